This is an optimization exercise on Yosys and OpenROAD, whose aim is small area, not a production implementation.
In this exercise RTL edits were held to simulation tests only and were not proved equivalent to the original.
The runs stand in the order in which they began. Some may have run side by side, so a run need not build on the results above it, and the first need not be the original design.
Not every run is shown, and edits may drop behaviour that the tests do not exercise.
No driver is modelled on the clock port, so clocking that relies on it looks cheaper here than on a real chip.
Power is estimated from default activity; no workload was simulated.

===== flow/design.v =====
`timescale 1 ns / 1 ps
`timescale 1 ns / 1 ps
module CPWindowAdding(
	input SYS_CLK,
	input RST,
	input [27:0] DATA_IN,
	input [6:0] DATA_INDEX_IN,
	input DATA_IN_VALID,
	output reg [27:0] DATA_OUT,
    output reg DATA_OUT_LAST,
	output reg DATA_OUT_VALID 
);
reg read_enable;
reg data_from_ram_enable;
reg [6:0] read_address;
reg data_out_last;  
reg [128*28-1:0] delay_line;
always @ (posedge SYS_CLK)
    delay_line <= {delay_line[127*28-1:0], DATA_IN};
wire [27:0] delayed_128 = delay_line[128*28-1:127*28];  
wire [27:0] delayed_127 = delay_line[127*28-1:126*28];  
always @ (posedge SYS_CLK)
    begin
        if(RST)
        	begin
                data_out_last <= 1'b0;
        		read_enable <= 1'b0;
                data_from_ram_enable <= 1'b0;
        	end
        else
        	begin
                data_out_last <= 1'B0;
                data_from_ram_enable <= read_enable;
        		if (DATA_INDEX_IN == 7'd126) 
        		    begin
        		        read_enable <= 1'b1;
        		    end
        		if (read_address == 7'd127) 
        		    begin
        		        read_enable <= 1'b0;
                        data_out_last <= 1'b1;
        		    end
        	end
    end
always @ (posedge SYS_CLK)
    begin
        if(RST)
        	begin
        		read_address <= 7'd0;
        	end
        else
        	begin
 				if (DATA_INDEX_IN == 7'd127 ||read_enable) 
 				    begin
 				        read_address <= read_address + 1'b1;
 				    end
 				else 
 				    begin
 				        read_address <= 7'd0;
 				    end       		
        	end
    end
reg [26:0] prev_first_half;
always @ (posedge SYS_CLK)
    begin
        if (RST)
            prev_first_half <= 27'd0;
        else if (DATA_INDEX_IN == 7'd127)
            prev_first_half <= delayed_127[27:1];
    end
wire [27:0] window = {DATA_IN[27], DATA_IN[27:1]} + {prev_first_half[26], prev_first_half};
always @ (posedge SYS_CLK)
    begin
        if (DATA_INDEX_IN == 7'd96)
            DATA_OUT <= window;
        else if (DATA_INDEX_IN > 7'd96)
            DATA_OUT <= DATA_IN;
        else
            DATA_OUT <= delayed_128;
    end
always @ (posedge SYS_CLK)
    begin
        if(RST)
        	begin
                DATA_OUT_LAST <= 1'b0;
        		DATA_OUT_VALID <= 1'b0;
        	end
        else
        	begin
                DATA_OUT_LAST <= data_out_last;
        		if (DATA_INDEX_IN >= 7'd96 || data_from_ram_enable)
        		    DATA_OUT_VALID <= 1'b1;
        		else if (~DATA_IN_VALID)
        		    DATA_OUT_VALID <= 1'b0;
        	end
    end
endmodule

===== flow/run.sh =====
#!/bin/bash
# synth_recipe.tcl (not shown) runs the flow's synth.tcl, then flattens the netlist and writes it again
# the make line also repeats each setting of config.mk as NAME=value (left out here)
make -C /OpenROAD-flow-scripts/flow DESIGN_CONFIG=/design/flow/config.mk WORK_HOME=/design/flow/orfs CLKGATE_MAP_FILE= SYNTH_SCRIPT=/design/flow/synth_recipe.tcl finish

===== flow/config.mk =====
export PLATFORM = sky130hd
export DESIGN_NAME = CPWindowAdding
export DESIGN_NICKNAME = CPWindowAdding
export VERILOG_FILES = /design/flow/design.v
export SDC_FILE = /design/flow/constraint.sdc
export NUM_CORES = 4
export LEC_CHECK = 0
export CAP_MARGIN = 20
export CORE_MARGIN = 2
export CORE_UTILIZATION = 65
export PLACE_DENSITY = 0.75
export SLEW_MARGIN = 20

===== flow/constraint.sdc =====
create_clock -name core_clock -period 6.5 [get_ports {SYS_CLK}]
set_input_delay 1.3000 -clock core_clock [delete_from_list [all_inputs] [get_ports {SYS_CLK}]]
set_output_delay 1.3000 -clock core_clock [all_outputs]
set_load 0.01 [all_outputs]

==> flow_summary.ini, run 1 <==
[power]
switching_share = 0.1964
ir_drop_uv = 300.9
powerDensity_nw_per_um2 = 471.3
p_int_mw = 33.54
p_switching_mw = 8.199
power.share.clock = 0.446
power.leakage_nw = 36.33
pwr-share-seq = 0.551
power_frac_comb = 0.003

[synthesis]
synthTopCellsByArea = dfxtp_1 96%, nand2_1 0.61%, a21oi_1 0.52%, ha_1 0.46%, nor2_1 0.18%
ys_seq_area_frac = 0.9646
yosys.area.top_type_share = 0.9646
syn_nets = 4187
synth-compound-area-share = 0.01273
ys_types = 54
synth_mux_area_frac = 0.0003963
synth_xor_area_frac = 0.002774
postSynthAreaPerCell_um2 = 18.39
synth_top_family_by_area = compound AO/OA/AOI/OAI gates
yosys_most_used_dff = dfxtp_1
ys_warn_count = 1
synthSimpleGateAreaFrac = 0.01248
syn-cell-area_um2 = 75780
synth_largest_area_cell = dfxtp_1
synth-seq-cells = 3651
synth_fa_ha_area_frac = 0.004888
synth_enable_flop_cells = 0
syn_inst = 4120
async_reset_ff_frac = 0

[clock_tree]
h-tree-depth = 5
ctsResizeCount = 0
cts_root_buf = clkbuf_16
clkLatencyLatePin_ns = 0.88
holdBufCountCts = 0
cts_buffer_depth = 4
cts-buffers-inserted = 319
cts_tree = done
postCtsSetupRepairBufs = 0
clk_pin_slew_ns = 0.07
clock_sinks = 3651

[hold_path]
hp-class = reg2reg

[status]
status = complete, no violations

[floorplan]
start_util = 0.6538
die_w_um = 345.4
dieArea_um2 = 119300
die_h_um = 345.4
placement_rows = 125
core_um2 = 115900
ios = 68

[final_layout]
area.growth.synth_to_final_pct = 16.89
antenna_cells = 0
fillers = 5776
nNetsFinal = 4550
drive_above_1_share = 0.1056

[timing]
tightest_slew_ns = 1.080
post-route-period-util = 0.5438
min_period_ns = 3.535
rsz0062_at_grt = false
finalMaxSlewViolations = 0
fin_hold_ws_ns = 0.2962
clock_skew_ns = 0.05211
finalHoldViolCount = 0
tns_ns = 0
final-setup-viol-count = 0
max_freq_mhz = 282.9
relSlewSlack = 0.2798

[drt]
drtAntennaViolNets = 0
wl_um = 119800
wl_per_cell_um = 19.23
wl_met1_um = 53510
dr_wl_met2_um = 57880
firstDrtPassIters = 5
drc = 0
maxUsedRoutingLayer = met5
vias = 28160
via_per_inst = 4.520
drtIter0Drc = 1609
routed-wl-met3_um = 6183

[grt]
groute.usage.overall = 0.2076
grt_pass1_vias = 31650
antenna_found_initial = 9
grt_max_degree = 39
grt-ovfl-total = 0
grt_pass1_wl_um = 187800

[placement]
place_congestion = 0.7728
io_buffers = 67
hpwl_um = 50410

[run]
cap_violations = 0

[setup_path]
required_ns = 7.27
path_class = in2reg
crit_path_max_fanout = 4
arrival_ns = 4.31
end_kind = register
cp-start-kind = primary input
-- cells in the mapped netlist, types with 7 or more instances --
library cell / count
xnor2_1: 15
o21ai_0: 23
nand3_1: 13
dfxtp_1: 3651
nand4_1: 7
and3_1: 7
a21oi_1: 79
inv_1: 10
nand2_1: 123
ha_1: 28
clkbuf_1: 23
nor2_1: 37
a21o_1: 9
nor3_1: 12
xor2_1: 9
-- sequential cells by signal, indices dropped and copies added (netlist names) --
register              count
prev_first_half          27
DATA_OUT_LAST             1
DATA_OUT                 28
data_from_ram_enable      1
delay_line             3584
read_address              7
read_enable               1
data_out_last             1
DATA_OUT_VALID            1
-- layer usage --
metal,up-vias,track usage
met5,-,0
met4,4,0.06293
met3,195,0.04862
met2,626,0.3403
met1,13690,0.2772
li1,13650,-
-- through the flow --
stage	cells	worst slack (ns)	total power, mW	area [µm²]	utilization
after global placement	5686	2.217	23.58	78260	0.6753
final	6231	2.965	41.74	88570	0.7643
after global routing	6231	2.921	42.96	88570	0.7643
after detailed placement	5686	2.208	23.60	78260	0.6753
after floorplan	4120	3.260	23.46	75780	-
after CTS	6231	3.085	42.13	88570	0.7643
-- kinds of logic after synthesis --
group / after synthesis
DFF: 3651
and+or+nand+nor: 217
AOI/OAI and AO/OA: 156
buffers and inverters: 40
adders and majority gates: 29
xor gates and xnor gates: 24
muxes: 3
-- placed cells by master, fill, tap and decap left out, types with 3 or more instances in the layout --
master	Yosys	routed
nor2_1	37	37
nand4_1	7	7
clkinv_8	0	9
bufinv_16	0	21
clkbuf_16	0	322
nor2b_1	4	4
buf_4	0	5
a211oi_1	6	6
clkinvlp_4	0	12
xnor2_1	15	15
a211o_1	5	5
nand2_1	123	123
clkdlybuf4s50_1	0	66
a21oi_1	79	79
clkbuf_1	23	64
o21ai_0	23	23
a31oi_1	6	6
nor3_1	12	12
nand3_1	13	13
inv_6	0	7
a21o_1	9	9
xor2_1	9	9
clkbuf_8	0	59
ha_1	28	28
clkinv_4	0	3
o21bai_1	4	4
mux2i_1	3	3
and3_1	7	7
inv_1	10	10
o21ai_1	4	4
clkinv_2	0	47
dfxtp_1	3651	3651
-- power by group through the flow --
stage          logic (mW)  clock network (mW)  registers [mW]
2_1_floorplan      0.0508                   0            23.4
3_3_place_gp        0.135                   0            23.4
3_5_place_dp        0.135                   0            23.5
4_1_cts             0.138                19.0            23.0
5_1_grt             0.147                19.8            23.0
6_report            0.139                18.6            23.0
-- worst paths after layout --
path | start | endpoint | slack, ns | cells after the start
setup / recovery | DATA_IN[1] | DATA_OUT[16]$_DFF_P_ | 2.97 | 11
hold / removal | delay_line[1879]$_DFF_P_ | delay_line[1907]$_DFF_P_ | 0.30 | 0
setup reg to reg | prev_first_half[0]$_SDFFE_PP0P_ | DATA_OUT[24]$_DFF_P_ | 3.64 | 10
hold reg to reg | delay_line[1879]$_DFF_P_ | delay_line[1907]$_DFF_P_ | 0.30 | 0
-- critical path: stages --
cell and delay, ns:
clkdlybuf4s50_1 0.52, ha_1 0.30, inv_1 0.10, fa_1 0.22, and2b_1 0.22, o21ai_1 0.25, o21ai_2 0.15, a21oi_1 0.52
nor2_1 0.14, or3_1 0.33, a31o_2 0.25
-- area by class of cell --
type                            instances  area (µm²)  area share
Sequential cell                      3651       73090      0.8252
Clock buffer                          445        9110      0.1029
Multi-Input combinational cell        429        2522     0.02848
Tap cell                             1524        1907     0.02153
Clock inverter                        100        1201     0.01356
Timing Repair Buffer                   72       703.2    0.007939
Inverter                               10       37.54   0.0004238
==> run 2, diff against run 1 <==
--- a/flow/config.mk
+++ b/flow/config.mk
@@ -8,5 +8,4 @@
 export CAP_MARGIN = 20
 export CORE_MARGIN = 2
-export CORE_UTILIZATION = 65
-export PLACE_DENSITY = 0.75
+export CORE_UTILIZATION = 40
 export SLEW_MARGIN = 20
==> run 2 against run 1 <==
Clock skew up 0.0058 ns. Via count down 2.8%. Sequential share of layout area down 2.1 points. Register-to-register slack better by 0.16 ns. Sequential cell count unchanged. Routed wire length down 25%. Worst hold slack worse by 0.021 ns. Largest power group unchanged. Global-route usage down 11 points. Clock-buffer cell count up 47. Maximum frequency down 1.6%. Total power up 2.3%.
==> flow_summary.ini, run 2 <==
[synthesis]
syn_nets = 4187
syn-cell-area_um2 = 75780
syn_inst = 4120
ys_warn_count = 1
synth-seq-cells = 3651
synth_largest_area_cell = dfxtp_1
synth_enable_flop_cells = 0
yosys.area.top_type_share = 0.9646
postSynthAreaPerCell_um2 = 18.39
ys_top_cells_by_count = 3651 x dfxtp_1, 123 x nand2_1, 79 x a21oi_1
async_reset_ff_frac = 0
ys_seq_area_frac = 0.9646
ys_types = 54
synth_most_common_cell = dfxtp_1
synthTopCellsByArea = dfxtp_1 96%, nand2_1 0.61%, a21oi_1 0.52%, ha_1 0.46%, nor2_1 0.18%
yosys_most_used_dff = dfxtp_1

[grt]
grt_pass1_wl_um = 148700
grt-ovfl-total = 0
groute.usage.overall = 0.09649
antenna_found_initial = 12
grt_pass1_vias = 28120
grt_max_degree = 39

[clock_tree]
cts_tree = done
clk_pin_slew_ns = 0.06
ctsResizeCount = 0
cts-buffers-inserted = 346
cts_buffer_depth = 4
clock_sinks = 3651
holdBufCountCts = 0
clkLatencyLatePin_ns = 0.92
h-tree-depth = 5
postCtsSetupRepairBufs = 0
cts_root_buf = clkbuf_16

[drt]
wl_per_cell_um = 12.42
drc = 0
drtIter0Drc = 1151
drtAntennaViolNets = 0
firstDrtPassIters = 5
vias = 27370
wl_um = 90180
via_per_inst = 3.769

[final_layout]
most-common-layout-cells = 3651 x dfxtp_1, 347 x clkbuf_16, 122 x nand2_1
top_regs = delay_line: 3584 flops, DATA_OUT: 28 flops, prev_first_half: 27 flops
fillers = 15560
final_cell_area_um2 = 90870
drive_above_1_share = 0.1144
final_util = 0.4834
largest_reg_flops = 3584
area.growth.synth_to_final_pct = 19.92
final_common_cell = dfxtp_1
largest_register = delay_line
nNetsFinal = 4578

[placement]
pre_cts_ws_ns = 1.895
place_congestion = 0.7191
hpwl_um = 45780
place_area_um2 = 79490
io_buffers = 67

[timing]
finalHoldViolCount = 0
relSlewSlack = 0.4771
final-setup-viol-count = 0
max_freq_mhz = 278.3
tns_ns = 0
post-route-period-util = 0.5529
rsz0062_at_grt = false
finalMaxSlewViolations = 0
worst_slack_ns = 2.906
min_period_ns = 3.594
tightest_slew_ns = 0.7825
clock_skew_ns = 0.05789

[hold_path]
hp-class = reg2reg
hold_depth = 0

[floorplan]
start_util = 0.4031
die_w_um = 439.2
placement_rows = 159
ios = 68
core_um2 = 188000
dieArea_um2 = 192900
die_h_um = 439.2

[power]
ir_drop_uv = 301.0
switching_share = 0.1861
powerDensity_nw_per_um2 = 469.7
p_int_mw = 34.74
p_switching_mw = 7.942
power.leakage_nw = 36.86
power_frac_comb = 0.003
pwr-share-seq = 0.538
power.share.clock = 0.459

[setup_path]
crit_path_max_fanout = 4
required_ns = 7.23
end_kind = register
cp-start-kind = primary input
reg2reg_depth = 10
path_class = in2reg
arrival_ns = 4.32

[status]
status = complete, no violations

[run]
cap_violations = 0
## run 2: cell count changes in the layout (fill, tap and decap cells not counted), sizes merged
cell           before  now
bufinv             21   30
clkbuf            445  492
clkdlybuf4s50      66   67
clkinv             59   54
diode               0    3
inv                18   23
## run 2: area by class of cell
class | instances | area [µm²] | share of cell area
sequential | 3651 | 73090 | 0.8043
clock buffer | 492 | 9958 | 0.1096
tap | 2495 | 3122 | 0.03435
multi-input combinational | 429 | 2524 | 0.02777
clock inverter | 109 | 1415 | 0.01557
timing repair buffer | 73 | 715.7 | 0.007876
inverter | 10 | 37.54 | 0.0004131
antenna | 3 | 7.507 | 0.00008261
## run 2: final timing paths
| check | from | end | slack, ns |
|---|---|---|---|
| setup / recovery | DATA_IN[1] | DATA_OUT[24]$_DFF_P_ | 2.91 |
| hold / removal | delay_line[1288]$_DFF_P_ | delay_line[1316]$_DFF_P_ | 0.28 |
| setup reg to reg | prev_first_half[0]$_SDFFE_PP0P_ | DATA_OUT[24]$_DFF_P_ | 3.80 |
| hold reg to reg | delay_line[1288]$_DFF_P_ | delay_line[1316]$_DFF_P_ | 0.28 |
## run 2: layer usage
metal  global-route usage  vias to the layer above  routed length (µm)
met5                    0                        -                   0
met4              0.05897                        0                4502
met3              0.02834                      317                4832
met2               0.1356                      482               36830
met1               0.1308                    12830               44010
li1                     -                    13740                   -
## run 2: metrics by stage
stage	std cells	total power, mW	hold WS [ns]
CTS	7259	43.37	0.2798
global placement	6658	23.60	0.3097
detailed placement	6658	23.60	0.3121
global route	7261	44.31	0.2885
finish	7262	42.68	0.2755
floorplan	4120	23.46	0.3096
## run 2: power groups by stage
stage / registers (mW) / clock network (mW) / logic (mW)
floorplan: 23.4 / 0 / 0.0508
global placement: 23.5 / 0 / 0.141
detailed placement: 23.5 / 0 / 0.141
CTS: 23.0 / 20.3 / 0.141
global route: 23.0 / 21.2 / 0.149
finish: 23.0 / 19.6 / 0.138
## run 2: cells by family (layout without fill, tap and decap cells)
logic type,count (synthesis),count (layout),synth area share
buffers and inverters,40,684,0.002163
adder cells (fa/ha/maj),29,29,0.004888
flip-flops,3651,3651,0.9646
XOR/XNOR,24,24,0.002774
other,0,3,0
multiplexers,3,3,0.0003963
AND/OR/NAND/NOR,217,217,0.01248
AO/OA/AOI/OAI,156,156,0.01273
## run 2: worst max-delay path, stage by stage
cell and delay [ns]:
clkdlybuf4s50_1 0.72, ha_1 0.30, inv_1 0.07, fa_1 0.37, and2b_1 0.22, o21ai_1 0.10
o21ai_2 0.26, a21oi_1 0.24, o41ai_1 0.47, xnor2_1 0.17, o21ai_0 0.09
==> run 3, diff against run 2 <==
==> flow/flow/run.sh (new file) <==
#!/bin/bash
# Own flow: the standard layout, with the clock tree built from clkbuf_8
# leaf clusters and no dummy loads, and the ports buffered with buf_1.
set -euo pipefail
export CTS_ARGS="-sink_clustering_enable -repair_clock_nets -dont_use_dummy_load -buf_list sky130_fd_sc_hd__clkbuf_8 -sink_clustering_size 18 -sink_clustering_max_diameter 45"
export BUFFER_PORTS_ARGS="-buffer_cell sky130_fd_sc_hd__buf_1"
bash standard.sh finish > standard_flow.log 2>&1
==> flow/standard.sh (new file) <==
#!/bin/bash
# synth_recipe.tcl (not shown) runs the flow's synth.tcl, then flattens the netlist and writes it again
# the make line also repeats each setting of config.mk as NAME=value (left out here)
make -C /OpenROAD-flow-scripts/flow DESIGN_CONFIG=/design/flow/config.mk WORK_HOME=/design/flow/orfs CLKGATE_MAP_FILE= SYNTH_SCRIPT=/design/flow/synth_recipe.tcl "${@:-finish}"
--- a/flow/config.mk
+++ b/flow/config.mk
@@ -8,4 +8,5 @@
 export CAP_MARGIN = 20
 export CORE_MARGIN = 2
-export CORE_UTILIZATION = 40
+export CORE_UTILIZATION = 75
+export PLACE_DENSITY = 0.85
 export SLEW_MARGIN = 20
removed: flow/run.sh
==> run 3 against run 2 <==
Synthesized cell count did not move. Synthesized area is the same. Clock skew up 0.037 ns. Setup slack better by 0.22 ns. Critical path depth is 1 lower. Register-to-register slack lost 0.37 ns. Via count grew 0.52%. Die area decreased by 46%. Routed wire length up 34%. Critical path type unchanged. Critical endpoint unchanged. Largest power group unchanged.
==> flow_summary.ini, run 3 <==
[setup_path]
reg2reg_depth = 10
path_class = in2reg
r2r-start = prev_first_half[0]$_SDFFE_PP0P_
crit_path_start = DATA_IN[2]
rr_endpoint = DATA_OUT[24]$_DFF_P_
worst-path-buf-inv = 2
endpoint = DATA_OUT[24]$_DFF_P_
critPathMaxStageDelay_ns = 0.50
r2r_slack_ns = 3.43
cp.depth = 10
end_kind = register
crit_chain = buf_1, inv_1, fa_1, and2b_1, o21ai_1, o21ai_2, a21oi_1, o41ai_1, xnor2_1, o21ai_0
cp_top_family = compound AO/OA/AOI/OAI gates
crit_path_max_fanout = 4
cp-start-kind = primary input
arrival_ns = 4.06
required_ns = 7.19
worst_path_max_delay_cell = fa_1

[clock_tree]
cts_tree = done
clkLatencyLatePin_ns = 0.92
h-tree-depth = 4
cts-buffers-inserted = 225
cts_buffer_depth = 3
holdBufCountCts = 0
postCtsSetupRepairBufs = 0
cts_root_buf = clkbuf_8
ctsResizeCount = 0
clk_pin_slew_ns = 0.10
clock_sinks = 3651

[hold_path]
hp-class = reg2reg

[drt]
drtAntennaViolNets = 0
drtIter0Drc = 1687
vias = 27510
wl_um = 120700
firstDrtPassIters = 5
via_per_inst = 4.836
wl_per_cell_um = 21.22
drc = 0

[synthesis]
synth_largest_area_cell = dfxtp_1
ys_warn_count = 1
postSynthAreaPerCell_um2 = 18.39
ys_types = 54
synth_most_common_cell = dfxtp_1
ys_top_cells_by_count = 3651 x dfxtp_1, 123 x nand2_1, 79 x a21oi_1
synthTopCellsByArea = dfxtp_1 96%, nand2_1 0.61%, a21oi_1 0.52%, ha_1 0.46%, nor2_1 0.18%
synth_enable_flop_cells = 0
synth-seq-cells = 3651
syn-cell-area_um2 = 75780
async_reset_ff_frac = 0
syn_inst = 4120
yosys_most_used_dff = dfxtp_1
syn_nets = 4187
ys_seq_area_frac = 0.9646
yosys.area.top_type_share = 0.9646

[floorplan]
die_w_um = 321.9
core_um2 = 100100
placement_rows = 116
start_util = 0.7566
dieArea_um2 = 103600
ios = 68
die_h_um = 321.9

[power]
ir_drop_uv = 289.6
powerDensity_nw_per_um2 = 401.5
power.leakage_nw = 32.73

[timing]
clock_skew_ns = 0.09448
tns_ns = 0
min_period_ns = 3.369
rsz0062_at_grt = false
relSlewSlack = 0.4646
tightest_slew_ns = 0.8012
fin_hold_ws_ns = 0.2550
max_freq_mhz = 296.8
final-setup-viol-count = 0
post-route-period-util = 0.5184
finalHoldViolCount = 0
finalMaxSlewViolations = 0

[grt]
grt-ovfl-total = 0
groute.usage.overall = 0.2314
grt_max_degree = 39
antenna_found_initial = 12
grt_pass1_wl_um = 176400
grt_pass1_vias = 29960

[final_layout]
nNetsFinal = 4457
most-common-layout-cells = 3651 x dfxtp_1, 225 x clkbuf_8, 123 x nand2_1
area.growth.synth_to_final_pct = 6.493
fillers = 4327
drive_above_1_share = 0.05492
final_common_cell = dfxtp_1
largest_register = delay_line
top_regs = delay_line: 3584 flops, DATA_OUT: 28 flops, prev_first_half: 27 flops
largest_reg_flops = 3584

[placement]
place_congestion = 0.7727
io_buffers = 67
hpwl_um = 66510

[status]
status = complete, no violations

[run]
cap_violations = 0
==> run 3: cell counts after synthesis <==
No cell type changed its count.
==> run 3: worst register-to-register path, stage by stage (launching register included) <==
cell and delay [ns]:
dfxtp_1 0.37, ha_1 0.25, inv_1 0.11, fa_1 0.42, and2b_1 0.27, o21ai_1 0.14
o21ai_2 0.32, a21oi_1 0.27, o41ai_1 0.45, xnor2_1 0.17, o21ai_0 0.09
==> run 3: how the worst min path moves through the flow <==
stage                                         from                        to  slack (ns)  cells after the start
after global placement    delay_line[1487]$_DFF_P_  delay_line[1515]$_DFF_P_        0.31                      0
after floorplan            delay_line[972]$_DFF_P_  delay_line[1000]$_DFF_P_        0.31                      0
after CTS                 delay_line[2029]$_DFF_P_  delay_line[2057]$_DFF_P_        0.26                      0
final                     delay_line[2029]$_DFF_P_  delay_line[2057]$_DFF_P_        0.25                      0
after global routing       delay_line[570]$_DFF_P_   delay_line[598]$_DFF_P_        0.25                      0
after detailed placement  delay_line[2386]$_DFF_P_  delay_line[2414]$_DFF_P_        0.31                      0
==> run 3: power breakdown <==
group	switching [mW]	total, mW	internal (mW)
sequential	0.165	23.0	22.8
combinational	0.0911	0.123	0.0317
clock	6.17	9.28	3.11
==> run 3: per-layer routing <==
layer / up-vias / global-route usage / share of wire
met2: 762 / 0.3863 / 0.49
li1: 13190 / - / -
met1: 13250 / 0.2982 / 0.41
met4: 6 / 0.08006 / 0.035
met5: - / 0 / 0.00025
met3: 312 / 0.05684 / 0.059
==> run 3: area by class of cell <==
cell class,count,area (µm²),share of cell area
repair buffers,73,317.8,0.003938
diodes,3,7.507,0.00009303
well taps,1298,1624,0.02013
clock buffers,225,3097,0.03838
inverters,10,37.54,0.0004652
multi-input cells,429,2521,0.03124
flip-flops and latches,3651,73090,0.9058
==> run 3: logic make-up after synthesis <==
| kind of cell | Yosys count | synth area share |
|---|---|---|
| adders and majority gates | 29 | 0.004888 |
| buffers and inverters | 40 | 0.002163 |
| AOI/OAI and AO/OA | 156 | 0.01273 |
| muxes | 3 | 0.0003963 |
| and+or+nand+nor | 217 | 0.01248 |
| DFF | 3651 | 0.9646 |
| xor gates and xnor gates | 24 | 0.002774 |
==> run 3: per-stage QoR <==
step,total power [mW],cells,util,setup slack [ns],cell area [µm²]
after floorplan,23.46,4120,-,3.260,75780
after detailed placement,23.61,5460,0.7745,2.480,77560
after global routing,33.36,5688,0.8057,3.013,80690
after global placement,23.55,5460,0.7745,2.568,77560
final,32.40,5689,0.8058,3.131,80690
after CTS,32.48,5685,0.8054,3.362,80660
==> run 4, diff against run 3 <==
==> flow/run.sh (new file) <==
#!/bin/bash
# synth_recipe.tcl (not shown) runs the flow's synth.tcl, then flattens the netlist and writes it again
# the make line also repeats each setting of config.mk as NAME=value (left out here)
make -C /OpenROAD-flow-scripts/flow DESIGN_CONFIG=/design/flow/config.mk WORK_HOME=/design/flow/orfs CLKGATE_MAP_FILE= SYNTH_SCRIPT=/design/flow/synth_recipe.tcl finish
--- a/flow/config.mk
+++ b/flow/config.mk
@@ -8,5 +8,8 @@
 export CAP_MARGIN = 20
 export CORE_MARGIN = 2
-export CORE_UTILIZATION = 75
-export PLACE_DENSITY = 0.85
+export CORE_UTILIZATION = 80
+export CTS_BUF_LIST = sky130_fd_sc_hd__clkbuf_8
+export CTS_CLUSTER_DIAMETER = 40
+export CTS_CLUSTER_SIZE = 16
+export PLACE_DENSITY = 0.88
 export SLEW_MARGIN = 20
removed: flow/flow/run.sh
removed: flow/standard.sh
==> run 4 against run 3 <==
The flow now stops in 3_5_place_dp. Synthesized area unchanged. Synthesized cell count unchanged.
==> flow_summary.ini, run 4 <==
[synthesis]
synth-seq-cells = 3651
syn_nets = 4187
yosys.area.top_type_share = 0.9646
synth_largest_area_cell = dfxtp_1
syn_inst = 4120
ys_seq_area_frac = 0.9646
ys_top_cells_by_count = 3651 x dfxtp_1, 123 x nand2_1, 79 x a21oi_1
synth_enable_flop_cells = 0
synth_most_common_cell = dfxtp_1
synthTopCellsByArea = dfxtp_1 96%, nand2_1 0.61%, a21oi_1 0.52%, ha_1 0.46%, nor2_1 0.18%
async_reset_ff_frac = 0
syn-cell-area_um2 = 75780
yosys_most_used_dff = dfxtp_1
ys_warn_count = 1
ys_types = 54
postSynthAreaPerCell_um2 = 18.39

[floorplan]
start_util = 0.8095
placement_rows = 112
die_w_um = 311.8
die_h_um = 311.8
ios = 68

[placement]
place_congestion = 0.8055
hpwl_um = 83090
io_buffers = 67

[status]
failing_step = 3_5_place_dp
status = stopped before the end
first-error = [ERROR DPL-0033] detailed placement checks failed during check placement.
[run 4: how the worst min path moves through the flow]
| stage | cells after the start | slack (ns) | startpoint | to |
|---|---|---|---|---|
| after floorplan | 0 | 0.31 | delay_line[972]$_DFF_P_ | delay_line[1000]$_DFF_P_ |
| after global placement | 0 | 0.31 | delay_line[2212]$_DFF_P_ | delay_line[2240]$_DFF_P_ |
[run 4: power by group through the flow]
stage	sequential [mW]	clock, mW	combinational [mW]
global placement	23.4	0	0.132
floorplan	23.4	0	0.0508
[run 4: logic make-up after synthesis]
family                   synth area share
AND/OR/NAND/NOR                   0.01248
AO/OA/AOI/OAI                     0.01273
multiplexers                    0.0003963
buffers and inverters            0.002163
adder cells (fa/ha/maj)          0.004888
XOR/XNOR                         0.002774
flip-flops                         0.9646
==> run 5, diff against run 4 <==
==> flow/design.v (replaced) <==
`timescale 1 ns / 1 ps
`timescale 1 ns / 1 ps
module CPWindowAdding(
	input SYS_CLK,
	input RST,
	input [27:0] DATA_IN,
	input [6:0] DATA_INDEX_IN,
	input DATA_IN_VALID,
	output reg [27:0] DATA_OUT,
    output reg DATA_OUT_LAST,
	output reg DATA_OUT_VALID 
);
reg [128*28-1:0] delay_line;
always @ (posedge SYS_CLK)
    delay_line <= {delay_line[127*28-1:0], DATA_IN};
wire [27:0] delayed_128 = delay_line[128*28-1:127*28];  
wire [27:0] delayed_127 = delay_line[127*28-1:126*28];  
reg read_active;
reg [6:0] read_count;
always @ (posedge SYS_CLK)
    begin
        if (RST)
            read_active <= 1'b0;
        else
            read_active <= (read_active && read_count != 7'd127) || DATA_INDEX_IN == 7'd127;
        read_count <= read_active ? read_count + 1'b1 : 7'd0;
    end
reg [26:0] prev_first_half;
always @ (posedge SYS_CLK)
    begin
        if (RST)
            prev_first_half <= 27'd0;
        else if (DATA_INDEX_IN == 7'd127)
            prev_first_half <= delayed_127[27:1];
    end
wire [27:0] window = {DATA_IN[27], DATA_IN[27:1]} + {prev_first_half[26], prev_first_half};
always @ (posedge SYS_CLK)
    begin
        if (DATA_INDEX_IN == 7'd96)
            DATA_OUT <= window;
        else if (DATA_INDEX_IN > 7'd96)
            DATA_OUT <= DATA_IN;
        else
            DATA_OUT <= delayed_128;
    end
always @ (posedge SYS_CLK)
    begin
        if(RST)
        	begin
                DATA_OUT_LAST <= 1'b0;
        		DATA_OUT_VALID <= 1'b0;
        	end
        else
        	begin
                DATA_OUT_LAST <= read_active && read_count == 7'd127;
        		if (DATA_INDEX_IN >= 7'd96 || read_active)
        		    DATA_OUT_VALID <= 1'b1;
        		else if (~DATA_IN_VALID)
        		    DATA_OUT_VALID <= 1'b0;
        	end
    end
endmodule
==> flow/flow/run.sh (new file) <==
#!/bin/bash
# Own flow: the standard layout (standard.sh) with a leaner clock tree:
# clkbuf_16 branches, clkbuf_8 leaf buffers over small clusters, no dummy
# loads, and post_cts.tcl upsizing any slow leaf buffer; the ports are
# buffered with buf_1. make's full output goes to standard_flow.log and each
# ORFS step's log to orfs/logs/.
set -euo pipefail
export CTS_ARGS="-sink_clustering_enable -repair_clock_nets -dont_use_dummy_load -root_buf sky130_fd_sc_hd__clkbuf_16 -buf_list sky130_fd_sc_hd__clkbuf_16 -sink_clustering_buffer sky130_fd_sc_hd__clkbuf_8 -sink_clustering_size 20 -sink_clustering_max_diameter 40"
export BUFFER_PORTS_ARGS="-buffer_cell sky130_fd_sc_hd__buf_1"
export POST_CTS_TCL="$(pwd)/flow/post_cts.tcl"
bash standard.sh finish > standard_flow.log 2>&1
==> flow/flow/post_cts.tcl (new file) <==
estimate_parasitics -placement
set upsized 0
foreach inst [get_cells -quiet clkbuf_leaf_*] {
  set y [get_pins -of_objects $inst -filter "direction==output"]
  if {[get_property $y slew_max] > 0.100} {
    replace_cell $inst sky130_fd_sc_hd__clkbuf_16
    incr upsized
  }
}
puts "post_cts: upsized $upsized leaf clock buffers"
if {$upsized > 0} {
  detailed_placement
  check_placement -verbose
  estimate_parasitics -placement
}
set worst 0
foreach inst [get_cells -quiet clkbuf_leaf_*] {
  set y [get_pins -of_objects $inst -filter "direction==output"]
  set s [get_property $y slew_max]
  if {$s > $worst} { set worst $s }
}
puts "post_cts: worst leaf clock buffer output slew $worst"
==> flow/standard.sh (new file) <==
#!/bin/bash
# synth_recipe.tcl (not shown) runs the flow's synth.tcl, then flattens the netlist and writes it again
# the make line also repeats each setting of config.mk as NAME=value (left out here)
make -C /OpenROAD-flow-scripts/flow DESIGN_CONFIG=/design/flow/config.mk WORK_HOME=/design/flow/orfs CLKGATE_MAP_FILE= SYNTH_SCRIPT=/design/flow/synth_recipe.tcl "${@:-finish}"
--- a/flow/config.mk
+++ b/flow/config.mk
@@ -8,8 +8,5 @@
 export CAP_MARGIN = 20
 export CORE_MARGIN = 2
-export CORE_UTILIZATION = 80
-export CTS_BUF_LIST = sky130_fd_sc_hd__clkbuf_8
-export CTS_CLUSTER_DIAMETER = 40
-export CTS_CLUSTER_SIZE = 16
-export PLACE_DENSITY = 0.88
+export CORE_UTILIZATION = 75
+export PLACE_DENSITY = 0.85
 export SLEW_MARGIN = 20
removed: flow/run.sh
==> run 5 against run 4 <==
Now clean on timing, DRC and antenna. Synthesized area is essentially flat. Synthesized cell count shrank 0.49%.
==> flow_summary.ini, run 5 <==
[setup_path]
crit_chain = buf_1, ha_1, inv_1, fa_1, nor2b_1, o2111ai_1, a211oi_1, nor3_2, nor4bb_1, a211oi_2, xnor2_1, o21ai_1
path_class = in2reg
required_ns = 7.12
crit_path_max_fanout = 3
end_kind = register
critPathMaxStageDelay_ns = 0.88
worst_path_max_delay_cell = nor4bb_1
arrival_ns = 5.41
cp-start-kind = primary input
reg2reg_depth = 11

[floorplan]
die_h_um = 321.8
placement_rows = 116
die_w_um = 321.8
start_util = 0.7563
dieArea_um2 = 103500
ios = 68
core_um2 = 100100

[drt]
firstDrtPassIters = 9
drtIter0Drc = 3192
dr_wl_met2_um = 78130
drtAntennaViolNets = 0
maxUsedRoutingLayer = met5
wl_met1_um = 61230
routed-wl-met3_um = 10690
via_per_inst = 5.214
drc = 0
vias = 29570
wl_um = 157200
wl_per_cell_um = 27.72

[synthesis]
ys_warn_count = 1
postSynthAreaPerCell_um2 = 18.47
ys_top_cells_by_count = 3649 x dfxtp_1, 98 x nand2_1, 83 x a21oi_1
yosys.area.top_type_share = 0.9644
syn-cell-area_um2 = 75740
ys_seq_area_frac = 0.9644
syn_nets = 4167
async_reset_ff_frac = 0
synth_most_common_cell = dfxtp_1
synth-seq-cells = 3649
synthTopCellsByArea = dfxtp_1 96%, a21oi_1 0.55%, nand2_1 0.49%, ha_1 0.46%, o21ai_0 0.19%
synth_largest_area_cell = dfxtp_1
syn_inst = 4100
synth_enable_flop_cells = 0
ys_types = 57
yosys_most_used_dff = dfxtp_1

[clock_tree]
clock_sinks = 3649
clk_pin_slew_ns = 0.11
cts_tree = done
clkLatencyLatePin_ns = 0.84

[hold_path]
hold_depth = 0
hp-class = reg2reg

[final_layout]
top_regs = delay_line: 3584 flops, DATA_OUT: 28 flops, prev_first_half: 27 flops
area.growth.synth_to_final_pct = 8.767
final_common_cell = dfxtp_1
most-common-layout-cells = 3649 x dfxtp_1, 160 x clkbuf_16, 98 x nand2_1
nNetsFinal = 4436
largest_register = delay_line
drive_above_1_share = 0.05542
largest_reg_flops = 3584
fillers = 4076

[status]
status = complete, no violations

[timing]
final-setup-viol-count = 0
tightest_slew_ns = 1.003
relSlewSlack = 0.3219
max_freq_mhz = 208.7
tns_ns = 0
finalMaxSlewViolations = 0
finalHoldViolCount = 0
rsz0062_at_grt = false
clock_skew_ns = 0.1156
fin_hold_ws_ns = 0.2596
post-route-period-util = 0.7370
min_period_ns = 4.791

[grt]
antenna_found_initial = 12
grt_max_degree = 37
grt_pass1_vias = 32930
groute.usage.overall = 0.2918
grt_pass1_wl_um = 217400
grt-ovfl-total = 0

[power]
power.leakage_nw = 33.41
powerDensity_nw_per_um2 = 430.9
ir_drop_uv = 441.9

[placement]
place_congestion = 0.7929
hpwl_um = 61480
io_buffers = 67

[run]
cap_violations = 0
-- run 5: path summary, 6_finish.rpt --
kind,startpoint,to,slack [ns]
worst min register to register,delay_line[267]$_DFF_P_,delay_line[295]$_DFF_P_,0.26
worst min-delay path,delay_line[267]$_DFF_P_,delay_line[295]$_DFF_P_,0.26
worst max register to register,prev_first_half[0]$_SDFFE_PP0P_,DATA_OUT[24]$_DFF_P_,2.00
worst max-delay path,DATA_IN[1],DATA_OUT[24]$_DFF_P_,1.71
-- run 5: routing by layer --
layer,vias up,GRT usage
met5,-,0
met4,8,0.1106
met3,572,0.06992
met2,1272,0.4855
met1,14560,0.3744
li1,13150,-
-- run 5: kinds of logic (layout without fill, tap and decap cells) --
logic type,Yosys count,count (layout),synth area share
multiplexers,2,2,0.0002643
AND/OR/NAND/NOR,194,194,0.01217
XOR/XNOR,24,24,0.002775
adder cells (fa/ha/maj),29,29,0.004890
flip-flops,3649,3649,0.9644
AO/OA/AOI/OAI,162,162,0.01287
buffers and inverters,40,307,0.002593
other,0,5,0
-- run 5: worst max-delay path, delay by kind of cell --
family	cells	cell delay [ns]
simple gates	3	1.35
compound gates	4	1.09
fa+ha+maj	2	1.05
buf+inv	2	0.35
xor+xnor	1	0.25
-- run 5: cell type report --
type / count / area, µm² / area share
antenna: 5 / 12.51 / 0.0001519
clock buffer: 219 / 4816 / 0.05846
inverter: 14 / 52.55 / 0.0006379
multi-input combinational: 411 / 2505 / 0.03041
sequential: 3649 / 73050 / 0.8867
tap: 1298 / 1624 / 0.01971
timing repair buffer: 74 / 324.1 / 0.003934
-- run 5: where the power goes --
part / switching (mW) / total [mW] / leakage (nW) / internal [mW]
clock network: 7.14 / 12.3 / 2.40 / 5.20
logic: 0.107 / 0.140 / 1.08 / 0.0331
registers: 0.203 / 23.0 / 29.9 / 22.8
total: 7.45 / 35.5 / 33.4 / 28.0
-- run 5: metrics by stage --
| stage | area [µm²] | util | setup WS [ns] | power [mW] | cells |
|---|---|---|---|---|---|
| final | 82380 | 0.8226 | 1.709 | 35.50 | 5670 |
| after global placement | 77530 | 0.7742 | 2.370 | 23.53 | 5445 |
| after global routing | 82370 | 0.8225 | 1.906 | 36.30 | 5666 |
| after floorplan | 75740 | - | 3.244 | 23.45 | 4100 |
| after detailed placement | 77530 | 0.7742 | 2.118 | 23.59 | 5445 |
==> run 6, diff against run 5 <==
==> flow/flow/run.sh (replaced) <==
#!/bin/bash
# Own flow: the standard layout (standard.sh) with a leaner clock tree:
# clkbuf_8 buffers over small clusters of flip-flops, no dummy loads, and
# post_cts.tcl upsizing any leaf buffer whose slew comes out high. The ports
# are buffered with buf_1. make's full output goes to standard_flow.log and
# each ORFS step's log to orfs/logs/.
set -euo pipefail
export CTS_ARGS="-sink_clustering_enable -repair_clock_nets -dont_use_dummy_load -buf_list sky130_fd_sc_hd__clkbuf_8 -sink_clustering_size 17 -sink_clustering_max_diameter 40"
export BUFFER_PORTS_ARGS="-buffer_cell sky130_fd_sc_hd__buf_1"
export POST_CTS_TCL="$(pwd)/flow/post_cts.tcl"
bash standard.sh finish > standard_flow.log 2>&1
==> flow/flow/post_cts.tcl (replaced) <==
set leaf_slew_limit 0.110
proc slow_leaves {limit} {
  set slow {}
  foreach inst [get_cells -quiet clkbuf_leaf_*] {
    if {[get_property $inst ref_name] ne "sky130_fd_sc_hd__clkbuf_8"} { continue }
    set y [get_pins -of_objects $inst -filter "direction==output"]
    if {[get_property $y slew_max] > $limit} { lappend slow $inst }
  }
  return $slow
}
for {set round 1} {$round <= 3} {incr round} {
  estimate_parasitics -placement
  set slow [slow_leaves $leaf_slew_limit]
  puts "post_cts: round $round, [llength $slow] slow leaf clock buffers"
  if {[llength $slow] == 0} { break }
  foreach inst $slow { replace_cell $inst sky130_fd_sc_hd__clkbuf_16 }
  detailed_placement -incremental
  check_placement -verbose
}
estimate_parasitics -placement
set worst 0
foreach inst [get_cells -quiet clkbuf_leaf_*] {
  set y [get_pins -of_objects $inst -filter "direction==output"]
  set s [get_property $y slew_max]
  if {$s > $worst} { set worst $s }
}
puts "post_cts: worst leaf clock buffer output slew $worst"
--- a/flow/config.mk
+++ b/flow/config.mk
@@ -8,5 +8,5 @@
 export CAP_MARGIN = 20
 export CORE_MARGIN = 2
-export CORE_UTILIZATION = 75
-export PLACE_DENSITY = 0.85
+export CORE_UTILIZATION = 62
+export PLACE_DENSITY = 0.72
 export SLEW_MARGIN = 20
==> run 6 against run 5 <==
Largest cell class unchanged. Synthesized cell count did not move. Maximum frequency up 40%. Clock-buffer cell count is 71 higher. Synthesized area is the same. Routed wire length shrank 45%. Utilization down 15 points. Sequential share of layout area grew 0.49 points. Via count down 12%. Still clean on timing, DRC and antenna. Register-to-register slack better by 1.2 ns. Global-route usage fell by 15 points. Cell count is 7.0% higher. Design area shrank 0.55%.
==> flow_summary.ini, run 6 <==
[setup_path]
worst-path-buf-inv = 2
required_ns = 7.35
crit_chain = buf_1, ha_1, inv_1, fa_1, nor2b_1, o2111ai_1, a211oi_1, o31ai_2, a31oi_1, a221oi_2, xor2_1, o22ai_1
cp_top_family = compound AO/OA/AOI/OAI gates
r2r_slack_ns = 3.24
critPathMaxStageDelay_ns = 0.51
crit_path_max_fanout = 3
arrival_ns = 4.27
worst_path_max_delay_cell = ha_1
reg2reg_depth = 11
r2r-start = prev_first_half[0]$_SDFFE_PP0P_
cp-start-kind = primary input
rr_endpoint = DATA_OUT[26]$_DFF_P_
path_class = in2reg
end_kind = register

[grt]
grt_pass1_vias = 26320
grt-ovfl-total = 0
grt_pass1_wl_um = 139700
groute.usage.overall = 0.1425
antenna_found_initial = 5
grt_max_degree = 34

[hold_path]
hp-class = reg2reg
hold_depth = 0
min_to = delay_line[2889]$_DFF_P_
min_from = delay_line[2861]$_DFF_P_

[timing]
tns_ns = 0
max_freq_mhz = 292.1
fin_hold_ws_ns = 0.2640
relSlewSlack = 0.2959
finalHoldViolCount = 0
finalMaxSlewViolations = 0
rsz0062_at_grt = false
post-route-period-util = 0.5266
final-setup-viol-count = 0
tightest_slew_ns = 1.056
clock_skew_ns = 0.09124
min_period_ns = 3.423

[final_layout]
final_cells = 6066
largest_register = delay_line
drive_above_1_share = 0.07054
largest_reg_flops = 3584
final_common_cell = dfxtp_1
final_cell_area_um2 = 81930
most-common-layout-cells = 3649 x dfxtp_1, 290 x clkbuf_8, 98 x nand2_1
area.growth.synth_to_final_pct = 8.173
fillers = 7769
top_regs = delay_line: 3584 flops, DATA_OUT: 28 flops, prev_first_half: 27 flops
nNetsFinal = 4506

[synthesis]
yosys_most_used_dff = dfxtp_1
ys_warn_count = 1
syn-cell-area_um2 = 75740
synthTopCellsByArea = dfxtp_1 96%, a21oi_1 0.55%, nand2_1 0.49%, ha_1 0.46%, o21ai_0 0.19%
ys_seq_area_frac = 0.9644
synth_largest_area_cell = dfxtp_1
syn_inst = 4100
ys_top_cells_by_count = 3649 x dfxtp_1, 98 x nand2_1, 83 x a21oi_1
async_reset_ff_frac = 0
syn_nets = 4167
synth_enable_flop_cells = 0
ys_types = 57
synth_most_common_cell = dfxtp_1
yosys.area.top_type_share = 0.9644
postSynthAreaPerCell_um2 = 18.47
synth-seq-cells = 3649

[clock_tree]
clk_pin_slew_ns = 0.10
cts_tree = done
clock_sinks = 3649
clkLatencyLatePin_ns = 0.96

[status]
status = complete, no violations

[floorplan]
die_h_um = 353.5
ios = 68
start_util = 0.6231
dieArea_um2 = 125000
core_um2 = 121600
placement_rows = 128
die_w_um = 353.5

[power]
p_switching_mw = 6.298
power.share.clock = 0.305
fin_total_pwr_mw = 33.15
p_int_mw = 26.85
power.leakage_nw = 33.10
ir_drop_uv = 281.6
powerDensity_nw_per_um2 = 404.6
power_frac_comb = 0.003
switching_share = 0.1900
pwr-share-seq = 0.691

[drt]
drtAntennaViolNets = 0
via_per_inst = 4.304
wl_um = 86970
wl_per_cell_um = 14.34
drtIter0Drc = 1330
drc = 0
vias = 26110
firstDrtPassIters = 4

[run]
cap_violations = 0

[placement]
dpl.cell_count = 5772
place_area_um2 = 77930
io_buffers = 67
place_congestion = 0.7688
hpwl_um = 45700
-- run 6: cell count changes in the layout (fill, tap and decap cells not counted), sizes merged --
cell / previous run / this run
diode: 5 / 4
clkbuf: 219 / 291
buf: 74 / 72
-- run 6: worst max-delay path by stage --
| stage | cells past startpoint | start | slack (ns) | end |
|---|---|---|---|---|
| global route | 12 | DATA_IN[1] | 2.98 | DATA_OUT[26]$_DFF_P_ |
| global placement | 12 | DATA_IN[1] | 2.29 | DATA_OUT[26]$_DFF_P_ |
| finish | 12 | DATA_IN[1] | 3.08 | DATA_OUT[26]$_DFF_P_ |
| floorplan | 11 | DATA_IN[1] | 3.24 | DATA_OUT[24]$_DFF_P_ |
| detailed placement | 12 | DATA_IN[1] | 2.21 | DATA_OUT[26]$_DFF_P_ |
-- run 6: metal layers --
layer  wire, µm  up-vias  track usage
li1           -    13280            -
met1      49280    12170       0.2359
met2      30690      475       0.1713
met3       4890      189      0.04041
met4       2075        4      0.05728
met5         29        -            0
-- run 6: stage by stage --
step,utilization,worst slack [ns]
global placement,0.6411,2.286
finish,0.6740,3.077
floorplan,-,3.244
global route,0.6740,2.976
detailed placement,0.6411,2.213
-- run 6: area by class of cell --
| class | instances | area [µm²] | share of cell area |
|---|---|---|---|
| multi-input cells | 411 | 2500 | 0.03051 |
| repair buffers | 73 | 297.8 | 0.003634 |
| well taps | 1625 | 2033 | 0.02481 |
| inverters | 14 | 52.55 | 0.0006414 |
| flip-flops and latches | 3649 | 73050 | 0.8916 |
| diodes | 4 | 10.01 | 0.0001222 |
| clock buffers | 290 | 3991 | 0.04871 |
-- run 6: cells by family after synthesis --
family                   share of synthesized area
AO/OA/AOI/OAI                              0.01287
XOR/XNOR                                  0.002775
adder cells (fa/ha/maj)                   0.004890
buffers and inverters                     0.002593
flip-flops                                  0.9644
multiplexers                             0.0002643
AND/OR/NAND/NOR                            0.01217
-- run 6: power by group through the flow --
stage               Combinational, mW  Sequential [mW]  Clock (mW)
finish                          0.110             22.9        10.1
global route                    0.121             23.0        11.3
detailed placement              0.109             23.4           0
global placement                0.109             23.4           0
floorplan                      0.0536             23.4           0
==> run 7, diff against run 6 <==
--- a/flow/flow/run.sh
+++ b/flow/flow/run.sh
@@ -6,5 +6,5 @@
 # each ORFS step's log to orfs/logs/.
 set -euo pipefail
-export CTS_ARGS="-sink_clustering_enable -repair_clock_nets -dont_use_dummy_load -buf_list sky130_fd_sc_hd__clkbuf_8 -sink_clustering_size 17 -sink_clustering_max_diameter 40"
+export CTS_ARGS="-sink_clustering_enable -repair_clock_nets -dont_use_dummy_load -buf_list sky130_fd_sc_hd__clkbuf_8 -sink_clustering_size 14 -sink_clustering_max_diameter 35"
 export BUFFER_PORTS_ARGS="-buffer_cell sky130_fd_sc_hd__buf_1"
 export POST_CTS_TCL="$(pwd)/flow/post_cts.tcl"
--- a/flow/config.mk
+++ b/flow/config.mk
@@ -8,5 +8,5 @@
 export CAP_MARGIN = 20
 export CORE_MARGIN = 2
-export CORE_UTILIZATION = 62
-export PLACE_DENSITY = 0.72
+export CORE_UTILIZATION = 70
+export PLACE_DENSITY = 0.8
 export SLEW_MARGIN = 20
==> run 7 against run 6 <==
Die area decreased by 11%. Critical path depth unchanged. Synthesized area is the same. Non-clock buffer count fell by 1. Setup slack gained 0.30 ns. Via count grew 4.2%. First-iteration DRC count is 22% higher. Cell count fell by 2.8%. Clock skew rose by 0.033 ns. Highest routed layer unchanged. Largest cell class unchanged. Routed wire length increased by 23%. Worst hold slack worse by 0.0062 ns. Global-route usage increased by 5.8 points.
==> flow_summary.ini, run 7 <==
[synthesis]
ys_warn_count = 1
ys_top_cells_by_count = 3649 x dfxtp_1, 98 x nand2_1, 83 x a21oi_1
yosys_most_used_dff = dfxtp_1
synth_largest_area_cell = dfxtp_1
ys_seq_area_frac = 0.9644
synth_enable_flop_cells = 0
synth-seq-cells = 3649
syn_inst = 4100
syn_nets = 4167
synth_most_common_cell = dfxtp_1
ys_types = 57
syn-cell-area_um2 = 75740
yosys.area.top_type_share = 0.9644
postSynthAreaPerCell_um2 = 18.47
synthTopCellsByArea = dfxtp_1 96%, a21oi_1 0.55%, nand2_1 0.49%, ha_1 0.46%, o21ai_0 0.19%
async_reset_ff_frac = 0

[final_layout]
nNetsFinal = 4559
final_cell_area_um2 = 82390
largest_register = delay_line
multi_input_area_um2 = 2502
area.growth.synth_to_final_pct = 8.776
seqCellArea_um2 = 73050
final_common_cell = dfxtp_1
largest_reg_flops = 3584
top_regs = delay_line: 3584 flops, DATA_OUT: 28 flops, prev_first_half: 27 flops
most-common-layout-cells = 3649 x dfxtp_1, 344 x clkbuf_8, 97 x nand2_1
fillers = 5173
drive_above_1_share = 0.08151

[setup_path]
path_class = in2reg
required_ns = 7.32
crit_path_max_fanout = 3
end_kind = register
reg2reg_depth = 11
cp-start-kind = primary input
arrival_ns = 3.94

[clock_tree]
clkLatencyLatePin_ns = 1.00
cts_tree = done
clock_sinks = 3649
clk_pin_slew_ns = 0.09

[power]
powerDensity_nw_per_um2 = 415.6
ir_drop_uv = 264.9
power.leakage_nw = 33.48

[hold_path]
hp-class = reg2reg
hold_depth = 0

[drt]
wl_per_cell_um = 18.11
vias = 27200
wl_um = 106800
drtAntennaViolNets = 0
drc = 0
drtIter0Drc = 1624
via_per_inst = 4.614
firstDrtPassIters = 7

[timing]
post-route-period-util = 0.4801
tns_ns = 0
fin_hold_ws_ns = 0.2578
relSlewSlack = 0.3391
finalMaxSlewViolations = 0
worst_slack_ns = 3.379
min_period_ns = 3.121
rsz0062_at_grt = false
tightest_slew_ns = 0.9914
clock_skew_ns = 0.1243
final-setup-viol-count = 0
finalHoldViolCount = 0
max_freq_mhz = 320.4

[placement]
place_area_um2 = 77650
pre_cts_ws_ns = 2.563
hpwl_um = 55930
place_congestion = 0.8106
io_buffers = 67

[grt]
grt-ovfl-total = 0
antenna_found_initial = 14
grt_max_degree = 37
grt_pass1_wl_um = 168100
grt_pass1_vias = 29870
groute.usage.overall = 0.2003

[floorplan]
placement_rows = 120
ios = 68
die_h_um = 332.9
dieArea_um2 = 110900
start_util = 0.7065
core_um2 = 107200
die_w_um = 332.9

[run]
cap_violations = 0

[status]
status = complete, no violations
==> run 7: cell counts after synthesis <==
No cell type changed its count.
==> run 7: area by class of cell <==
cell class / count / share of cell area
Sequential cell: 3649 / 0.8866
Clock buffer: 344 / 0.05746
Multi-Input combinational cell: 411 / 0.03037
Tap cell: 1403 / 0.02131
Timing Repair Buffer: 72 / 0.003508
Inverter: 14 / 0.0006378
Antenna cell: 3 / 0.00009112
==> run 7: final timing paths <==
path | slack [ns] | endpoint | from
worst max register to register | 3.44 | DATA_OUT[26]$_DFF_P_ | prev_first_half[0]$_SDFFE_PP0P_
worst min register to register | 0.26 | delay_line[266]$_DFF_P_ | delay_line[238]$_DFF_P_
worst max-delay path | 3.38 | DATA_OUT[26]$_DFF_P_ | DATA_IN[1]
worst min-delay path | 0.26 | delay_line[266]$_DFF_P_ | delay_line[238]$_DFF_P_
==> run 7: power breakdown <==
group	total [mW]	switching (mW)	internal, mW
Combinational	0.109	0.0770	0.0316
Clock	11.2	6.46	4.72
Sequential	23.0	0.144	22.8
==> run 7: logic make-up after synthesis <==
logic type / Yosys count / share of synthesized area
buf+inv: 40 / 0.002593
simple gates: 194 / 0.01217
fa+ha+maj: 29 / 0.004890
compound gates: 162 / 0.01287
mux: 2 / 0.0002643
xor+xnor: 24 / 0.002775
flops: 3649 / 0.9644
==> run 7: worst max-delay path, cell delays in order <==
cell,delay [ns]
buf_1,0.17
ha_1,0.21
inv_1,0.06
fa_1,0.38
nor2b_1,0.25
o2111ai_1,0.22
a211oi_1,0.38
o31ai_2,0.12
a31oi_1,0.36
a221oi_2,0.14
xor2_1,0.16
o22ai_1,0.17
==> run 7: stage by stage <==
| step | utilization | power [mW] | std cells |
|---|---|---|---|
| final | 0.7686 | 34.25 | 5896 |
| after global routing | 0.7685 | 35.40 | 5895 |
| after detailed placement | 0.7243 | 23.57 | 5549 |
| after global placement | 0.7243 | 23.53 | 5549 |
| after floorplan | - | 23.45 | 4100 |
==> run 7: layer usage <==
layer,share of wire,wire (µm),global-route usage,up-vias
met1,0.47,50420,0.2818,13020
met3,0.060,6384,0.05941,182
li1,-,-,-,13400
met4,0.020,2185,0.06807,4
met5,0.00017,18,0,-
met2,0.45,47790,0.3008,598
==> run 8, diff against run 7 <==
--- a/flow/design.v
+++ b/flow/design.v
@@ -16,4 +16,5 @@
 wire [27:0] delayed_128 = delay_line[128*28-1:127*28];  
 wire [27:0] delayed_127 = delay_line[127*28-1:126*28];  
+localparam BLK = 4;
 reg read_active;
 reg [6:0] read_count;
@@ -34,5 +35,30 @@
             prev_first_half <= delayed_127[27:1];
     end
-wire [27:0] window = {DATA_IN[27], DATA_IN[27:1]} + {prev_first_half[26], prev_first_half};
+wire [27:0] win_a = {DATA_IN[27], DATA_IN[27:1]};
+wire [27:0] win_b = {prev_first_half[26], prev_first_half};
+wire [27:0] win_g = win_a & win_b;
+wire [27:0] win_p = win_a | win_b;
+wire [28:0] win_c;
+genvar gi;
+generate for (gi = 0; gi < 28; gi = gi + 1) begin : ripple
+    if (gi % BLK == 0) begin : lookahead
+        if (gi == 0) begin : first
+            assign win_c[gi] = 1'b0;
+        end else begin : next
+            wire [BLK-1:0] bg = win_g[gi-1 -: BLK];
+            wire [BLK-1:0] bp = win_p[gi-1 -: BLK];
+            wire [BLK:0] bc;
+            assign bc[0] = 1'b0;
+            genvar gj;
+            for (gj = 0; gj < BLK; gj = gj + 1) begin : chain
+                assign bc[gj+1] = bg[gj] | (bp[gj] & bc[gj]);
+            end
+            assign win_c[gi] = bc[BLK] | (&bp & win_c[gi-BLK]);
+        end
+    end else begin : carry
+        assign win_c[gi] = win_g[gi-1] | (win_c[gi-1] & win_p[gi-1]);
+    end
+end endgenerate
+wire [27:0] window = win_a ^ win_b ^ win_c[27:0];
 always @ (posedge SYS_CLK)
     begin
==> flow/flow/run.sh (replaced) <==
#!/bin/bash
# Own flow: the standard layout (standard.sh) with a leaner clock tree:
# clkbuf_8 buffers over clusters of at most 18 flip-flops, no dummy loads,
# and rebalance.tcl moving flip-flops off any leaf buffer whose clock slew
# comes out high. The ports are buffered with buf_1. make's full output goes
# to standard_flow.log and each ORFS step's log to orfs/logs/.
set -euo pipefail
export CTS_ARGS="-sink_clustering_enable -repair_clock_nets -dont_use_dummy_load -buf_list sky130_fd_sc_hd__clkbuf_8 -sink_clustering_size 18 -sink_clustering_max_diameter 45"
export BUFFER_PORTS_ARGS="-buffer_cell sky130_fd_sc_hd__buf_1"
export POST_CTS_TCL="$(pwd)/flow/rebalance.tcl"
bash standard.sh finish > standard_flow.log 2>&1
==> flow/flow/rebalance.tcl (new file) <==
set leaf_slew_limit 0.106
set leaf_slew_target 0.098
set max_reach 40000 ;# dbu: how far a flip-flop may be from its new buffer

set block [ord::get_db_block]

proc leaf_info {} {
  # name -> {slew x y} for every leaf clock buffer
  set info [dict create]
  foreach inst [get_cells -quiet clkbuf_leaf_*] {
    set name [get_full_name $inst]
    set worst 0
    set y [get_pins -of_objects $inst -filter "direction==output"]
    foreach pin [get_pins -quiet -of_objects [get_nets -of_objects $y] -filter "direction==input"] {
      set s [get_property $pin slew_max]
      if {$s > $worst} { set worst $s }
    }
    set dbi [$::block findInst $name]
    set loc [$dbi getLocation]
    dict set info $name [list $worst [lindex $loc 0] [lindex $loc 1]]
  }
  return $info
}

proc leaf_net {name} {
  return [[$::block findInst $name] findITerm X]
}

set moved 0
for {set round 1} {$round <= 60} {incr round} {
  estimate_parasitics -placement
  set info [leaf_info]
  set slow {}
  dict for {name v} $info {
    if {[lindex $v 0] > $leaf_slew_limit} { lappend slow $name }
  }
  if {$round == 1 || [llength $slow] == 0} {
    puts "rebalance: round $round, [llength $slow] leaf buffers over $leaf_slew_limit ns"
  }
  if {[llength $slow] == 0} { break }
  set taken {}
  foreach name $slow {
    lassign [dict get $info $name] s bx by
    set net [[leaf_net $name] getNet]
    # the farthest flip-flop clock pin on this leaf
    set far ""
    set fard -1
    foreach it [$net getITerms] {
      if {[$it isOutputSignal]} { continue }
      set loc [[$it getInst] getLocation]
      set d [expr {abs([lindex $loc 0]-$bx) + abs([lindex $loc 1]-$by)}]
      if {$d > $fard} { set fard $d; set far $it; set fx [lindex $loc 0]; set fy [lindex $loc 1] }
    }
    if {$far eq ""} { continue }
    # the nearest leaf buffer with slew to spare
    set best ""
    set bestd $max_reach
    dict for {other v} $info {
      if {$other eq $name || [lsearch -exact $taken $other] >= 0} { continue }
      if {[lindex $v 0] > $leaf_slew_target} { continue }
      set d [expr {abs([lindex $v 1]-$fx) + abs([lindex $v 2]-$fy)}]
      if {$d < $bestd} { set bestd $d; set best $other }
    }
    if {$best eq ""} { continue }
    lappend taken $best
    set to [[leaf_net $best] getNet]
    $far disconnect
    $far connect $to
    incr moved
  }
}
estimate_parasitics -placement
set worst 0
dict for {name v} [leaf_info] { if {[lindex $v 0] > $worst} { set worst [lindex $v 0] } }
puts "rebalance: moved $moved flip-flop clock pins; worst leaf sink slew now $worst ns"
--- a/flow/config.mk
+++ b/flow/config.mk
@@ -8,5 +8,5 @@
 export CAP_MARGIN = 20
 export CORE_MARGIN = 2
-export CORE_UTILIZATION = 70
-export PLACE_DENSITY = 0.8
+export CORE_UTILIZATION = 72
+export PLACE_DENSITY = 0.82
 export SLEW_MARGIN = 20
removed: flow/flow/post_cts.tcl
==> run 8 against run 7 <==
The flow now stops in 4_1_cts. Synthesized area is 0.33% lower. Synthesized cell count is 2.2% lower.
==> flow_summary.ini, run 8 <==
[synthesis]
synth_enable_flop_cells = 0
ys_types = 38
ys_top_cells_by_count = 3649 x dfxtp_1, 99 x nand2_1, 54 x inv_1
syn-cell-area_um2 = 75500
synth-seq-cells = 3649
syn_inst = 4011
synth_most_common_cell = dfxtp_1
postSynthAreaPerCell_um2 = 18.82
async_reset_ff_frac = 0
syn_nets = 4113
yosys_most_used_dff = dfxtp_1
ys_warn_count = 1
yosys.area.top_type_share = 0.9676
synth_largest_area_cell = dfxtp_1
ys_seq_area_frac = 0.9676
synthTopCellsByArea = dfxtp_1 97%, ha_1 0.70%, fa_1 0.58%, nand2_1 0.49%, inv_1 0.27%

[floorplan]
die_w_um = 327.8
die_h_um = 327.8
ios = 68
placement_rows = 118
start_util = 0.7274

[placement]
pre_cts_ws_ns = 0.3768
place_congestion = 0.7578
hpwl_um = 56420
io_buffers = 67

[status]
status = stopped before the end
failing_step = 4_1_cts
first-error = Error: cts.tcl, 90 can't read "::block": no such variable

[clock_tree]
clock_sinks = 3649
## run 8: changes by cell type after synthesis, sizes merged, moves of 8 or more
cell,before,now
fa,1,22
xnor2,13,5
and3,15,1
a31oi,8,0
nor2,29,10
a21oi,85,39
a221o,0,8
inv,14,54
a22oi,0,20
clkbuf,23,8
ha,28,42
o21ai,35,2
## run 8: kinds of logic after synthesis
family	after synthesis	share of synthesized area
DFF	3649	0.9676
xor gates and xnor gates	9	0.001044
and+or+nand+nor	141	0.008303
buffers and inverters	70	0.003613
AOI/OAI and AO/OA	78	0.006662
adders and majority gates	64	0.01279
## run 8: worst max-delay path by stage
stage,from,endpoint,cells past startpoint,slack (ns)
3_5_place_dp,DATA_IN[1],DATA_OUT[23]$_DFF_P_,15,0.38
3_3_place_gp,DATA_IN[1],DATA_OUT[23]$_DFF_P_,15,0.51
2_1_floorplan,DATA_IN[1],DATA_OUT[23]$_DFF_P_,14,1.12
## run 8: power by group through the flow
stage | clock network [mW] | registers (mW) | logic, mW
after floorplan | 0 | 23.4 | 0.0306
after global placement | 0 | 23.4 | 0.0762
after detailed placement | 0 | 23.5 | 0.0827
## run 8: per-stage QoR
stage / instance area [µm²] / instances
3_5_place_dp: 77440 / 5446
3_3_place_gp: 77440 / 5446
2_1_floorplan: 75500 / 4011
==> run 9, diff against run 8 <==
--- a/flow/design.v
+++ b/flow/design.v
@@ -16,5 +16,4 @@
 wire [27:0] delayed_128 = delay_line[128*28-1:127*28];  
 wire [27:0] delayed_127 = delay_line[127*28-1:126*28];  
-localparam BLK = 4;
 reg read_active;
 reg [6:0] read_count;
@@ -35,30 +34,5 @@
             prev_first_half <= delayed_127[27:1];
     end
-wire [27:0] win_a = {DATA_IN[27], DATA_IN[27:1]};
-wire [27:0] win_b = {prev_first_half[26], prev_first_half};
-wire [27:0] win_g = win_a & win_b;
-wire [27:0] win_p = win_a | win_b;
-wire [28:0] win_c;
-genvar gi;
-generate for (gi = 0; gi < 28; gi = gi + 1) begin : ripple
-    if (gi % BLK == 0) begin : lookahead
-        if (gi == 0) begin : first
-            assign win_c[gi] = 1'b0;
-        end else begin : next
-            wire [BLK-1:0] bg = win_g[gi-1 -: BLK];
-            wire [BLK-1:0] bp = win_p[gi-1 -: BLK];
-            wire [BLK:0] bc;
-            assign bc[0] = 1'b0;
-            genvar gj;
-            for (gj = 0; gj < BLK; gj = gj + 1) begin : chain
-                assign bc[gj+1] = bg[gj] | (bp[gj] & bc[gj]);
-            end
-            assign win_c[gi] = bc[BLK] | (&bp & win_c[gi-BLK]);
-        end
-    end else begin : carry
-        assign win_c[gi] = win_g[gi-1] | (win_c[gi-1] & win_p[gi-1]);
-    end
-end endgenerate
-wire [27:0] window = win_a ^ win_b ^ win_c[27:0];
+wire [27:0] window = {DATA_IN[27], DATA_IN[27:1]} + {prev_first_half[26], prev_first_half};
 always @ (posedge SYS_CLK)
     begin
==> run 9 against run 8 <==
The run again fails in 4_1_cts. Synthesized area up 0.33%. Synthesized cell count is 2.2% higher.
==> flow_summary.ini, run 9 <==
[floorplan]
die_w_um = 328.3
die_h_um = 328.3
ios = 68
start_util = 0.7287
placement_rows = 118

[placement]
hpwl_um = 57280
place_congestion = 0.8179
io_buffers = 67

[synthesis]
synth_most_common_cell = dfxtp_1
yosys_most_used_dff = dfxtp_1
synth_largest_area_cell = dfxtp_1
syn_inst = 4100
ys_warn_count = 1
syn-cell-area_um2 = 75740
syn_nets = 4167
postSynthAreaPerCell_um2 = 18.47
ys_top_cells_by_count = 3649 x dfxtp_1, 98 x nand2_1, 83 x a21oi_1
yosys.area.top_type_share = 0.9644
synth-seq-cells = 3649
synth_enable_flop_cells = 0
async_reset_ff_frac = 0
ys_seq_area_frac = 0.9644
ys_types = 57
synthTopCellsByArea = dfxtp_1 96%, a21oi_1 0.55%, nand2_1 0.49%, ha_1 0.46%, o21ai_0 0.19%

[status]
failing_step = 4_1_cts
status = stopped before the end
first-error = Error: cts.tcl, 90 can't read "::block": no such variable

[clock_tree]
clock_sinks = 3649
-- run 9: cell families after synthesis --
group / count (synthesis) / share of synthesized area
AO/OA/AOI/OAI: 162 / 0.01287
XOR/XNOR: 24 / 0.002775
adder cells (fa/ha/maj): 29 / 0.004890
buffers and inverters: 40 / 0.002593
flip-flops: 3649 / 0.9644
multiplexers: 2 / 0.0002643
AND/OR/NAND/NOR: 194 / 0.01217
-- run 9: worst min path at each step --
stage          cells after the start                  endpoint                      from
3_5_place_dp                       0  delay_line[1610]$_DFF_P_  delay_line[1582]$_DFF_P_
3_3_place_gp                       0   delay_line[116]$_DFF_P_    delay_line[88]$_DFF_P_
2_1_floorplan                      0  delay_line[1000]$_DFF_P_   delay_line[972]$_DFF_P_
-- run 9: power by group through the flow --
stage / sequential (mW) / combinational (mW) / clock (mW)
detailed placement: 23.5 / 0.108 / 0
floorplan: 23.4 / 0.0536 / 0
global placement: 23.4 / 0.104 / 0
-- run 9: through the flow --
stage / hold WS [ns] / std cells / setup WS (ns) / total power [mW] / instance area (µm²)
floorplan: 0.3096 / 4100 / 3.244 / 23.45 / 75740
global placement: 0.3097 / 5527 / 2.351 / 23.53 / 77630
detailed placement: 0.3121 / 5527 / 2.225 / 23.58 / 77630
==> run 10, diff against run 9 <==
--- a/flow/flow/rebalance.tcl
+++ b/flow/flow/rebalance.tcl
@@ -3,5 +3,5 @@
 set max_reach 40000 ;# dbu: how far a flip-flop may be from its new buffer
 
-set block [ord::get_db_block]
+set ::block [ord::get_db_block]
 
 proc leaf_info {} {
==> run 10 against run 9 <==
Synthesized area did not move. The run now finishes clean. Synthesized cell count is the same.
==> flow_summary.ini, run 10 <==
[status]
status = complete, no violations

[timing]
relSlewSlack = 0.2602
finalHoldViolCount = 0
final-setup-viol-count = 0
fin_hold_ws_ns = 0.2539
rsz0062_at_grt = false
min_period_ns = 3.563
tns_ns = 0
worst_slack_ns = 2.937
finalMaxSlewViolations = 0
post-route-period-util = 0.5482
max_freq_mhz = 280.7
tightest_slew_ns = 1.110
clock_skew_ns = 0.07818

[final_layout]
nNetsFinal = 4443
final_common_cell = dfxtp_1
final_cells = 5759
largest_register = delay_line
area.growth.synth_to_final_pct = 6.627
drive_above_1_share = 0.05716
top_regs = delay_line: 3584 flops, DATA_OUT: 28 flops, prev_first_half: 27 flops
final_cell_area_um2 = 80760
most-common-layout-cells = 3649 x dfxtp_1, 227 x clkbuf_8, 98 x nand2_1
final_util = 0.7770
fillers = 4866
largest_reg_flops = 3584

[placement]
io_buffers = 67
pre_cts_ws_ns = 2.225
place_area_um2 = 77630
dpl.cell_count = 5527
hpwl_um = 57280
place_congestion = 0.8179

[setup_path]
arrival_ns = 4.34
path_class = in2reg
worst_path_max_delay_cell = ha_1
cp_top_family = compound AO/OA/AOI/OAI gates
critPathMaxStageDelay_ns = 0.49
required_ns = 7.27
end_kind = register
crit_chain = buf_1, ha_1, inv_1, fa_1, nor2b_1, o2111ai_1, a211oi_1, o31ai_2, a31oi_1, xnor2_1, nand2_1, a31oi_1
r2r_slack_ns = 3.18
cpMostUsedCell = a31oi_1
worst-path-buf-inv = 2
crit_path_max_fanout = 3
cp-start-kind = primary input

[synthesis]
syn_nets = 4167
yosys.area.top_type_share = 0.9644
ys_top_cells_by_count = 3649 x dfxtp_1, 98 x nand2_1, 83 x a21oi_1
synth-seq-cells = 3649
ys_warn_count = 1
synth_most_common_cell = dfxtp_1
syn_inst = 4100
ys_seq_area_frac = 0.9644
synth_enable_flop_cells = 0
async_reset_ff_frac = 0
ys_types = 57
synth_largest_area_cell = dfxtp_1
syn-cell-area_um2 = 75740
postSynthAreaPerCell_um2 = 18.47
synthTopCellsByArea = dfxtp_1 96%, a21oi_1 0.55%, nand2_1 0.49%, ha_1 0.46%, o21ai_0 0.19%
yosys_most_used_dff = dfxtp_1

[grt]
grt_pass1_wl_um = 166100
grt-ovfl-total = 0
antenna_found_initial = 7
grt_max_degree = 37
grt_pass1_vias = 28830
groute.usage.overall = 0.2053

[power]
p_switching_mw = 6.302
power.share.clock = 0.285
switching_share = 0.1952
powerDensity_nw_per_um2 = 399.7
pwr-share-seq = 0.711
ir_drop_uv = 306.2
power_frac_comb = 0.003
p_int_mw = 25.98
fin_total_pwr_mw = 32.28
power.leakage_nw = 32.64

[drt]
via_per_inst = 4.622
drtAntennaViolNets = 0
drc = 0
firstDrtPassIters = 5
drtIter0Drc = 1550
wl_um = 106500
wl_per_cell_um = 18.49
vias = 26620

[floorplan]
ios = 68
dieArea_um2 = 107800
core_um2 = 103900
die_h_um = 328.3
placement_rows = 118
start_util = 0.7287
die_w_um = 328.3

[hold_path]
hp-class = reg2reg

[run]
cap_violations = 0

[clock_tree]
clkLatencyLatePin_ns = 0.91
clock_sinks = 3649
cts_tree = done
clk_pin_slew_ns = 0.11
## run 10: cell counts after synthesis
Identical to the previous run, type by type.
## run 10: worst register-to-register path, stage by stage (launching register included)
cell and delay, ns:
dfxtp_1 0.35, ha_1 0.47, inv_1 0.14, fa_1 0.43
nor2b_1 0.24, o2111ai_1 0.22, a211oi_1 0.37, o31ai_2 0.12
a31oi_1 0.35, xnor2_1 0.21, nand2_1 0.10, a31oi_1 0.24
## run 10: final cells by class
class | instances | area (µm²) | area share
Antenna cell | 5 | 12.51 | 0.0001549
Clock buffer | 227 | 3124 | 0.03868
Inverter | 14 | 52.55 | 0.0006507
Multi-Input combinational cell | 411 | 2500 | 0.03095
Sequential cell | 3649 | 73050 | 0.9045
Tap cell | 1380 | 1727 | 0.02138
Timing Repair Buffer | 73 | 297.8 | 0.003687
## run 10: worst paths after layout
check / start / to / depth (start not counted)
min reg2reg: delay_line[351]$_DFF_P_ / delay_line[379]$_DFF_P_ / 0
max: DATA_IN[1] / DATA_OUT[22]$_DFF_P_ / 12
min: delay_line[351]$_DFF_P_ / delay_line[379]$_DFF_P_ / 0
max reg2reg: prev_first_half[0]$_SDFFE_PP0P_ / DATA_OUT[22]$_DFF_P_ / 11
## run 10: routing by layer
metal  vias to the layer above  GRT usage  wire [µm]
met3                       192    0.04679       6509
met1                     12680     0.2909      49250
li1                      13150          -          -
met4                         4    0.07296       2421
met5                         -          0         27
met2                       596     0.3160      48290
## run 10: kinds of logic after synthesis
logic type	count (synthesis)	synth area share
adders and majority gates	29	0.004890
DFF	3649	0.9644
muxes	2	0.0002643
AOI/OAI and AO/OA	162	0.01287
xor gates and xnor gates	24	0.002775
buffers and inverters	40	0.002593
and+or+nand+nor	194	0.01217
## run 10: power groups by stage
stage / clock (mW) / combinational (mW) / sequential (mW)
final: 9.21 / 0.112 / 23.0
after detailed placement: 0 / 0.108 / 23.5
after floorplan: 0 / 0.0536 / 23.4
after global routing: 10.2 / 0.120 / 23.0
after global placement: 0 / 0.104 / 23.4
==> run 11, diff against run 10 <==
--- a/flow/design.v
+++ b/flow/design.v
@@ -16,4 +16,5 @@
 wire [27:0] delayed_128 = delay_line[128*28-1:127*28];  
 wire [27:0] delayed_127 = delay_line[127*28-1:126*28];  
+localparam BLK = 4;
 reg read_active;
 reg [6:0] read_count;
@@ -34,5 +35,30 @@
             prev_first_half <= delayed_127[27:1];
     end
-wire [27:0] window = {DATA_IN[27], DATA_IN[27:1]} + {prev_first_half[26], prev_first_half};
+wire [27:0] win_a = {DATA_IN[27], DATA_IN[27:1]};
+wire [27:0] win_b = {prev_first_half[26], prev_first_half};
+wire [27:0] win_g = win_a & win_b;
+wire [27:0] win_p = win_a | win_b;
+wire [28:0] win_c;
+genvar gi;
+generate for (gi = 0; gi < 28; gi = gi + 1) begin : ripple
+    if (gi % BLK == 0) begin : lookahead
+        if (gi == 0) begin : first
+            assign win_c[gi] = 1'b0;
+        end else begin : next
+            wire [BLK-1:0] bg = win_g[gi-1 -: BLK];
+            wire [BLK-1:0] bp = win_p[gi-1 -: BLK];
+            wire [BLK:0] bc;
+            assign bc[0] = 1'b0;
+            genvar gj;
+            for (gj = 0; gj < BLK; gj = gj + 1) begin : chain
+                assign bc[gj+1] = bg[gj] | (bp[gj] & bc[gj]);
+            end
+            assign win_c[gi] = bc[BLK] | (&bp & win_c[gi-BLK]);
+        end
+    end else begin : carry
+        assign win_c[gi] = win_g[gi-1] | (win_c[gi-1] & win_p[gi-1]);
+    end
+end endgenerate
+wire [27:0] window = win_a ^ win_b ^ win_c[27:0];
 always @ (posedge SYS_CLK)
     begin
--- a/flow/flow/run.sh
+++ b/flow/flow/run.sh
@@ -6,5 +6,5 @@
 # to standard_flow.log and each ORFS step's log to orfs/logs/.
 set -euo pipefail
-export CTS_ARGS="-sink_clustering_enable -repair_clock_nets -dont_use_dummy_load -buf_list sky130_fd_sc_hd__clkbuf_8 -sink_clustering_size 18 -sink_clustering_max_diameter 45"
+export CTS_ARGS="-sink_clustering_enable -repair_clock_nets -dont_use_dummy_load -buf_list sky130_fd_sc_hd__clkbuf_8 -sink_clustering_size 18 -sink_clustering_max_diameter 50"
 export BUFFER_PORTS_ARGS="-buffer_cell sky130_fd_sc_hd__buf_1"
 export POST_CTS_TCL="$(pwd)/flow/rebalance.tcl"
--- a/flow/flow/rebalance.tcl
+++ b/flow/flow/rebalance.tcl
@@ -1,5 +1,5 @@
 set leaf_slew_limit 0.106
-set leaf_slew_target 0.098
-set max_reach 40000 ;# dbu: how far a flip-flop may be from its new buffer
+set leaf_slew_target 0.100
+set max_reach 50000 ;# dbu: how far a flip-flop may be from its new buffer
 
 set ::block [ord::get_db_block]
--- a/flow/config.mk
+++ b/flow/config.mk
@@ -8,5 +8,5 @@
 export CAP_MARGIN = 20
 export CORE_MARGIN = 2
-export CORE_UTILIZATION = 72
-export PLACE_DENSITY = 0.82
+export CORE_UTILIZATION = 70
+export PLACE_DENSITY = 0.65
 export SLEW_MARGIN = 20
==> run 11 against run 10 <==
Still clean. Synthesized area decreased by 0.33%. First-iteration DRC count decreased by 30%. Design area fell by 0.24%. Die area rose by 2.5%. Routed wire length fell by 26%. Sequential cell count unchanged. Critical endpoint is now DATA_OUT[23]$_DFF_P_. Highest routed layer is now met4.
==> flow_summary.ini, run 11 <==
[status]
status = complete, no violations

[clock_tree]
clk_pin_slew_ns = 0.10
clock_sinks = 3649
cts_tree = done
clkLatencyLatePin_ns = 0.86

[synthesis]
ys_warn_count = 1
syn_nets = 4113
ys_types = 38
ys_seq_area_frac = 0.9676
yosys.area.top_type_share = 0.9676
synthTopCellsByArea = dfxtp_1 97%, ha_1 0.70%, fa_1 0.58%, nand2_1 0.49%, inv_1 0.27%
ys_top_cells_by_count = 3649 x dfxtp_1, 99 x nand2_1, 54 x inv_1
async_reset_ff_frac = 0
synth_most_common_cell = dfxtp_1
synth_largest_area_cell = dfxtp_1
synth_enable_flop_cells = 0
syn-cell-area_um2 = 75500
postSynthAreaPerCell_um2 = 18.82
syn_inst = 4011
yosys_most_used_dff = dfxtp_1
synth-seq-cells = 3649

[placement]
place_area_um2 = 77500
hpwl_um = 42320
pre_cts_ws_ns = 0.3035
io_buffers = 67
place_congestion = 0.7170

[final_layout]
largest_register = delay_line
nNetsFinal = 4394
final_cell_area_um2 = 80570
final_common_cell = dfxtp_1
most-common-layout-cells = 3649 x dfxtp_1, 222 x clkbuf_8, 98 x nand2_1
largest_reg_flops = 3584
area.growth.synth_to_final_pct = 6.717
drive_above_1_share = 0.05455
final_util = 0.7526
top_regs = delay_line: 3584 flops, DATA_OUT: 28 flops, prev_first_half: 27 flops

[floorplan]
placement_rows = 120
ios = 68
die_w_um = 332.4
start_util = 0.7052
die_h_um = 332.4
core_um2 = 107100
dieArea_um2 = 110500

[drt]
drtIter0Drc = 1078
via_per_inst = 4.345
wl_per_cell_um = 13.74
vias = 24760
drc = 0
drtAntennaViolNets = 0
wl_um = 78300
firstDrtPassIters = 4

[run]
cap_violations = 0

[timing]
worst_slack_ns = 1.144
max_freq_mhz = 186.7
min_period_ns = 5.356
rsz0062_at_grt = false
finalMaxSlewViolations = 0
finalHoldViolCount = 0
tightest_slew_ns = 1.023
relSlewSlack = 0.3162
post-route-period-util = 0.8239
tns_ns = 0
clock_skew_ns = 0.04485
final-setup-viol-count = 0

[hold_path]
min_to = delay_line[219]$_DFF_P_
min_from = delay_line[191]$_DFF_P_
hp-class = reg2reg
hold_depth = 0

[setup_path]
end_kind = register
cp-start-kind = primary input
arrival_ns = 6.11
r2r_slack_ns = 1.55
r2r-start = prev_first_half[0]$_SDFFE_PP0P_
crit_path_max_fanout = 3
reg2reg_depth = 14
rr_endpoint = DATA_OUT[23]$_DFF_P_
required_ns = 7.25
path_class = in2reg

[grt]
antenna_found_initial = 9
grt_pass1_vias = 24260
grt_max_degree = 36
groute.usage.overall = 0.1465
grt_pass1_wl_um = 126700
grt-ovfl-total = 0

[power]
powerDensity_nw_per_um2 = 395.2
fin_total_pwr_mw = 31.84
ir_drop_uv = 311.7
power.leakage_nw = 32.77
==> run 11: cell count changes in the layout (fill, tap and decap cells not counted), moves of 8 or more <==
cell     delta
a21oi_1    -44
inv_1      +40
o21ai_0    -27
fa_1       +21
a22oi_1    +20
nor2_1     -19
ha_1       +14
and3_1     -12
a221o_1     +8
a31oi_1     -8
xnor2_1     -8
==> run 11: worst max path at each step <==
| stage | endpoint | startpoint | depth (start not counted) | slack, ns |
|---|---|---|---|---|
| final | DATA_OUT[23]$_DFF_P_ | DATA_IN[1] | 16 | 1.14 |
| after global routing | DATA_OUT[23]$_DFF_P_ | DATA_IN[1] | 16 | 1.15 |
| after detailed placement | DATA_OUT[23]$_DFF_P_ | DATA_IN[1] | 16 | 0.30 |
| after global placement | DATA_OUT[23]$_DFF_P_ | DATA_IN[1] | 16 | 0.36 |
| after floorplan | DATA_OUT[23]$_DFF_P_ | DATA_IN[1] | 14 | 1.12 |
==> run 11: per-stage QoR <==
step | hold slack [ns] | instances
floorplan | 0.3096 | 4011
global placement | 0.3096 | 5471
detailed placement | 0.3121 | 5471
global route | 0.3060 | 5695
finish | 0.3002 | 5698
==> run 11: worst max-delay path, cell delays in order <==
cell and delay, ns:
buf_1 0.10, buf_12 0.15, ha_1 0.21, fa_1 0.39, fa_1 0.58, fa_1 0.49
nor4b_1 0.20, or4_1 0.48, a211o_1 0.32, a21o_1 0.22, fa_1 0.38, fa_1 0.40
fa_1 0.39, xnor2_1 0.16, nor2_1 0.05, a221o_1 0.28
==> run 11: layer usage <==
layer	part of all wire	track usage	vias to the layer above
met3	0.074	0.03959	159
met2	0.34	0.1739	395
met4	0.025	0.05580	0
li1	-	-	12720
met5	0	0	-
met1	0.56	0.2493	11480
==> run 11: power breakdown <==
| part | switching (mW) | internal [mW] | leakage (nW) | total, mW |
|---|---|---|---|---|
| Combinational | 0.0592 | 0.0235 | 1.24 | 0.0827 |
| Clock | 5.78 | 3.06 | 1.60 | 8.84 |
| Sequential | 0.112 | 22.8 | 29.9 | 22.9 |
| Total | 5.95 | 25.9 | 32.8 | 31.8 |
==> run 11: cell families (layout without fill, tap and decap cells) <==
family | Yosys count | in the layout | share of synthesized area
adders and majority gates | 64 | 64 | 0.01279
other | 0 | 5 | 0
DFF | 3649 | 3649 | 0.9676
AOI/OAI and AO/OA | 78 | 78 | 0.006662
buffers and inverters | 70 | 349 | 0.003613
and+or+nand+nor | 141 | 141 | 0.008303
xor gates and xnor gates | 9 | 9 | 0.001044
==> run 11: final cells by class <==
| type | instances | area [µm²] |
|---|---|---|
| well taps | 1403 | 1755 |
| repair buffers | 73 | 310.3 |
| inverters | 54 | 202.7 |
| fillers | 6303 | 26480 |
| multi-input cells | 292 | 2182 |
| clock buffers | 222 | 3055 |
| diodes | 5 | 12.51 |
| flip-flops and latches | 3649 | 73050 |
==> run 12, diff against run 11 <==
--- a/flow/design.v
+++ b/flow/design.v
@@ -16,5 +16,4 @@
 wire [27:0] delayed_128 = delay_line[128*28-1:127*28];  
 wire [27:0] delayed_127 = delay_line[127*28-1:126*28];  
-localparam BLK = 4;
 reg read_active;
 reg [6:0] read_count;
@@ -35,30 +34,5 @@
             prev_first_half <= delayed_127[27:1];
     end
-wire [27:0] win_a = {DATA_IN[27], DATA_IN[27:1]};
-wire [27:0] win_b = {prev_first_half[26], prev_first_half};
-wire [27:0] win_g = win_a & win_b;
-wire [27:0] win_p = win_a | win_b;
-wire [28:0] win_c;
-genvar gi;
-generate for (gi = 0; gi < 28; gi = gi + 1) begin : ripple
-    if (gi % BLK == 0) begin : lookahead
-        if (gi == 0) begin : first
-            assign win_c[gi] = 1'b0;
-        end else begin : next
-            wire [BLK-1:0] bg = win_g[gi-1 -: BLK];
-            wire [BLK-1:0] bp = win_p[gi-1 -: BLK];
-            wire [BLK:0] bc;
-            assign bc[0] = 1'b0;
-            genvar gj;
-            for (gj = 0; gj < BLK; gj = gj + 1) begin : chain
-                assign bc[gj+1] = bg[gj] | (bp[gj] & bc[gj]);
-            end
-            assign win_c[gi] = bc[BLK] | (&bp & win_c[gi-BLK]);
-        end
-    end else begin : carry
-        assign win_c[gi] = win_g[gi-1] | (win_c[gi-1] & win_p[gi-1]);
-    end
-end endgenerate
-wire [27:0] window = win_a ^ win_b ^ win_c[27:0];
+wire [27:0] window = {DATA_IN[27], DATA_IN[27:1]} + {prev_first_half[26], prev_first_half};
 always @ (posedge SYS_CLK)
     begin
==> run 12 against run 11 <==
Sequential share of layout area fell by 0.21 points. Die area grew 0.32%. Utilization is 0.065 points higher. Critical path type unchanged.
==> flow_summary.ini, run 12 <==
[final_layout]
nNetsFinal = 4440
largest_register = delay_line
final_cell_area_um2 = 80750
final_common_cell = dfxtp_1
drive_above_1_share = 0.05651
area.growth.synth_to_final_pct = 6.611
most-common-layout-cells = 3649 x dfxtp_1, 224 x clkbuf_8, 98 x nand2_1
largest_reg_flops = 3584
top_regs = delay_line: 3584 flops, DATA_OUT: 28 flops, prev_first_half: 27 flops

[setup_path]
required_ns = 7.21
reg2reg_depth = 11
end_kind = register
rr_endpoint = DATA_OUT[26]$_DFF_P_
cp_top_family = compound AO/OA/AOI/OAI gates
cp-start-kind = primary input
crit_path_max_fanout = 3
worst_path_max_delay_cell = ha_1
r2r_slack_ns = 3.39
cp.depth = 12
r2r-start = prev_first_half[0]$_SDFFE_PP0P_
worst-path-buf-inv = 2
path_class = in2reg
crit_chain = buf_1, ha_1, inv_1, fa_1, nor2b_1, o2111ai_1, a211oi_1, o31ai_2, a31oi_1, a221oi_2, xor2_1, o22ai_1
arrival_ns = 4.06
critPathMaxStageDelay_ns = 0.43

[synthesis]
synth_most_common_cell = dfxtp_1
syn_inst = 4100
postSynthAreaPerCell_um2 = 18.47
yosys_most_used_dff = dfxtp_1
yosys.area.top_type_share = 0.9644
async_reset_ff_frac = 0
ys_warn_count = 1
syn-cell-area_um2 = 75740
ys_seq_area_frac = 0.9644
ys_types = 57
synth-seq-cells = 3649
synth_enable_flop_cells = 0
synthTopCellsByArea = dfxtp_1 96%, a21oi_1 0.55%, nand2_1 0.49%, ha_1 0.46%, o21ai_0 0.19%
synth_largest_area_cell = dfxtp_1
ys_top_cells_by_count = 3649 x dfxtp_1, 98 x nand2_1, 83 x a21oi_1
syn_nets = 4167

[power]
power_frac_comb = 0.003
power.leakage_nw = 32.62
pwr-share-seq = 0.718
ir_drop_uv = 270.0
power.share.clock = 0.278
p_switching_mw = 5.977
powerDensity_nw_per_um2 = 395.1
p_int_mw = 25.93
switching_share = 0.1873

[timing]
min_period_ns = 3.353
post-route-period-util = 0.5159
finalHoldViolCount = 0
clock_skew_ns = 0.06234
tns_ns = 0
tightest_slew_ns = 0.9717
relSlewSlack = 0.3522
final-setup-viol-count = 0
rsz0062_at_grt = false
max_freq_mhz = 298.2
finalMaxSlewViolations = 0

[clock_tree]
cts_tree = done
clock_sinks = 3649
clkLatencyLatePin_ns = 0.86
clk_pin_slew_ns = 0.10

[placement]
place_area_um2 = 77660
place_congestion = 0.7747
hpwl_um = 44980
io_buffers = 67

[grt]
grt-ovfl-total = 0
grt_max_degree = 37
grt_pass1_wl_um = 130300
groute.usage.overall = 0.1504
antenna_found_initial = 11
grt_pass1_vias = 24810

[drt]
firstDrtPassIters = 4
via_per_inst = 4.436
drtIter0Drc = 1189
wl_per_cell_um = 14.11
vias = 25630
drc = 0
wl_um = 81520
drtAntennaViolNets = 0

[floorplan]
die_w_um = 332.9
core_um2 = 107200
ios = 68
dieArea_um2 = 110900
start_util = 0.7065
placement_rows = 120
die_h_um = 332.9

[hold_path]
min_to = delay_line[195]$_DFF_P_
hold_depth = 0
min_from = delay_line[167]$_DFF_P_
hp-class = reg2reg

[status]
status = complete, no violations

[run]
cap_violations = 0
[run 12: cell count changes after synthesis, sizes merged, moves of 14 or more]
cell / delta
o21ai: +33
fa: -21
ha: -14
and3: +14
a22oi: -20
clkbuf: +15
inv: -40
a21oi: +46
nor2: +19
[run 12: layout make-up]
| cell class | count | area [µm²] |
|---|---|---|
| inverters | 14 | 52.55 |
| clock buffers | 224 | 3083 |
| diodes | 5 | 12.51 |
| well taps | 1403 | 1755 |
| fillers | 6287 | 26450 |
| repair buffers | 73 | 297.8 |
| flip-flops and latches | 3649 | 73050 |
| multi-input cells | 411 | 2500 |
[run 12: metrics by stage]
stage | cells | worst slack, ns | utilization | power, mW | hold WS (ns)
after floorplan | 4100 | 3.244 | - | 23.45 | 0.3096
after global placement | 5550 | 2.418 | 0.7244 | 23.54 | 0.3098
after detailed placement | 5550 | 2.394 | 0.7244 | 23.56 | 0.3121
after global routing | 5776 | 3.032 | 0.7532 | 33.09 | 0.2930
final | 5779 | 3.147 | 0.7533 | 31.90 | 0.2893
[run 12: power groups by stage]
stage          Clock [mW]  Combinational [mW]  Sequential (mW)
6_report             8.87               0.108             22.9
3_5_place_dp            0               0.107             23.4
3_3_place_gp            0               0.106             23.4
5_1_grt              9.99               0.118             23.0
2_1_floorplan           0              0.0536             23.4
[run 12: layer usage]
layer / global-route usage / wire length (µm) / up-vias
met3: 0.03673 / 4632 / 193
met1: 0.2577 / 47120 / 11840
met2: 0.1781 / 27430 / 459
li1: - / - / 13150
met4: 0.05825 / 2334 / 0
met5: 0 / 0 / -
[run 12: worst max path at each step]
stage               start                    to  slack [ns]
2_1_floorplan  DATA_IN[1]  DATA_OUT[24]$_DFF_P_        3.24
3_3_place_gp   DATA_IN[1]  DATA_OUT[26]$_DFF_P_        2.42
3_5_place_dp   DATA_IN[1]  DATA_OUT[26]$_DFF_P_        2.39
5_1_grt        DATA_IN[1]  DATA_OUT[26]$_DFF_P_        3.03
6_report       DATA_IN[1]  DATA_OUT[26]$_DFF_P_        3.15
[run 12: cells by family after synthesis]
| group | count (synthesis) | share of synthesized area |
|---|---|---|
| compound gates | 162 | 0.01287 |
| xor+xnor | 24 | 0.002775 |
| fa+ha+maj | 29 | 0.004890 |
| buf+inv | 40 | 0.002593 |
| flops | 3649 | 0.9644 |
| mux | 2 | 0.0002643 |
| simple gates | 194 | 0.01217 |
==> run 13, diff against run 12 <==
--- a/flow/design.v
+++ b/flow/design.v
@@ -34,5 +34,29 @@
             prev_first_half <= delayed_127[27:1];
     end
-wire [27:0] window = {DATA_IN[27], DATA_IN[27:1]} + {prev_first_half[26], prev_first_half};
+localparam BLK = 2;
+wire [27:0] win_a = {DATA_IN[27], DATA_IN[27:1]};
+wire [27:0] win_b = {prev_first_half[26], prev_first_half};
+wire [27:0] win_s0;         
+wire [27:0] win_rc;         
+wire [28/BLK:0] win_bc;     
+wire [27:0] window;
+assign win_bc[0] = 1'b0;
+genvar gi;
+generate for (gi = 0; gi < 28; gi = gi + 1) begin : bits
+    wire cin = (gi % BLK == 0) ? 1'b0 : win_rc[gi-1];
+    assign win_s0[gi] = win_a[gi] ^ win_b[gi] ^ cin;
+    assign win_rc[gi] = (win_a[gi] & win_b[gi]) | (cin & (win_a[gi] ^ win_b[gi]));
+end
+for (gi = 0; gi < 28; gi = gi + BLK) begin : blocks
+    wire [BLK-1:0] s0 = win_s0[gi+BLK-1:gi];
+    wire [BLK:0] ones;      
+    assign ones[0] = 1'b1;
+    genvar gj;
+    for (gj = 0; gj < BLK; gj = gj + 1) begin : inc
+        assign ones[gj+1] = ones[gj] & s0[gj];
+        assign window[gi+gj] = s0[gj] ^ (win_bc[gi/BLK] & ones[gj]);
+    end
+    assign win_bc[gi/BLK+1] = win_rc[gi+BLK-1] | (win_bc[gi/BLK] & ones[BLK]);
+end endgenerate
 always @ (posedge SYS_CLK)
     begin
==> flow/flow/run.sh (replaced) <==
#!/bin/bash
# Own flow: the standard layout (standard.sh) with a leaner clock tree:
# clkbuf_8 buffers over clusters of at most 21 flip-flops and no dummy
# loads. rebalance.tcl (after CTS) and grt_rebalance.tcl (after global
# routing) move flip-flops off any leaf buffer whose clock slew comes out high.
# The ports are buffered with buf_1. make's full output goes to
# standard_flow.log and each ORFS step's log to orfs/logs/.
set -euo pipefail
export CTS_ARGS="-sink_clustering_enable -repair_clock_nets -dont_use_dummy_load -buf_list sky130_fd_sc_hd__clkbuf_8 -sink_clustering_size 18 -sink_clustering_max_diameter 50"
export BUFFER_PORTS_ARGS="-buffer_cell sky130_fd_sc_hd__buf_1"
export POST_CTS_TCL="$(pwd)/flow/rebalance.tcl"
export POST_GLOBAL_ROUTE_TCL="$(pwd)/flow/grt_rebalance.tcl"
bash standard.sh finish > standard_flow.log 2>&1
==> flow/flow/grt_rebalance.tcl (new file) <==
set grt_slew_limit 0.110
set grt_slew_target 0.102
set grt_max_reach 40000 ;# dbu: how far a flip-flop may be from its new buffer
set ::grt_block [ord::get_db_block]

proc grt_leaf_info {} {
  # name -> {worst sink slew, x, y} for every leaf clock buffer
  set info [dict create]
  foreach inst [get_cells -quiet clkbuf_leaf_*] {
    set name [get_full_name $inst]
    set worst 0
    set y [get_pins -of_objects $inst -filter "direction==output"]
    foreach pin [get_pins -quiet -of_objects [get_nets -of_objects $y] -filter "direction==input"] {
      set s [get_property $pin slew_max]
      if {$s > $worst} { set worst $s }
    }
    set loc [[$::grt_block findInst $name] getLocation]
    dict set info $name [list $worst [lindex $loc 0] [lindex $loc 1]]
  }
  return $info
}

set grt_moved 0
set grt_started 0
for {set round 1} {$round <= 20} {incr round} {
  estimate_parasitics -global_routing
  set info [grt_leaf_info]
  set slow {}
  dict for {name v} $info {
    if {[lindex $v 0] > $grt_slew_limit} { lappend slow $name }
  }
  puts "grt_rebalance: round $round, [llength $slow] leaf buffers over $grt_slew_limit ns"
  if {[llength $slow] == 0} { break }
  if {!$grt_started} {
    global_route -start_incremental
    set grt_started 1
  }
  set taken {}
  set moved_now 0
  foreach name $slow {
    lassign [dict get $info $name] s bx by
    set net [[$::grt_block findInst $name] findITerm X]
    set net [$net getNet]
    set far ""
    set fard -1
    foreach it [$net getITerms] {
      if {[$it isOutputSignal]} { continue }
      set loc [[$it getInst] getLocation]
      set d [expr {abs([lindex $loc 0]-$bx) + abs([lindex $loc 1]-$by)}]
      if {$d > $fard} { set fard $d; set far $it; set fx [lindex $loc 0]; set fy [lindex $loc 1] }
    }
    if {$far eq ""} { continue }
    set best ""
    set bestd $grt_max_reach
    dict for {other v} $info {
      if {$other eq $name || [lsearch -exact $taken $other] >= 0} { continue }
      if {[lindex $v 0] > $grt_slew_target} { continue }
      set d [expr {abs([lindex $v 1]-$fx) + abs([lindex $v 2]-$fy)}]
      if {$d < $bestd} { set bestd $d; set best $other }
    }
    if {$best eq ""} { continue }
    lappend taken $best
    set to [[[$::grt_block findInst $best] findITerm X] getNet]
    $far disconnect
    $far connect $to
    incr grt_moved
    incr moved_now
  }
  if {$moved_now == 0} { break }
  # route the changed nets before estimating again
  global_route -end_incremental
  global_route -start_incremental
}
if {$grt_started} {
  global_route -end_incremental
  estimate_parasitics -global_routing
  write_guides $::env(RESULTS_DIR)/route.guide
}
set worst 0
dict for {name v} [grt_leaf_info] { if {[lindex $v 0] > $worst} { set worst [lindex $v 0] } }
puts "grt_rebalance: moved $grt_moved flip-flop clock pins; worst leaf sink slew now $worst ns"
==> run 13 against run 12 <==
Still clean on timing, DRC and antenna. Non-clock buffer count is 2 lower. Setup slack got worse by 0.33 ns. Worst hold slack gained 0.017 ns. Critical path depth fell by 1. Sequential power hardly changed. Clock power hardly changed. Global-route usage increased by 0.074 points. Clock skew is 0.0054 ns lower. Register-to-register slack lost 0.05 ns. Sequential cell count is the same. Design area is 0.60% lower.
==> flow_summary.ini, run 13 <==
[status]
status = complete, no violations

[clock_tree]
clk_pin_slew_ns = 0.10
cts_tree = done
clkLatencyLatePin_ns = 0.87
clock_sinks = 3649

[drt]
drc = 0
drtIter0Drc = 1106
vias = 24630
firstDrtPassIters = 4
wl_um = 81230
drtAntennaViolNets = 0
wl_per_cell_um = 14.31
via_per_inst = 4.338

[setup_path]
crit_path_max_fanout = 3
worst_path_max_delay_cell = o41ai_1
reg2reg_depth = 11
worst-path-buf-inv = 2
cp-start-kind = primary input
cp_top_family = adder cells
r2r-start = prev_first_half[6]$_SDFFE_PP0P_
r2r_slack_ns = 3.34
arrival_ns = 4.49
end_kind = register
critPathMaxStageDelay_ns = 0.61
rr_endpoint = DATA_OUT[27]$_DFF_P_
cpMostUsedCell = fa_1
path_class = in2reg
crit_chain = buf_1, ha_1, inv_1, fa_1, nand2b_1, o21ai_0, o41ai_1, o31ai_1, fa_1, nor4_1, a221o_1
required_ns = 7.30

[hold_path]
min_to = delay_line[3392]$_DFF_P_
hold_depth = 0
hp-class = reg2reg
min_from = delay_line[3364]$_DFF_P_

[synthesis]
yosys.area.top_type_share = 0.9710
synth_largest_area_cell = dfxtp_1
syn-cell-area_um2 = 75230
ys_seq_area_frac = 0.9710
synth-seq-cells = 3649
async_reset_ff_frac = 0
syn_inst = 3991
syn_nets = 4069
ys_top_cells_by_count = 3649 x dfxtp_1, 105 x nand2_1, 40 x inv_1
synth_enable_flop_cells = 0
yosys_most_used_dff = dfxtp_1
synth_most_common_cell = dfxtp_1
ys_warn_count = 1
synthTopCellsByArea = dfxtp_1 97%, nand2_1 0.52%, ha_1 0.43%, fa_1 0.37%, a21oi_1 0.20%
postSynthAreaPerCell_um2 = 18.85
ys_types = 39

[power]
fin_total_pwr_mw = 31.86
ir_drop_uv = 331.3
power.leakage_nw = 32.52
powerDensity_nw_per_um2 = 396.9

[floorplan]
ios = 68
die_w_um = 331.8
dieArea_um2 = 110100
start_util = 0.7037
die_h_um = 331.8
placement_rows = 120
core_um2 = 106900

[timing]
min_period_ns = 3.687
tightest_slew_ns = 1.005
clock_skew_ns = 0.05690
fin_hold_ws_ns = 0.3065
finalHoldViolCount = 0
final-setup-viol-count = 0
post-route-period-util = 0.5673
max_freq_mhz = 271.2
finalMaxSlewViolations = 0
relSlewSlack = 0.3299
tns_ns = 0

[run]
cap_violations = 0

[final_layout]
final_common_cell = dfxtp_1
nNetsFinal = 4348
top_regs = delay_line: 3584 flops, DATA_OUT: 28 flops, prev_first_half: 27 flops
final_cell_area_um2 = 80270
largest_register = delay_line
area.growth.synth_to_final_pct = 6.698
final_util = 0.7508
most-common-layout-cells = 3649 x dfxtp_1, 222 x clkbuf_8, 104 x nand2_1
drive_above_1_share = 0.05459
largest_reg_flops = 3584

[placement]
place_area_um2 = 77200
io_buffers = 67
place_congestion = 0.7620
hpwl_um = 45640

[grt]
antenna_found_initial = 8
groute.usage.overall = 0.1511
grt_pass1_wl_um = 128600
grt_pass1_vias = 24050
grt_max_degree = 39
grt-ovfl-total = 0
run 13: changes by cell type in the layout (fill, tap and decap cells not counted), sizes merged, moves of 8 or more:
cell,change
a22oi,+17
o21ai,-21
fa,+13
a21oi,-55
nor2,-22
and3,-14
inv,+26
a31oi,-8
xor2,-8
run 13: final cells by class:
cell class / instances / area [µm²]
sequential: 3649 / 73050
fill: 6285 / 26640
timing repair buffer: 71 / 282.8
antenna: 6 / 15.01
inverter: 40 / 150.1
tap: 1403 / 1755
multi-input combinational: 286 / 1958
clock buffer: 222 / 3055
run 13: power breakdown:
group	leakage, nW	internal (mW)	switching [mW]	total [mW]
registers	29.9	22.8	0.117	22.9
logic	0.989	0.0246	0.0584	0.0831
clock network	1.60	3.06	5.79	8.85
total	32.5	25.9	5.96	31.9
run 13: per-layer routing:
layer | wire, µm | up-vias | part of all wire | track usage
met2 | 27630 | 370 | 0.34 | 0.1794
li1 | - | 12680 | - | -
met4 | 1862 | 2 | 0.023 | 0.05600
met1 | 47470 | 11400 | 0.58 | 0.2602
met5 | 16 | - | 0.00020 | 0
met3 | 4254 | 171 | 0.052 | 0.03725
run 13: worst max-delay path by stage:
stage	start	to	slack, ns	cells past startpoint
final	DATA_IN[21]	DATA_OUT[27]$_DFF_P_	2.81	11
after floorplan	DATA_IN[11]	DATA_OUT[27]$_DFF_P_	2.81	11
after global placement	DATA_IN[21]	DATA_OUT[27]$_DFF_P_	2.10	11
after detailed placement	DATA_IN[21]	DATA_OUT[27]$_DFF_P_	2.06	11
run 13: logic make-up after synthesis:
| kind of cell | after synthesis | synth area share |
|---|---|---|
| buf+inv | 56 | 0.003077 |
| flops | 3649 | 0.9710 |
| simple gates | 149 | 0.008915 |
| xor+xnor | 16 | 0.001863 |
| mux | 7 | 0.0009314 |
| fa+ha+maj | 40 | 0.008050 |
| compound gates | 74 | 0.006121 |
run 13: metrics by stage:
stage | worst slack, ns | cells
detailed placement | 2.064 | 5449
finish | 2.813 | 5677
floorplan | 2.807 | 3991
global placement | 2.100 | 5449
==> run 14, diff against run 13 <==
--- a/flow/flow/run.sh
+++ b/flow/flow/run.sh
@@ -7,5 +7,5 @@
 # standard_flow.log and each ORFS step's log to orfs/logs/.
 set -euo pipefail
-export CTS_ARGS="-sink_clustering_enable -repair_clock_nets -dont_use_dummy_load -buf_list sky130_fd_sc_hd__clkbuf_8 -sink_clustering_size 18 -sink_clustering_max_diameter 50"
+export CTS_ARGS="-sink_clustering_enable -repair_clock_nets -dont_use_dummy_load -buf_list sky130_fd_sc_hd__clkbuf_8 -sink_clustering_size 19 -sink_clustering_max_diameter 50"
 export BUFFER_PORTS_ARGS="-buffer_cell sky130_fd_sc_hd__buf_1"
 export POST_CTS_TCL="$(pwd)/flow/rebalance.tcl"
==> run 14 against run 13 <==
Sequential share of layout area rose by 0.15 points. Via count rose by 0.45%. Utilization fell by 0.12 points. Register-to-register slack barely moved. Highest routed layer unchanged. Maximum frequency rose by 0.24%. Critical path depth did not move. Global-route usage rose by 0.095 points. Largest power group unchanged. Cell count fell by 0.21%.
==> flow_summary.ini, run 14 <==
[status]
status = complete, no violations

[timing]
final-setup-viol-count = 0
tightest_slew_ns = 0.9801
max_freq_mhz = 271.9
clock_skew_ns = 0.05638
relSlewSlack = 0.3466
tns_ns = 0
min_period_ns = 3.678
finalMaxSlewViolations = 0
post-route-period-util = 0.5659
finalHoldViolCount = 0
fin_hold_ws_ns = 0.2999

[placement]
dpl.cell_count = 5449
io_buffers = 67
place_congestion = 0.7620
hpwl_um = 45640

[clock_tree]
cts_tree = done
clkLatencyLatePin_ns = 0.87
clk_pin_slew_ns = 0.10
clock_sinks = 3649

[drt]
drc = 0
drtIter0Drc = 1168
via_per_inst = 4.367
drtAntennaViolNets = 0
firstDrtPassIters = 5
wl_per_cell_um = 14.44
wl_um = 81830
vias = 24740

[synthesis]
ys_types = 39
synth_enable_flop_cells = 0
syn_inst = 3991
ys_warn_count = 1
synthTopCellsByArea = dfxtp_1 97%, nand2_1 0.52%, ha_1 0.43%, fa_1 0.37%, a21oi_1 0.20%
syn_nets = 4069
yosys.area.top_type_share = 0.9710
synth_most_common_cell = dfxtp_1
async_reset_ff_frac = 0
ys_top_cells_by_count = 3649 x dfxtp_1, 105 x nand2_1, 40 x inv_1
synth_largest_area_cell = dfxtp_1
syn-cell-area_um2 = 75230
yosys_most_used_dff = dfxtp_1
postSynthAreaPerCell_um2 = 18.85
synth-seq-cells = 3649
ys_seq_area_frac = 0.9710

[setup_path]
required_ns = 7.31
rr_endpoint = DATA_OUT[27]$_DFF_P_
cpMostUsedCell = fa_1
r2r_slack_ns = 3.35
crit_path_max_fanout = 3
path_class = in2reg
worst_path_max_delay_cell = o41ai_1
reg2reg_depth = 11
r2r-start = prev_first_half[6]$_SDFFE_PP0P_
arrival_ns = 4.48
critPathMaxStageDelay_ns = 0.61
end_kind = register
cp-start-kind = primary input
crit_chain = buf_1, ha_1, inv_1, fa_1, nand2b_1, o21ai_0, o41ai_1, o31ai_1, fa_1, nor4_1, a221o_1

[grt]
grt_pass1_wl_um = 129400
groute.usage.overall = 0.1520
grt_max_degree = 39
grt_pass1_vias = 24110
grt-ovfl-total = 0
antenna_found_initial = 9

[power]
power_frac_comb = 0.003
power.leakage_nw = 32.46
powerDensity_nw_per_um2 = 396.1
power.share.clock = 0.275
p_switching_mw = 5.963
pwr-share-seq = 0.722
ir_drop_uv = 327.1
p_int_mw = 25.78
switching_share = 0.1878

[hold_path]
min_from = delay_line[260]$_DFF_P_
hold_depth = 0
min_to = delay_line[288]$_DFF_P_
hp-class = reg2reg

[final_layout]
largest_reg_flops = 3584
largest_register = delay_line
top_regs = delay_line: 3584 flops, DATA_OUT: 28 flops, prev_first_half: 27 flops
most-common-layout-cells = 3649 x dfxtp_1, 213 x clkbuf_8, 104 x nand2_1
nNetsFinal = 4339
area.growth.synth_to_final_pct = 6.523
final_common_cell = dfxtp_1
drive_above_1_share = 0.05259
final_cells = 5665

[run]
cap_violations = 0

[floorplan]
dieArea_um2 = 110100
placement_rows = 120
start_util = 0.7037
core_um2 = 106900
die_w_um = 331.8
ios = 68
die_h_um = 331.8
[run 14: changes by cell type in the layout (fill, tap and decap cells not counted)]
cell      previous run  this run
clkbuf_8           222       213
diode_2              6         3
[run 14: through the flow]
step,cell area [µm²],total power [mW],worst slack [ns],utilization
final,80140,31.74,2.822,0.7496
after global placement,77200,23.52,2.100,0.7221
after detailed placement,77200,23.54,2.064,0.7221
after floorplan,75230,23.42,2.807,-
[run 14: power groups by stage]
| stage | Sequential [mW] | Clock [mW] | Combinational [mW] |
|---|---|---|---|
| after floorplan | 23.4 | 0 | 0.0342 |
| after global placement | 23.4 | 0 | 0.0823 |
| after detailed placement | 23.5 | 0 | 0.0841 |
| final | 22.9 | 8.73 | 0.0834 |
[run 14: kinds of logic (layout without fill, tap and decap cells)]
logic type,count (synthesis),after routing,share of synthesized area
buf+inv,56,324,0.003077
mux,7,7,0.0009314
flops,3649,3649,0.9710
other cells,0,3,0
fa+ha+maj,40,40,0.008050
simple gates,149,149,0.008915
xor+xnor,16,16,0.001863
compound gates,74,74,0.006121
[run 14: worst max-delay path by stage]
stage / startpoint / to / slack (ns)
after floorplan: DATA_IN[11] / DATA_OUT[27]$_DFF_P_ / 2.81
after global placement: DATA_IN[21] / DATA_OUT[27]$_DFF_P_ / 2.10
after detailed placement: DATA_IN[21] / DATA_OUT[27]$_DFF_P_ / 2.06
final: DATA_IN[21] / DATA_OUT[27]$_DFF_P_ / 2.82
[run 14: cell type report]
| class | count | area, µm² |
|---|---|---|
| flip-flops and latches | 3649 | 73050 |
| fillers | 6349 | 26770 |
| clock buffers | 213 | 2932 |
| multi-input cells | 286 | 1958 |
| well taps | 1403 | 1755 |
| repair buffers | 71 | 282.8 |
| inverters | 40 | 150.1 |
| diodes | 3 | 7.507 |
[run 14: critical path: cells and delay by family]
| kind | cells | cell delay (ns) |
|---|---|---|
| AO/OA/AOI/OAI | 4 | 1.03 |
| adder cells (fa/ha/maj) | 3 | 1.18 |
| buffers and inverters | 2 | 0.53 |
| AND/OR/NAND/NOR | 2 | 0.43 |
[run 14: metal layers]
layer | track usage | vias up | wire [µm]
li1 | - | 12660 | -
met1 | 0.2608 | 11520 | 47630
met2 | 0.1819 | 379 | 27940
met3 | 0.03731 | 176 | 4172
met4 | 0.05609 | 2 | 2070
met5 | 0 | - | 16
==> run 15, diff against run 14 <==
==> flow/flow/run.sh (replaced) <==
#!/bin/bash
# Own flow: the standard layout (standard.sh) with a leaner clock tree:
# clkbuf_8 buffers over clusters of at most 20 flip-flops and no dummy
# loads. rebalance.tcl (after CTS) and grt_rebalance.tcl (after global
# routing) move flip-flops off any leaf buffer whose clock slew comes out high.
# The ports are buffered with buf_1. make's full output goes to
# standard_flow.log and each ORFS step's log to orfs/logs/.
set -euo pipefail
export CTS_ARGS="-sink_clustering_enable -repair_clock_nets -dont_use_dummy_load -buf_list sky130_fd_sc_hd__clkbuf_8 -sink_clustering_size 20 -sink_clustering_max_diameter 50"
export BUFFER_PORTS_ARGS="-buffer_cell sky130_fd_sc_hd__buf_1"
export POST_CTS_TCL="$(pwd)/flow/rebalance.tcl"
export POST_GLOBAL_ROUTE_TCL="$(pwd)/flow/grt_rebalance.tcl"
bash standard.sh finish > standard_flow.log 2>&1
--- a/flow/flow/grt_rebalance.tcl
+++ b/flow/flow/grt_rebalance.tcl
@@ -1,4 +1,4 @@
-set grt_slew_limit 0.110
-set grt_slew_target 0.102
+set grt_slew_limit 0.124
+set grt_slew_target 0.112
 set grt_max_reach 40000 ;# dbu: how far a flip-flop may be from its new buffer
 set ::grt_block [ord::get_db_block]
==> run 15 against run 14 <==
Global-route usage shrank 0.10 points. Largest cell class unchanged. Via count decreased by 0.41%. Critical endpoint unchanged. Synthesized cell count unchanged. Clock-buffer cell count decreased by 9. Critical path type unchanged.
==> flow_summary.ini, run 15 <==
[power]
power.leakage_nw = 32.39
p_switching_mw = 5.926
power.share.clock = 0.272
p_int_mw = 25.67
ir_drop_uv = 312.7
power_frac_comb = 0.003
powerDensity_nw_per_um2 = 394.8
switching_share = 0.1876
pwr-share-seq = 0.726

[synthesis]
synthTopCellsByArea = dfxtp_1 97%, nand2_1 0.52%, ha_1 0.43%, fa_1 0.37%, a21oi_1 0.20%
synth_largest_area_cell = dfxtp_1
yosys_most_used_dff = dfxtp_1
ys_types = 39
ys_top_cells_by_count = 3649 x dfxtp_1, 105 x nand2_1, 40 x inv_1
async_reset_ff_frac = 0
synth_enable_flop_cells = 0
synth_most_common_cell = dfxtp_1
syn_nets = 4069
syn-cell-area_um2 = 75230
yosys.area.top_type_share = 0.9710
ys_warn_count = 1
ys_seq_area_frac = 0.9710
synth-seq-cells = 3649
postSynthAreaPerCell_um2 = 18.85
syn_inst = 3991

[final_layout]
final_common_cell = dfxtp_1
seqCellArea_um2 = 73050
fillers = 6303
final_cells = 5659
final_util = 0.7485
most-common-layout-cells = 3649 x dfxtp_1, 204 x clkbuf_8, 104 x nand2_1
multi_input_area_um2 = 1958
final_cell_area_um2 = 80020
top_regs = delay_line: 3584 flops, DATA_OUT: 28 flops, prev_first_half: 27 flops
drive_above_1_share = 0.05059
largest_register = delay_line
largest_reg_flops = 3584
nNetsFinal = 4330
area.growth.synth_to_final_pct = 6.368

[setup_path]
arrival_ns = 4.50
path_class = in2reg
r2r-start = prev_first_half[6]$_SDFFE_PP0P_
endpoint = DATA_OUT[27]$_DFF_P_
crit_path_start = DATA_IN[21]
r2r_slack_ns = 3.35
crit_path_max_fanout = 3
rr_endpoint = DATA_OUT[27]$_DFF_P_
end_kind = register
reg2reg_depth = 11
required_ns = 7.31
cp-start-kind = primary input

[status]
status = complete, no violations

[timing]
post-route-period-util = 0.5665
final-setup-viol-count = 0
tightest_slew_ns = 1.001
relSlewSlack = 0.3326
tns_ns = 0
finalHoldViolCount = 0
max_freq_mhz = 271.6
finalMaxSlewViolations = 0
min_period_ns = 3.682
clock_skew_ns = 0.05922
worst_slack_ns = 2.818

[placement]
dpl.cell_count = 5449
hpwl_um = 45640
io_buffers = 67
pre_cts_ws_ns = 2.064
place_area_um2 = 77200
place_congestion = 0.7620

[grt]
grt_pass1_vias = 23910
grt_max_degree = 39
antenna_found_initial = 9
groute.usage.overall = 0.1510
grt_pass1_wl_um = 128300
grt-ovfl-total = 0

[floorplan]
die_w_um = 331.8
start_util = 0.7037
dieArea_um2 = 110100
die_h_um = 331.8
placement_rows = 120
ios = 68
core_um2 = 106900

[drt]
wl_um = 81430
firstDrtPassIters = 4
drtAntennaViolNets = 0
wl_per_cell_um = 14.39
drtIter0Drc = 1198
vias = 24640
drc = 0
via_per_inst = 4.353

[clock_tree]
clock_sinks = 3649
cts_tree = done
clk_pin_slew_ns = 0.10
clkLatencyLatePin_ns = 0.87

[hold_path]
hp-class = reg2reg

[run]
cap_violations = 0
[run 15: cell counts after synthesis]
Identical to the previous run, type by type.
[run 15: layout make-up]
class | count | share of cell area
antenna | 6 | 0.0001876
clock buffer | 204 | 0.03509
inverter | 40 | 0.001876
multi-input combinational | 286 | 0.02447
sequential | 3649 | 0.9129
tap | 1403 | 0.02194
timing repair buffer | 71 | 0.003534
[run 15: routing by layer]
metal	part of all wire	wire length (µm)	track usage
met3	0.050	4034	0.03538
met5	0.00015	12	0
met4	0.024	1958	0.05435
met2	0.34	27760	0.1802
met1	0.59	47660	0.2610
[run 15: cell families after synthesis]
logic type | Yosys count | synth area share
AND/OR/NAND/NOR | 149 | 0.008915
multiplexers | 7 | 0.0009314
adder cells (fa/ha/maj) | 40 | 0.008050
buffers and inverters | 56 | 0.003077
XOR/XNOR | 16 | 0.001863
AO/OA/AOI/OAI | 74 | 0.006121
flip-flops | 3649 | 0.9710
[run 15: critical path: stages]
cell	delay, ns
buf_1	0.49
ha_1	0.27
inv_1	0.05
fa_1	0.52
nand2b_1	0.14
o21ai_0	0.12
o41ai_1	0.62
o31ai_1	0.16
fa_1	0.39
nor4_1	0.28
a221o_1	0.14
[run 15: power by group through the flow]
stage               combinational [mW]  clock [mW]  sequential [mW]
detailed placement              0.0841           0             23.5
finish                          0.0834        8.58             22.9
global placement                0.0823           0             23.4
floorplan                       0.0342           0             23.4
[run 15: per-stage QoR]
stage / power (mW) / hold WS [ns]
6_report: 31.59 / 0.2965
3_5_place_dp: 23.54 / 0.3121
3_3_place_gp: 23.52 / 0.3095
2_1_floorplan: 23.42 / 0.3096
[run 15: how the worst min path moves through the flow]
stage          slack (ns)                  endpoint  cells past startpoint                      from
2_1_floorplan        0.31  delay_line[1000]$_DFF_P_                      0   delay_line[972]$_DFF_P_
3_3_place_gp         0.31  delay_line[1292]$_DFF_P_                      0  delay_line[1264]$_DFF_P_
3_5_place_dp         0.31  delay_line[1156]$_DFF_P_                      0  delay_line[1128]$_DFF_P_
6_report             0.30  delay_line[3392]$_DFF_P_                      0  delay_line[3364]$_DFF_P_
==> run 16, diff against run 15 <==
==> flow/flow/run.sh (replaced) <==
#!/bin/bash
# Own flow: the standard layout (standard.sh) with a leaner clock tree:
# clkbuf_8 buffers over clusters of at most 19 flip-flops and no dummy
# loads. rebalance.tcl (after CTS) and grt_rebalance.tcl (after global
# routing) move flip-flops off any leaf buffer whose clock slew comes out high.
# The ports are buffered with buf_1. make's full output goes to
# standard_flow.log and each ORFS step's log to orfs/logs/.
set -euo pipefail
export CTS_ARGS="-sink_clustering_enable -repair_clock_nets -dont_use_dummy_load -buf_list sky130_fd_sc_hd__clkbuf_8 -sink_clustering_size 19 -sink_clustering_max_diameter 50"
export BUFFER_PORTS_ARGS="-buffer_cell sky130_fd_sc_hd__buf_1"
export POST_CTS_TCL="$(pwd)/flow/rebalance.tcl"
export POST_GLOBAL_ROUTE_TCL="$(pwd)/flow/grt_rebalance.tcl"
bash standard.sh finish > standard_flow.log 2>&1
--- a/flow/config.mk
+++ b/flow/config.mk
@@ -8,5 +8,5 @@
 export CAP_MARGIN = 20
 export CORE_MARGIN = 2
-export CORE_UTILIZATION = 70
-export PLACE_DENSITY = 0.65
+export CORE_UTILIZATION = 68
+export PLACE_DENSITY = 0.6
 export SLEW_MARGIN = 20
==> run 16 against run 15 <==
Sequential power is essentially flat. Clock-buffer cell count grew 10. Clock skew up 0.012 ns. Worst hold slack lost 0.044 ns. Sequential share of layout area fell by 0.27 points. Utilization down 2.0 points. Synthesized area unchanged. Sequential cell count unchanged. Critical endpoint unchanged.
==> flow_summary.ini, run 16 <==
[timing]
finalMaxSlewViolations = 0
clock_skew_ns = 0.07074
relSlewSlack = 0.3614
finalHoldViolCount = 0
min_period_ns = 3.541
final-setup-viol-count = 0
tightest_slew_ns = 0.9579
fin_hold_ws_ns = 0.2524
max_freq_mhz = 282.4
tns_ns = 0
post-route-period-util = 0.5447
worst_slack_ns = 2.959

[final_layout]
multi_input_area_um2 = 1958
fillers = 6883
final_util = 0.7282
most-common-layout-cells = 3649 x dfxtp_1, 214 x clkbuf_8, 104 x nand2_1
drive_above_1_share = 0.05282
seqCellArea_um2 = 73050
final_common_cell = dfxtp_1
largest_reg_flops = 3584
area.growth.synth_to_final_pct = 6.689
nNetsFinal = 4340
top_regs = delay_line: 3584 flops, DATA_OUT: 28 flops, prev_first_half: 27 flops
largest_register = delay_line

[drt]
via_per_inst = 4.270
drc = 0
drtIter0Drc = 1127
wl_um = 78300
wl_per_cell_um = 13.61
vias = 24560
firstDrtPassIters = 4
drtAntennaViolNets = 0

[synthesis]
syn-cell-area_um2 = 75230
async_reset_ff_frac = 0
synth_most_common_cell = dfxtp_1
synthTopCellsByArea = dfxtp_1 97%, nand2_1 0.52%, ha_1 0.43%, fa_1 0.37%, a21oi_1 0.20%
yosys.area.top_type_share = 0.9710
yosys_most_used_dff = dfxtp_1
ys_warn_count = 1
syn_nets = 4069
ys_top_cells_by_count = 3649 x dfxtp_1, 105 x nand2_1, 40 x inv_1
postSynthAreaPerCell_um2 = 18.85
synthSimpleGateAreaFrac = 0.008915
synth-compound-area-share = 0.006121
synth_fa_ha_area_frac = 0.008050
syn_inst = 3991
synth_xor_area_frac = 0.001863
ys_seq_area_frac = 0.9710
synth_top_family_by_area = simple AND/OR/NAND/NOR gates
synth_enable_flop_cells = 0
synth_largest_area_cell = dfxtp_1
synth-seq-cells = 3649
ys_types = 39
synth_mux_area_frac = 0.0009314

[placement]
io_buffers = 67
place_congestion = 0.7582
pre_cts_ws_ns = 2.087
hpwl_um = 42510

[floorplan]
core_um2 = 110200
ios = 68
placement_rows = 122
die_w_um = 336.6
start_util = 0.6826
dieArea_um2 = 113300
die_h_um = 336.6

[setup_path]
crit_chain = buf_1, ha_1, inv_1, fa_1, nand2b_1, o21ai_0, o41ai_1, o31ai_1, fa_1, nor4_1, a221o_1
crit_path_max_fanout = 3
cp-start-kind = primary input
required_ns = 7.26
worst-path-buf-inv = 2
end_kind = register
path_class = in2reg
cp_top_family = adder cells
cpMostUsedCell = fa_1
worst_path_max_delay_cell = o41ai_1
arrival_ns = 4.30
critPathMaxStageDelay_ns = 0.56

[hold_path]
hp-class = reg2reg

[power]
ir_drop_uv = 316.2
power.leakage_nw = 32.47
powerDensity_nw_per_um2 = 395.3

[status]
status = complete, no violations

[grt]
groute.usage.overall = 0.1425
grt_pass1_vias = 23940
grt_pass1_wl_um = 125400
grt-ovfl-total = 0
grt_max_degree = 37
antenna_found_initial = 10

[clock_tree]
clock_sinks = 3649
clk_pin_slew_ns = 0.10
clkLatencyLatePin_ns = 0.88
cts_tree = done

[run]
cap_violations = 0
## run 16: layout make-up
cell class | instances | share of cell area
Antenna cell | 5 | 0.0001559
Clock buffer | 214 | 0.03670
Inverter | 40 | 0.001871
Multi-Input combinational cell | 286 | 0.02440
Sequential cell | 3649 | 0.9102
Tap cell | 1488 | 0.02320
Timing Repair Buffer | 71 | 0.003523
## run 16: cell families after synthesis
group | count (synthesis)
fa+ha+maj | 40
flops | 3649
compound gates | 74
buf+inv | 56
xor+xnor | 16
mux | 7
simple gates | 149
## run 16: final timing paths
| check | endpoint | slack (ns) | start | depth (start not counted) |
|---|---|---|---|---|
| max | DATA_OUT[27]$_DFF_P_ | 2.96 | DATA_IN[21] | 11 |
| min | delay_line[231]$_DFF_P_ | 0.25 | delay_line[203]$_DFF_P_ | 0 |
| max reg2reg | DATA_OUT[27]$_DFF_P_ | 3.33 | prev_first_half[4]$_SDFFE_PP0P_ | 11 |
| min reg2reg | delay_line[231]$_DFF_P_ | 0.25 | delay_line[203]$_DFF_P_ | 0 |
## run 16: where the power goes
| group | switching [mW] | internal, mW | total [mW] |
|---|---|---|---|
| sequential | 0.108 | 22.8 | 22.9 |
| clock | 5.77 | 2.96 | 8.73 |
| combinational | 0.0536 | 0.0244 | 0.0780 |
## run 16: metal layers
layer,global-route usage,wire length (µm),up-vias
li1,-,-,12670
met1,0.2439,45250,11350
met2,0.1675,26150,379
met3,0.03859,4997,162
met4,0.05167,1855,8
met5,0,53,-
## run 16: metrics by stage
| step | cells | instance area [µm²] | power, mW |
|---|---|---|---|
| final | 5753 | 80260 | 31.73 |
| after detailed placement | 5534 | 77300 | 23.52 |
| after global placement | 5534 | 77300 | 23.51 |
| after floorplan | 3991 | 75230 | 23.42 |
==> run 17, diff against run 16 <==
==> flow/flow/run.sh (replaced) <==
#!/bin/bash
# Own flow: the standard layout (standard.sh) with a leaner clock tree:
# clkbuf_8 buffers over clusters of at most 21 flip-flops and no dummy
# loads. rebalance.tcl (after CTS) and grt_rebalance.tcl (after global
# routing) move flip-flops off any leaf buffer whose clock slew comes out high.
# The ports are buffered with buf_1. make's full output goes to
# standard_flow.log and each ORFS step's log to orfs/logs/.
set -euo pipefail
export CTS_ARGS="-sink_clustering_enable -repair_clock_nets -dont_use_dummy_load -buf_list sky130_fd_sc_hd__clkbuf_8 -sink_clustering_size 21 -sink_clustering_max_diameter 50"
export BUFFER_PORTS_ARGS="-buffer_cell sky130_fd_sc_hd__buf_1"
export POST_CTS_TCL="$(pwd)/flow/rebalance.tcl"
export POST_GLOBAL_ROUTE_TCL="$(pwd)/flow/grt_rebalance.tcl"
bash standard.sh finish > standard_flow.log 2>&1
--- a/flow/config.mk
+++ b/flow/config.mk
@@ -8,5 +8,5 @@
 export CAP_MARGIN = 20
 export CORE_MARGIN = 2
-export CORE_UTILIZATION = 68
-export PLACE_DENSITY = 0.6
+export CORE_UTILIZATION = 70
+export PLACE_DENSITY = 0.65
 export SLEW_MARGIN = 20
==> run 17 against run 16 <==
Clock power is 2.5% lower. Total power fell by 0.63%. Non-clock buffer count unchanged. Sequential power barely moved. Critical path type unchanged.
==> flow_summary.ini, run 17 <==
[synthesis]
synth-compound-area-share = 0.006121
async_reset_ff_frac = 0
yosys.area.top_type_share = 0.9710
synth_xor_area_frac = 0.001863
syn_nets = 4069
syn_inst = 3991
syn-cell-area_um2 = 75230
ys_seq_area_frac = 0.9710
ys_types = 39
ys_top_cells_by_count = 3649 x dfxtp_1, 105 x nand2_1, 40 x inv_1
synth_fa_ha_area_frac = 0.008050
ys_warn_count = 1
synth_largest_area_cell = dfxtp_1
synth_mux_area_frac = 0.0009314
synth_enable_flop_cells = 0
yosys_most_used_dff = dfxtp_1
synth_most_common_cell = dfxtp_1
postSynthAreaPerCell_um2 = 18.85
synth-seq-cells = 3649
synth_top_family_by_area = simple AND/OR/NAND/NOR gates
synthSimpleGateAreaFrac = 0.008915
synthTopCellsByArea = dfxtp_1 97%, nand2_1 0.52%, ha_1 0.43%, fa_1 0.37%, a21oi_1 0.20%

[drt]
via_per_inst = 4.354
firstDrtPassIters = 4
wl_per_cell_um = 14.44
drtIter0Drc = 1121
vias = 24610
drtAntennaViolNets = 0
drc = 0
wl_um = 81620

[power]
powerDensity_nw_per_um2 = 394.4
ir_drop_uv = 335.4
power.leakage_nw = 32.35

[floorplan]
start_util = 0.7037
placement_rows = 120
core_um2 = 106900
die_w_um = 331.8
dieArea_um2 = 110100
ios = 68
die_h_um = 331.8

[setup_path]
crit_path_max_fanout = 3
crit_path_start = DATA_IN[21]
path_class = in2reg
cp-start-kind = primary input
r2r-start = prev_first_half[6]$_SDFFE_PP0P_
required_ns = 7.30
arrival_ns = 4.49
end_kind = register

[timing]
min_period_ns = 3.689
finalHoldViolCount = 0
max_freq_mhz = 271.1
worst_slack_ns = 2.811
clock_skew_ns = 0.05033
tightest_slew_ns = 1.019
final-setup-viol-count = 0
post-route-period-util = 0.5676
finalMaxSlewViolations = 0
tns_ns = 0
relSlewSlack = 0.3205

[grt]
antenna_found_initial = 8
grt-ovfl-total = 0
grt_pass1_wl_um = 128600
grt_pass1_vias = 23860
grt_max_degree = 39
groute.usage.overall = 0.1513

[clock_tree]
clk_pin_slew_ns = 0.12
clock_sinks = 3649
cts_tree = done
clkLatencyLatePin_ns = 0.85

[run]
cap_violations = 0

[status]
status = complete, no violations

[placement]
hpwl_um = 45640
io_buffers = 67
place_congestion = 0.7620
pre_cts_ws_ns = 2.064

[final_layout]
fillers = 6348
drive_above_1_share = 0.04925
largest_register = delay_line
final_common_cell = dfxtp_1
nNetsFinal = 4324
top_regs = delay_line: 3584 flops, DATA_OUT: 28 flops, prev_first_half: 27 flops
most-common-layout-cells = 3649 x dfxtp_1, 198 x clkbuf_8, 104 x nand2_1
largest_reg_flops = 3584
area.growth.synth_to_final_pct = 6.255

[hold_path]
min_from = delay_line[79]$_DFF_P_
hp-class = reg2reg
[run 17: final timing paths]
path | endpoint | slack, ns | depth (start not counted)
max | DATA_OUT[27]$_DFF_P_ | 2.81 | 11
min | delay_line[107]$_DFF_P_ | 0.30 | 0
max reg2reg | DATA_OUT[27]$_DFF_P_ | 3.35 | 11
min reg2reg | delay_line[107]$_DFF_P_ | 0.30 | 0
[run 17: final cells by class]
type / count / area, µm² / share of cell area
Timing Repair Buffer: 71 / 282.8 / 0.003538
Tap cell: 1403 / 1755 / 0.02196
Sequential cell: 3649 / 73050 / 0.9139
Multi-Input combinational cell: 286 / 1958 / 0.02450
Clock buffer: 198 / 2725 / 0.03409
Antenna cell: 5 / 12.51 / 0.0001565
Inverter: 40 / 150.1 / 0.001878
[run 17: cell families after synthesis]
family                     Yosys count
AOI/OAI and AO/OA                   74
xor gates and xnor gates            16
adders and majority gates           40
buffers and inverters               56
DFF                               3649
muxes                                7
and+or+nand+nor                    149
[run 17: critical path: stages]
cell and delay [ns]:
buf_1 0.48, ha_1 0.27, inv_1 0.05, fa_1 0.52
nand2b_1 0.15, o21ai_0 0.12, o41ai_1 0.61, o31ai_1 0.16
fa_1 0.39, nor4_1 0.28, a221o_1 0.14
[run 17: where the power goes]
part | total (mW) | internal (mW) | switching (mW)
Clock | 8.51 | 2.75 | 5.76
Combinational | 0.0834 | 0.0246 | 0.0587
Sequential | 22.9 | 22.8 | 0.117
[run 17: per-stage QoR]
stage               cells  cell area, µm²  power (mW)  hold WS [ns]  utilization
finish               5652           79930       31.53        0.3038       0.7477
detailed placement   5449           77200       23.54        0.3121       0.7221
global placement     5449           77200       23.52        0.3095       0.7221
floorplan            3991           75230       23.42        0.3096            -
[run 17: metal layers]
layer	share of wire	wire (µm)	track usage
met5	0.00020	16	0
met4	0.025	2021	0.05309
met3	0.052	4261	0.03801
met2	0.34	28010	0.1818
met1	0.58	47310	0.2592
==> run 18, diff against run 17 <==
==> flow/flow/run.sh (replaced) <==
#!/bin/bash
# Own flow: the standard layout (standard.sh) with a leaner clock tree:
# clkbuf_8 buffers over clusters of at most 20 flip-flops and no dummy
# loads. rebalance.tcl (after CTS) and grt_rebalance.tcl (after global
# routing) move flip-flops off any leaf buffer whose clock slew comes out high.
# The ports are buffered with buf_1. make's full output goes to
# standard_flow.log and each ORFS step's log to orfs/logs/.
set -euo pipefail
export CTS_ARGS="-sink_clustering_enable -repair_clock_nets -dont_use_dummy_load -buf_list sky130_fd_sc_hd__clkbuf_8 -sink_clustering_size 20 -sink_clustering_max_diameter 50"
export BUFFER_PORTS_ARGS="-buffer_cell sky130_fd_sc_hd__buf_1"
export POST_CTS_TCL="$(pwd)/flow/rebalance.tcl"
export POST_GLOBAL_ROUTE_TCL="$(pwd)/flow/grt_rebalance.tcl"
bash standard.sh finish > standard_flow.log 2>&1
--- a/flow/config.mk
+++ b/flow/config.mk
@@ -8,5 +8,5 @@
 export CAP_MARGIN = 20
 export CORE_MARGIN = 2
-export CORE_UTILIZATION = 70
-export PLACE_DENSITY = 0.65
+export CORE_UTILIZATION = 72
+export PLACE_DENSITY = 0.7
 export SLEW_MARGIN = 20
==> run 18 against run 17 <==
Largest power group unchanged. Die area down 2.7%. Clock-buffer cell count up 6. Still clean on timing, DRC and antenna. Sequential power about the same. Critical path depth up 1. Largest cell class unchanged. Utilization up 2.4 points. Critical endpoint unchanged.
==> flow_summary.ini, run 18 <==
[status]
status = complete, no violations

[synthesis]
synth_largest_area_cell = dfxtp_1
synthTopCellsByArea = dfxtp_1 97%, nand2_1 0.52%, ha_1 0.43%, fa_1 0.37%, a21oi_1 0.20%
syn-cell-area_um2 = 75230
ys_types = 39
yosys_most_used_dff = dfxtp_1
synth_enable_flop_cells = 0
postSynthAreaPerCell_um2 = 18.85
yosys.area.top_type_share = 0.9710
synth-seq-cells = 3649
ys_warn_count = 1
synth_most_common_cell = dfxtp_1
syn_inst = 3991
ys_seq_area_frac = 0.9710
syn_nets = 4069
ys_top_cells_by_count = 3649 x dfxtp_1, 105 x nand2_1, 40 x inv_1
async_reset_ff_frac = 0

[floorplan]
start_util = 0.7258
placement_rows = 118
die_h_um = 327.2
die_w_um = 327.2
core_um2 = 103600
ios = 68
dieArea_um2 = 107100

[timing]
post-route-period-util = 0.5590
min_period_ns = 3.634
final-setup-viol-count = 0
max_freq_mhz = 275.2
tns_ns = 0
worst_slack_ns = 2.866
tightest_slew_ns = 0.9444
finalMaxSlewViolations = 0
relSlewSlack = 0.3697
finalHoldViolCount = 0
clock_skew_ns = 0.04057

[final_layout]
nNetsFinal = 4329
area.growth.synth_to_final_pct = 6.315
final_util = 0.7717
drive_above_1_share = 0.05060
most-common-layout-cells = 3649 x dfxtp_1, 204 x clkbuf_8, 104 x nand2_1
final_common_cell = dfxtp_1
largest_register = delay_line
final_cells = 5633
top_regs = delay_line: 3584 flops, DATA_OUT: 28 flops, prev_first_half: 27 flops
largest_reg_flops = 3584

[drt]
via_per_inst = 4.355
vias = 24530
drtAntennaViolNets = 0
drtIter0Drc = 1238
drc = 0
wl_um = 82050
firstDrtPassIters = 5
wl_per_cell_um = 14.57

[power]
powerDensity_nw_per_um2 = 395.5
ir_drop_uv = 348.1
power.leakage_nw = 32.39

[setup_path]
cpMostUsedCell = fa_1
reg2reg_depth = 11
crit_path_max_fanout = 3
required_ns = 7.30
crit_chain = buf_1, ha_1, inv_1, fa_1, nand2b_1, o2bb2ai_1, nor4_2, o41ai_1, o31ai_1, fa_1, nor4_1, a221o_1
end_kind = register
worst_path_max_delay_cell = o41ai_1
arrival_ns = 4.44
path_class = in2reg
critPathMaxStageDelay_ns = 0.79
cp-start-kind = primary input

[placement]
dpl.cell_count = 5425
place_congestion = 0.7563
pre_cts_ws_ns = 1.962
hpwl_um = 45180
io_buffers = 67

[hold_path]
hp-class = reg2reg
hold_depth = 0

[clock_tree]
cts_tree = done
clock_sinks = 3649
clkLatencyLatePin_ns = 0.87
clk_pin_slew_ns = 0.11

[grt]
grt_pass1_vias = 24260
antenna_found_initial = 6
grt-ovfl-total = 0
grt_pass1_wl_um = 130300
grt_max_degree = 39
groute.usage.overall = 0.1580

[run]
cap_violations = 0
==> run 18: worst paths after layout <==
check	slack, ns	end	from
max	2.87	DATA_OUT[27]$_DFF_P_	DATA_IN[7]
min	0.30	delay_line[1811]$_DFF_P_	delay_line[1783]$_DFF_P_
max reg2reg	3.11	DATA_OUT[27]$_DFF_P_	prev_first_half[12]$_SDFFE_PP0P_
min reg2reg	0.30	delay_line[1811]$_DFF_P_	delay_line[1783]$_DFF_P_
==> run 18: kinds of logic (layout without fill, tap and decap cells) <==
family	Yosys count	in the layout	synth area share
other cells	0	4	0
buf+inv	56	314	0.003077
compound gates	74	74	0.006121
simple gates	149	149	0.008915
fa+ha+maj	40	40	0.008050
flops	3649	3649	0.9710
mux	7	7	0.0009314
xor+xnor	16	16	0.001863
==> run 18: final cells by class <==
cell class	count	area (µm²)
Tap cell	1380	1727
Sequential cell	3649	73050
Antenna cell	4	10.01
Clock buffer	204	2808
Inverter	40	150.1
Multi-Input combinational cell	286	1959
Fill cell	5653	23670
Timing Repair Buffer	70	275.3
==> run 18: power breakdown <==
part / internal, mW / switching (mW) / leakage [nW]
Clock: 2.83 / 5.80 / 1.47
Combinational: 0.0246 / 0.0550 / 0.983
Sequential: 22.8 / 0.115 / 29.9
Total: 25.7 / 5.97 / 32.4
==> run 18: critical path, delay by kind of cell <==
family                     cells  cell delay [ns]
AOI/OAI and AO/OA              4             1.29
and+or+nand+nor                3             0.50
buffers and inverters          2             0.24
adders and majority gates      3             1.11
==> run 18: through the flow <==
stage	hold slack, ns	power, mW	instance area (µm²)
final	0.3041	31.63	79980
after global placement	0.3095	23.51	77160
after detailed placement	0.3121	23.53	77160
after floorplan	0.3096	23.42	75230
==> run 18: per-layer routing <==
layer | track usage | share of wire
met1 | 0.2671 | 0.57
met2 | 0.1960 | 0.36
met3 | 0.03651 | 0.044
met4 | 0.05764 | 0.024
met5 | 0 | 0.00028

[static timing again, ports no longer ideal]
The flow's constraints put no driver on any port. The routed layouts listed below were extracted and timed again, unchanged, in two steps.
Step 1 (the two cells are an assumption about what drives the block):
set clk [get_ports {SYS_CLK}]
set_driving_cell -lib_cell sky130_fd_sc_hd__clkbuf_16 $clk
set_driving_cell -lib_cell sky130_fd_sc_hd__buf_2 [delete_from_list [all_inputs] $clk]
Step 2, shift: input delay + t, output delay - t, t = (earliest + latest rising clock arrival at the registers) / 2. This alone moves slack from input paths to output paths.
Slacks: ideal / step 1 / step 2; pairs: ideal / step 1.
run | t (ns) | setup WS [ns] | hold slack, ns | pins driven straight from the clock port
run 1 | 0.925 | 2.965 / 2.876 / 1.951 | 0.296 / 0.296 / 0.296 | 1
run 2 | 0.961 | 2.906 / 2.959 / 1.998 | 0.275 / 0.275 / 0.275 | 1
run 3 | 0.942 | 3.131 / 3.100 / 2.159 | 0.255 / 0.255 / 0.255 | 1
run 5 | 0.863 | 1.709 / 1.758 / 0.896 | 0.260 / 0.260 / 0.260 | 1
run 6 | 0.994 | 3.077 / 3.117 / 2.123 | 0.264 / 0.264 / 0.264 | 1
run 7 | 1.012 | 3.379 / 3.271 / 2.259 | 0.258 / 0.258 / 0.258 | 1
run 10 | 0.914 | 2.937 / 2.977 / 2.063 | 0.254 / 0.254 / 0.254 | 1
run 11 | 0.910 | 1.144 / 1.192 / 0.282 | 0.300 / 0.300 / 0.300 | 1
run 12 | 0.909 | 3.147 / 3.172 / 2.263 | 0.289 / 0.289 / 0.289 | 1
run 13 | 0.916 | 2.813 / 2.851 / 1.935 | 0.307 / 0.307 / 0.307 | 1
run 14 | 0.914 | 2.822 / 2.859 / 1.945 | 0.300 / 0.300 / 0.300 | 1
run 15 | 0.915 | 2.818 / 2.856 / 1.941 | 0.297 / 0.297 / 0.297 | 1
run 16 | 0.913 | 2.959 / 3.006 / 2.092 | 0.252 / 0.252 / 0.252 | 1
run 17 | 0.899 | 2.811 / 2.848 / 1.948 | 0.304 / 0.304 / 0.304 | 1
run 18 | 0.933 | 2.866 / 2.909 / 1.976 | 0.304 / 0.304 / 0.304 | 1
After both steps every run listed still meets setup and hold. The setup slack of run 7, which loses most, moves by -0.108 ns with the drivers and by -1.120 ns with both steps.
